From an optimization exercise on the open Yosys and OpenROAD flow, aimed at small area; shortcuts taken in it are not production practice. The RTL was checked by simulation tests, not by an equivalence proof against the original design. Runs are listed by start time; runs that overlapped did not see each other's results, and the first one shown may already differ from the original design. Some runs may be left out. An edit can pass the tests and still lose a function that they never use. The clock port is modelled as an ideal driver; clocking choices that lean on that would not hold on a real chip.

$ cat design/flow/config.mk
export PLATFORM = sky130hd
export DESIGN_NAME = top
export DESIGN_NICKNAME = top
export VERILOG_FILES = /design/flow/design.v
export SDC_FILE = /design/flow/constraint.sdc
export NUM_CORES = 4
export LEC_CHECK = 0
export CAP_MARGIN = 20
export CORE_MARGIN = 2
export CORE_UTILIZATION = 40
export SLEW_MARGIN = 20
$ cat design/flow/constraint.sdc
create_clock -name core_clock -period 20.0 [get_ports {clk}]
set_input_delay 4.0000 -clock core_clock [delete_from_list [all_inputs] [get_ports {clk}]]
set_output_delay 4.0000 -clock core_clock [all_outputs]
set_load 0.01 [all_outputs]
$ cat design/flow/design.v
module clkgen
    #(  parameter CLOCK_FREQ = 20_000_000,   
        parameter f_clk = 17)               
    ( input wire reset, sysclk,              
                output reg clk_div);         
    parameter limit = CLOCK_FREQ/f_clk;
    reg [31:0]counter;
    always @ (posedge sysclk)
    begin
        if (reset == 1'b0)
            begin
                clk_div = 1'b0;
                counter = 0;
            end
        else
        begin   
            if (counter < limit/2-1)
            begin
                clk_div = 0;
                counter = counter + 1;
            end
            else if (counter < limit-1)
            begin
                clk_div = 1;
                counter = counter + 1;
            end
            else if (counter == limit-1)
            begin
                clk_div = 0;
                counter = 0;
            end   
        end
    end
endmodule
module uart2 #(parameter PARITY = 0, parameter STOP_BITS = 1, parameter DATA_LENGTH = 8, BAUD_RATE = 460800, CLOCK_SPEED = 50000000)
            (   input clk, 
					input reset, 
					input rx_pin, 
					input tx_start, 
					input [7:0] tx_data,
               output tx_pin, 
					output tx_busy , 
					output reg [7:0] rx_data, 
					output reg rx_busy);
	parameter HALF_PERIOD = CLOCK_SPEED/BAUD_RATE/2;						
	parameter FULL_PERIOD = 2*HALF_PERIOD;
	parameter PACKET_SIZE = (PARITY + STOP_BITS + DATA_LENGTH + 1); 	 
	reg [1:0]current_state, next_state;
	parameter   idle = 2'b00,
				 tx_mode = 2'b01;
	reg [(PACKET_SIZE-1):0]tx_data_buffer;
	reg tx_pin_buffer;
	reg tx_busy_buffer;
	reg [3:0]tx_shift_counter;
	integer uart_clk;
	always @ (posedge clk or negedge reset) begin: tx_state_memory
	  if (!reset)
			current_state <= idle;
	  else
			current_state <= next_state;
	end
	always @ (current_state or tx_start or clk or tx_shift_counter) begin:tx_next_state_logic
	  case(current_state)
			idle:   
				 if(tx_start == 1'b1) 
					  next_state = tx_mode;
				 else
					  next_state = idle;
			tx_mode:
				 if(tx_shift_counter == (PACKET_SIZE))
					  next_state = idle;
				 else
					  next_state = tx_mode;
			default:
				 next_state = idle;
	  endcase
	end
	always @ (posedge clk) begin: tx_output_logic
		case(current_state)
			idle: begin
					tx_busy_buffer <= 1'b0;
					tx_pin_buffer <= 1'b1;
					tx_shift_counter <= 0;
					uart_clk <= 0;
					if(tx_start == 1'b1)
						tx_data_buffer <= { 1'b1, tx_data, 1'b0};     
				end
			tx_mode: begin
					tx_busy_buffer <= 1'b1;
					tx_pin_buffer <= tx_data_buffer[0];
					if (uart_clk == FULL_PERIOD - 1) 
						begin
							tx_data_buffer <= {1'b1, tx_data_buffer[9:1]};
							tx_shift_counter <= tx_shift_counter + 1;
							uart_clk <= 0;
						end
					else
						uart_clk <= uart_clk + 1;
				end
		endcase
	end
	assign tx_pin = tx_pin_buffer;
	assign tx_busy = tx_busy_buffer;
	reg [1:0] rx_current_state, rx_next_state;
	parameter   rx_idle = 2'b00,
				 rx_mode = 2'b10,
				 rx_end = 2'b11;
	reg [9:0]rx_data_buffer;
	integer rx_shift_counter;
	integer rx_clk_counter;
	always @ (posedge clk or negedge reset) begin: rx_state_memory
	  if (!reset)
			rx_current_state <= rx_idle;
	  else
			rx_current_state <= rx_next_state;
	end	
	always @ (rx_current_state or rx_pin or rx_shift_counter or clk or rx_clk_counter) begin:rx_next_state_logic
		case(rx_current_state)
			rx_idle: begin
				if(rx_pin == 1'b0) 
					rx_next_state <= rx_mode;
				else
					rx_next_state <= rx_idle;
			end
			rx_mode: begin
				if (rx_shift_counter == PACKET_SIZE)
					rx_next_state <= rx_end;
				else
					rx_next_state <= rx_mode;
			end
			rx_end: begin
				rx_next_state <= rx_idle;
			end
			default: begin
				rx_next_state <= rx_idle;
			end
		endcase
	end
	always @(posedge clk) begin : rx_output_logic
		case(rx_current_state)
			idle: begin
				rx_shift_counter <= 0;
				rx_clk_counter <= 0;
				rx_data_buffer <= 10'b0000000000;
				rx_busy <= 1'b0;
			end
			rx_mode: begin
				rx_busy <= 1'b1;
				rx_clk_counter <= rx_clk_counter + 1;
				if((rx_shift_counter == 0) && (rx_clk_counter == HALF_PERIOD)) begin
					rx_data_buffer <= {9'b000000000, rx_pin};
					rx_clk_counter <= 0;
					rx_shift_counter <= 1;
				end else if((rx_shift_counter <= PACKET_SIZE) && (rx_clk_counter == FULL_PERIOD)) begin
					rx_data_buffer[rx_shift_counter] <= rx_pin;
					rx_shift_counter <= rx_shift_counter + 1;
					rx_clk_counter <= 0;
				end else begin
					rx_data_buffer <= rx_data_buffer;
					rx_shift_counter <= rx_shift_counter;
				end
			end
			rx_end: begin
				rx_busy <= 1'b1;
				rx_shift_counter <= 0;
				rx_clk_counter <= 0;
				if((rx_data_buffer[0] == 1'b0) && (rx_data_buffer[9] == 1'b1))
					rx_data <= rx_data_buffer[8:1];
			end
		endcase
	end
endmodule
module top( input clk,
				input reset,
				input rx_in,
				output blinker,
            output tx_pin);			
    wire tx_clk_rst;
	 wire sys_rst;
    wire uart_busy_signal;
	 wire [7:0] tmp_rx_data;
	 wire tmp_rx_busy;
	 reg one_shot1, one_shot2;
	 wire begin_tx;
	 reg really_start;
	 reg [7:0] return_data;
    clkgen #(.CLOCK_FREQ(50000000), .f_clk(9600)) u1(sys_rst, clk, sys_clk);
    clkgen #(.CLOCK_FREQ(50000000), .f_clk(25)) u2(tx_clk_rst, clk, sys_clk2);
	 clkgen #(.CLOCK_FREQ(50000000), .f_clk(2)) u3(sys_rst, clk, sys_clk3);
    assign tx_clk_rst = (sys_rst & ~uart_busy_signal);
    assign sys_rst = reset;
	 assign blinker = sys_clk3;
    uart2 test_uart(    
        .clk(clk),
        .reset(sys_rst),
        .rx_pin(rx_in),
        .tx_start(really_start),
        .tx_data(return_data),
        .tx_pin(tx_pin), 
        .rx_data(tmp_rx_data), 
        .rx_busy(tmp_rx_busy),
        .tx_busy(uart_busy_signal));
	always @ (posedge clk) begin
		if(!reset) begin
			one_shot1 <= 1'b0;
		end else begin
			one_shot1 <= tmp_rx_busy;
		end
	end
	assign begin_tx = ~tmp_rx_busy & one_shot1;
	always @ (posedge clk) begin
		if (begin_tx == 1) begin
			return_data <= tmp_rx_data + 1;
			really_start <= 1'b1;
		 end else begin
			really_start <= 1'b0;
		end
	end
endmodule
$ cat design/flow/run.sh
#!/bin/bash
# synth_recipe.tcl (not shown) runs the flow's synth.tcl, then flattens the netlist and writes it again
# the make line also repeats each setting of config.mk as NAME=value (left out here)
make -C /OpenROAD-flow-scripts/flow DESIGN_CONFIG=/design/flow/config.mk WORK_HOME=/design/flow/orfs CLKGATE_MAP_FILE= SYNTH_SCRIPT=/design/flow/synth_recipe.tcl finish
==> reports/qor.yml, run 1 <==
finish:
  area_growth_pct: 9.14
  fillers: 2384
  n_antenna_cell: 0
  nets: 1037
  layout-drive-gt1-share_pct: 6.69
cts:
  htree_levels: 4
  root_buffer: "clkbuf_16"
  cts.repair.resized: 0
  insertion_delay_ns: 0.44
  postCtsHoldBufs: 0
  cts_sinks: 175
  clock_path_buffers: 2
  path_clk_slew_ns: 0.07
  numCtsBuffers: 17
  postCtsSetupBuffers: 0
  cts_tree: "done"
setup_path:
  crit_buf_inv: 1
  cp.arrival_ns: 1.30
  crit_type: "reg2out"
  path_max_fanout: 2
  r2r-start: "test_uart.rx_shift_counter[0]"
  end_kind: "output pin"
  worst_path_largest_cell_delay_ns: 0.53
  critPathLaunchType: "flop"
  r2r_slack_ns: 15.38
  r2r_cells: 11
  cp.required_ns: 16.00
  r2r_end: "test_uart.rx_data_buffer[9]"
  cp_slowest_cell: "clkdlybuf4s50_1"
  cp_top_family: "buffers and inverters"
  crit_chain: "clkdlybuf4s50_1"
drt:
  vias: 7332
  antenna_left: 0
  first_pass_iters: 8
  vias_per_cell: 5.41
  routed_wl_microns: 19500
  route.detailed.drc: 0
  drt_iter0_drc: 495
  route.detailed.wl_per_inst_microns: 14.4
yosys:
  ys_warn_count: 8
  synth_edf_count: 104
  yosysSeqAreaShare_pct: 47.0
  avgSynthCellArea_sq_um: 9.33
  synthFlopType: "edfxtp_1"
  synth-seq-cells: 175
  post_synth_num_cell_types: 64
  async_flop_share_pct: 1.71
  synth_area_sq_um: 9710
  syn_nets: 1058
  synth_cells: 1040
sta:
  clock_skew_ns: 0.0126
  min_period_ns: 5.30
  finalHoldViolCount: 0
  max_freq_mhz: 189
  slew_viol_final: 0
  rsz0062_at_grt: "false"
  finalSetupTns_ns: 0
  setup_violations: 0
  relSlewSlack_pct: 29.3
  timing.final.crit_share_pct: 26.5
  worst_pin_slew_ns: 1.05
global_routing:
  antenna_found_initial: 0
  globalRouteTotalUtil_pct: 15.8
  grt_pass1_vias: 6774
  grt-ovfl-total: 0
  grt_pass1_wl_microns: 33900
  grt_max_degree: 37
die:
  core_area_sq_um: 24000
  initial_core_util_pct: 40.4
  die-area_sq_um: 25500
  die_h_microns: 160
  io_pins: 5
  rows: 57
  die_w_microns: 160
placement:
  portBuffers: 4
  routabilityCongestion: 0.902
  place_hpwl_microns: 13100
min_path:
  worstHoldEndpoint: "test_uart.tx_pin_buffer"
  holdCritPathClass: "reg2reg"
  hp-start: "test_uart.tx_data_buffer[0]"
  min_path_cells: 1
run:
  drv_cap: 0
run_status:
  outcome: "complete, no violations"
[metrics by stage]
step / worst slack, ns / instances / hold WS, ns / utilization [%] / cell area, sq um
after detailed placement: 14.63 / 1324 / 0.419 / 41.7 / 10000
after global routing: 14.66 / 1356 / 0.452 / 44.1 / 10600
after floorplan: 15.20 / 1040 / 0.401 / - / 9710
after global placement: 14.66 / 1324 / 0.422 / 41.7 / 10000
after CTS: 14.67 / 1356 / 0.439 / 44.1 / 10600
final: 14.70 / 1356 / 0.429 / 44.1 / 10600
[per-layer routing]
layer	part of all wire [%]	GRT usage, %	vias to the layer above
met4	1.1	4.34	0
met1	51	23.2	3493
li1	-	-	3700
met5	0	0	-
met2	44	23.7	120
met3	3.3	3.17	19
[cells in the mapped netlist (all sizes together), types with 28 or more instances]
library cell  instances  area (sq um)
dfxtp                68          1360
nor2                165           619
nand2                83           312
edfxtp              104          3120
nor4                 33           206
xor2                 55           482
inv                  28           105
nand4                35           219
clkbuf               47           176
nand3                57           285
and3                 32           200
nor3                 31           160
xnor2                59           517
[placed cells by master (no fill, tap or decap), types with 4 or more instances in the layout]
cell and instances:
nor2_1 164, edfxtp_1 104, nand2_1 82, dfxtp_1 68
xnor2_1 59, nand3_1 57, xor2_1 55, nand4_1 35
nor4_1 32, and3_1 32, nor3_1 30, inv_1 28
o21ai_0 20, a21oi_1 18, clkbuf_16 17, or3_1 15
and2_1 15, mux2i_1 15, ha_1 15, and4_1 14
or4_1 11, or2_2 11, nor2b_1 11, mux2_2 10
a31oi_1 9, buf_4 8, nand4b_1 6, o211ai_1 6
nor3b_1 4, nand2b_1 4, a311oi_1 4, clkdlybuf4s50_1 4
[cell type report]
cell class	count	area, sq um	share of cell area, %
inverters	28	105	0.992
multi-input cells	785	4850	45.8
well taps	324	405	3.83
clock buffers	20	447	4.22
repair buffers	12	100	0.945
clock inverters	12	124	1.17
flip-flops and latches	175	4560	43.0
[logic make-up after synthesis]
logic type,Yosys count,share of synthesized area (%)
and+or+nand+nor,535,27.9
DFF,175,47.0
xor gates and xnor gates,114,10.3
AOI/OAI and AO/OA,95,6.86
buffers and inverters,80,3.18
muxes,26,2.86
adders and majority gates,15,1.93
[how the worst max path moves through the flow]
stage          startpoint        endpoint  slack (ns)  cells past startpoint
3_3_place_gp        reset      u3.clk_div       14.66                      4
3_5_place_dp        reset      u3.clk_div       14.63                      4
6_report       u3.clk_div         blinker       14.70                      1
4_1_cts        u3.clk_div         blinker       14.67                      1
2_1_floorplan       reset  u3.counter[10]       15.20                      4
5_1_grt        u3.clk_div         blinker       14.66                      1
[state kept, by name, summed over array words and instances, names as in the netlist, 2 cells and up]
signal                      count
test_uart.rx_current_state      2
test_uart.uart_clk             32
test_uart.rx_clk_counter       32
return_data                     8
test_uart.rx_shift_counter     32
u3.counter                     32
test_uart.tx_shift_counter      4
test_uart.rx_data               8
test_uart.rx_data_buffer       10
test_uart.tx_data_buffer        9
Power of run 1 is not shown: the default activity estimate is doubtful for this run.
==> run 2: changes to the inputs <==
==> design/flow/design.v (replaced) <==
module clkgen
    ( input wire reset, sysclk,
      output reg clk_div);
    reg [23:0] q;
    wire term = (q == 24'h398681);
    wire clr  = ~reset | term;
    always @(posedge sysclk) begin
        q       <= clr ? 24'd0 : {~q[22:0], q[23] ^ q[18]};
        clk_div <= reset & (clk_div ^ term);
    end
endmodule
module uart2
    (   input  clk,
        input  reset,
        input  rx_pin,
        output tx_pin);
    reg [3:0] ri;
    reg [6:0] rt;
    reg [9:0] sr;
    reg [7:0] rx_data;
    wire r_idle = (ri[3] & ri[2]);
    wire r_tail = (ri[3] & ri[1]);
    wire r_end  = (ri[3] & ri[1] & ri[0]);
    wire rtick  = rt[0] & ~rt[1] & ~rt[3] & rt[4] & ~rt[5];
    always @(posedge clk) begin
        if (r_idle)
            rt <= 7'b0101000;             
        else if (rtick)
            rt <= 7'b0001000;             
        else
            rt <= {~rt[5:0], rt[6] ^ rt[3]};
        if (rtick)
            sr <= {rx_pin, sr[9:1]};
        if (!reset)
            ri <= 4'd12;
        else if (r_idle)
            ri <= rx_pin ? 4'd12 : 4'd0;
        else if (rtick | r_tail)
            ri <= ri + 4'd1;
        if (reset & r_end & ~sr[0] & sr[9])
            rx_data <= sr[8:1];
    end
    reg [3:0] ti;
    reg [6:0] tt;
    reg carry;
    wire t_idle = (ti == 4'd1);
    wire t_stop = (ti == 4'd0);
    wire ttick  = tt[0] & ~tt[1] & tt[2] & tt[4] & tt[6];
    wire t_atA  = ~tt[1] & ~tt[3] & ~tt[4] & ~tt[5] & ~tt[6];
    wire dbit   = rx_data[ti[2:0]];
    always @(posedge clk) begin
        if (t_idle)
            tt <= 7'b0000100;             
        else if (ttick)
            tt <= 7'b1010100;             
        else
            tt <= {~tt[5:0], ~(tt[6] ^ tt[5])};
        if (!reset)
            ti <= 4'd1;
        else if (t_idle)
            ti <= r_end ? 4'd6 : 4'd1;
        else if (ttick | (t_stop & t_atA))
            ti <= ti + 4'd1;
        if (ti == 4'd7)
            carry <= 1'b1;
        else if (ti[3] & ttick)
            carry <= carry & dbit;
    end
    assign tx_pin = (ti == 4'd7) ? 1'b0 : (ti[3] ? (dbit ^ carry) : 1'b1);
endmodule
module top( input clk,
            input reset,
            input rx_in,
            output blinker,
            output tx_pin);
    clkgen u3(.reset(reset), .sysclk(clk), .clk_div(blinker));
    uart2 u_uart(.clk(clk), .reset(reset), .rx_pin(rx_in), .tx_pin(tx_pin));
endmodule
==> run 2 against run 1 <==
Still clean on timing, DRC and antenna. Worst hold slack got worse by 0.042 ns. Die area shrank 75%. Via count fell by 81%. Setup slack worse by 1.2 ns. Maximum frequency shrank 18%. Sequential cell count down 109. Synthesized cell count fell by 81%. Critical path depth rose by 6. Synthesized area fell by 76%. Routed wire length down 82%. Cell area decreased by 75%. Largest cell class is now sequential cells. Highest routed layer unchanged.
==> reports/qor.yml, run 2 <==
run_status:
  outcome: "complete, no violations"  # unchanged
setup_path:
  critPathLaunchType: "flop"  # unchanged
  crit_type: "reg2out"  # unchanged
  cp.arrival_ns: 2.45  # was 1.30 ns
  cp.required_ns: 16.00  # about the same
  cp_slowest_cell: "clkdlybuf4s50_1"  # unchanged
  crit_chain: "mux4_2 > nand2_1 > nand2_1 > ha_1 > inv_1 > a21oi_1 > clkdlybuf4s50_1"  # was clkdlybuf4s50_1
  end_kind: "output pin"  # unchanged
  path_max_fanout: 7  # was 2
  worst_path_largest_cell_delay_ns: 0.55  # was 0.53 ns
  crit_top_cell: "nand2_1"
die:
  die_h_microns: 79.8  # was 160 microns
  die-area_sq_um: 6370  # was 25500 sq um
  rows: 27  # was 57
  core_area_sq_um: 5540  # was 24000 sq um
  die_w_microns: 79.8  # was 160 microns
  initial_core_util_pct: 41.5  # was 40.4%
  io_pins: 5  # unchanged
cts:
  root_buffer: "clkbuf_8"  # was clkbuf_16
  postCtsHoldBufs: 0  # unchanged
  insertion_delay_ns: 0.33  # was 0.44 ns
  numCtsBuffers: 9  # was 17
  clock_path_buffers: 2  # unchanged
  cts.repair.resized: 0  # unchanged
  postCtsSetupBuffers: 0  # unchanged
  cts_sinks: 66  # was 175
  cts_tree: "done"  # unchanged
  htree_levels: 3  # was 4
  path_clk_slew_ns: 0.07  # about the same
sta:
  timing.final.crit_share_pct: 32.3  # was 26.5%
  max_freq_mhz: 155  # was 189 MHz
  worst_pin_slew_ns: 1.03  # was 1.05 ns
  hold_slack_ns: 0.387  # was 0.429 ns
  slew_viol_final: 0  # unchanged
  finalSetupTns_ns: 0  # unchanged
  relSlewSlack_pct: 31.1  # was 29.3%
  finalHoldViolCount: 0  # unchanged
  min_period_ns: 6.45  # was 5.30 ns
  clock_skew_ns: 0.00769  # was 0.0126 ns
  rsz0062_at_grt: "false"  # unchanged
  setup_violations: 0  # unchanged
global_routing:
  antenna_found_initial: 0  # unchanged
  grt_max_degree: 22  # was 37
  globalRouteTotalUtil_pct: 13.0  # was 15.8%
  grt_pass1_vias: 1330  # was 6774
  grt-ovfl-total: 0  # unchanged
  grt_pass1_wl_microns: 6040  # was 33900 microns
placement:
  routabilityCongestion: 0.726  # was 0.902
  place_inst: 263  # was 1324
  place_hpwl_microns: 2320  # was 13100 microns
  portBuffers: 4  # unchanged
finish:
  largest_register_ffs: 24
  largestRegisters: "u3.q (24), u_uart.sr (10), u_uart.rx_data (8)"
  final_cells: 279  # was 1356
  final_common_cell: "dfxtp_1"  # was nor2_1
  n_antenna_cell: 0  # unchanged
  mostFrequentLayoutCells: "48 x dfxtp_1, 35 x nor2_1, 18 x edfxtp_1, 13 x nand2_1, 10 x clkbuf_8"  # was 164 x nor2_1, 104 x edfxtp_1, 82 x nand2_1, 68 x dfxtp_1, 59 x xnor2_1
  area_growth_pct: 14.6  # was 9.14%
  utilization_pct: 47.6  # was 44.1%
  largest_register: "u3.q"
  fillers: 490  # was 2384
  nets: 210  # was 1037
  layout-drive-gt1-share_pct: 10.1  # was 6.69%
run:
  drv_cap: 0  # unchanged
drt:
  vias: 1363  # was 7332
  routed_wl_microns: 3440  # was 19500 microns
  route.detailed.drc: 0  # unchanged
  route.detailed.wl_per_inst_microns: 12.3  # was 14.4 microns
  antenna_left: 0  # unchanged
  drt_iter0_drc: 58  # was 495
  vias_per_cell: 4.89  # was 5.41
  first_pass_iters: 4  # was 8
yosys:
  synth_common_cells: "48 x dfxtp_1, 35 x nor2_1, 18 x edfxtp_1, 13 x nand2_1"  # was 165 x nor2_1, 104 x edfxtp_1, 83 x nand2_1, 68 x dfxtp_1, 59 x xnor2_1
  synth-seq-cells: 66  # was 175
  yosysSeqAreaShare_pct: 65.3  # was 47.0%
  avgSynthCellArea_sq_um: 11.9  # was 9.33 sq um
  async_flop_share_pct: 0  # was 1.71%
  yosysTopAreaCell: "dfxtp_1"  # was edfxtp_1
  synth_cells: 193  # was 1040
  post_synth_num_cell_types: 39  # was 64
  synth_top_area_share_pct: 41.8  # was 32.2%
  synth.most_common_cell: "dfxtp_1"  # was nor2_1
  synth_edf_count: 18  # was 104
  synth_area_sq_um: 2300  # was 9710 sq um
  syn_nets: 201  # was 1058
  ys_warn_count: 2  # was 8
  synthFlopType: "dfxtp_1"  # was edfxtp_1
  synth_area_leaders: "dfxtp_1 42%, edfxtp_1 24%, nor2_1 5.7%"  # was edfxtp_1 32%, dfxtp_1 14%, nor2_1 6.4%
min_path:
  holdCritPathClass: "reg2reg"  # unchanged
run 2: routing by layer:
metal | share of wire, % | track usage (%) | up-vias
li1 | - | - | 704
met1 | 51 | 16.9 | 623
met2 | 42 | 17.6 | 30
met3 | 4.7 | 5.09 | 6
met4 | 2.2 | 8.64 | 0
met5 | 0 | 0 | -
run 2: per-stage QoR:
| stage | area [sq um] | setup slack (ns) |
|---|---|---|
| 5_1_grt | 2640 | 13.37 |
| 6_report | 2640 | 13.55 |
| 2_1_floorplan | 2300 | 14.42 |
| 3_5_place_dp | 2390 | 13.87 |
| 3_3_place_gp | 2390 | 13.94 |
| 4_1_cts | 2640 | 13.51 |
run 2: path summary, 6_finish.rpt:
kind	cells after the start	slack (ns)	from	end
max	7	13.55	u_uart.ti[0]	tx_pin
min	1	0.39	u_uart.rt[4]	u_uart.rt[5]
max reg2reg	3	17.98	u3.q[23]	u3.q[9]
min reg2reg	1	0.39	u_uart.rt[4]	u_uart.rt[5]
run 2: kinds of logic (layout without fill, tap and decap cells):
kind of cell | after synthesis | after routing | synth area share [%]
adders and majority gates | 5 | 5 | 2.72
AOI/OAI and AO/OA | 25 | 25 | 8.32
muxes | 4 | 4 | 2.83
DFF | 66 | 66 | 65.3
buffers and inverters | 13 | 27 | 2.83
xor gates and xnor gates | 3 | 3 | 1.14
and+or+nand+nor | 77 | 77 | 16.9
run 2: critical path, delay by kind of cell, from the launching register on:
kind	cells	cell delay, ns
buffers and inverters	2	0.58
AO/OA/AOI/OAI	1	0.14
multiplexers	1	0.53
adder cells (fa/ha/maj)	1	0.26
AND/OR/NAND/NOR	2	0.13
flip-flops	1	0.48
run 2: final cells by class:
class | count | area, sq um | area share, %
flip-flops and latches | 66 | 1500 | 57.0
multi-input cells | 114 | 733 | 27.8
clock buffers | 11 | 163 | 6.17
well taps | 72 | 90.1 | 3.42
clock inverters | 5 | 81.3 | 3.09
repair buffers | 4 | 40.0 | 1.52
inverters | 7 | 26.3 | 0.997
Power of run 2 is not shown: the default activity estimate is doubtful for this run.
==> run 3: changes to the inputs <==
--- a/design/flow/design.v
+++ b/design/flow/design.v
@@ -3,7 +3,21 @@
       output reg clk_div);
-    reg [23:0] q;
-    wire term = (q == 24'h398681);
+    localparam [23:0] UNG  = 24'h955292;
+    localparam [23:0] TERM = 24'h004010;    
+    reg  [23:0] q;
+    wire term = (q == TERM);
     wire clr  = ~reset | term;
+    wire [23:0] d;
+    assign d[0] = ~(clr | (q[23] ^ q[18]));
+    genvar i;
+    generate
+        for (i = 1; i < 24; i = i + 1) begin : stage
+            if (UNG[i]) begin : copy
+                assign d[i] = q[i-1];
+            end else begin : inv
+                assign d[i] = ~(clr | q[i-1]);
+            end
+        end
+    endgenerate
     always @(posedge sysclk) begin
-        q       <= clr ? 24'd0 : {~q[22:0], q[23] ^ q[18]};
+        q       <= d;
         clk_div <= reset & (clk_div ^ term);
@@ -18,3 +32,3 @@
     reg [6:0] rt;
-    reg [9:0] sr;
+    reg [8:0] sr;     
     reg [7:0] rx_data;
@@ -23,2 +37,3 @@
     wire r_end  = (ri[3] & ri[1] & ri[0]);
+    wire r_w9   = (ri[3] & ~ri[1] & ri[0]);
     wire rtick  = rt[0] & ~rt[1] & ~rt[3] & rt[4] & ~rt[5];
@@ -31,4 +46,6 @@
             rt <= {~rt[5:0], rt[6] ^ rt[3]};
-        if (rtick)
-            sr <= {rx_pin, sr[9:1]};
+        if (rtick & ~r_w9)
+            sr <= {rx_pin, sr[8:1]};
+        else if (rtick)
+            sr[0] <= sr[0] | ~rx_pin;
         if (!reset)
@@ -39,3 +56,3 @@
             ri <= ri + 4'd1;
-        if (reset & r_end & ~sr[0] & sr[9])
+        if (reset & r_end & ~sr[0])
             rx_data <= sr[8:1];
==> run 3 against run 2 <==
Die area shrank 2.6%. Still clean on timing, DRC and antenna. First-iteration DRC count increased by 43%. Core utilization decreased by 0.95 points. Maximum frequency is 2.1% lower. Setup slack worse by 0.14 ns. Cell area down 3.8%. Non-clock buffer count did not move. Via count decreased by 4.0%. Synthesized area fell by 2.8%. Sequential cell count down 1.
==> reports/qor.yml, run 3 <==
setup_path:
  r2r_slack_ns: 18.17  # was 17.98 ns
  path_max_fanout: 6  # was 7
  crit_type: "reg2out"  # unchanged
  critPathLaunchType: "flop"  # unchanged
  cp.required_ns: 16.00  # about the same
  end_kind: "output pin"  # unchanged
  cp.arrival_ns: 2.59  # was 2.45 ns
global_routing:
  grt_pass1_wl_microns: 5710  # was 6040 microns
  grt_max_degree: 14  # was 22
  globalRouteTotalUtil_pct: 12.2  # was 13.0%
  antenna_found_initial: 0  # unchanged
  grt-ovfl-total: 0  # unchanged
  grt_pass1_vias: 1304  # was 1330
yosys:
  synth.most_common_cell: "dfxtp_1"  # unchanged
  synth_common_cells: "48 x dfxtp_1, 25 x nor2_1, 17 x edfxtp_1, 10 x a21oi_1, 10 x nand2_1"  # was 48 x dfxtp_1, 35 x nor2_1, 18 x edfxtp_1, 13 x nand2_1
  ys_warn_count: 2  # unchanged
  yosysSeqAreaShare_pct: 65.8  # was 65.3%
  async_flop_share_pct: 0  # unchanged
  synth_cells: 181  # was 193
  syn_nets: 189  # was 201
  synth-seq-cells: 65  # was 66
  yosysTopAreaCell: "dfxtp_1"  # unchanged
  synth_edf_count: 17  # was 18
  synth_area_sq_um: 2240  # was 2300 sq um
  avgSynthCellArea_sq_um: 12.4  # was 11.9 sq um
  synth_area_leaders: "dfxtp_1 43%, edfxtp_1 23%, nor2_1 4.2%"  # was dfxtp_1 42%, edfxtp_1 24%, nor2_1 5.7%
  post_synth_num_cell_types: 42  # was 39
  synth_top_area_share_pct: 43.0  # was 41.8%
  synthFlopType: "dfxtp_1"  # unchanged
die:
  io_pins: 5  # unchanged
  core_area_sq_um: 5440  # was 5540 sq um
  die_h_microns: 78.8  # was 79.8 microns
  initial_core_util_pct: 41.1  # was 41.5%
  die_w_microns: 78.8  # was 79.8 microns
  rows: 27  # unchanged
  die-area_sq_um: 6200  # was 6370 sq um
sta:
  relSlewSlack_pct: 33.6  # was 31.1%
  clock_skew_ns: 0.00759  # was 0.00769 ns
  worst_pin_slew_ns: 0.988  # was 1.03 ns
  timing.final.crit_share_pct: 33.0  # was 32.3%
  slew_viol_final: 0  # unchanged
  finalSetupTns_ns: 0  # unchanged
  min_period_ns: 6.59  # was 6.45 ns
  rsz0062_at_grt: "false"  # unchanged
  finalHoldViolCount: 0  # unchanged
  max_freq_mhz: 152  # was 155 MHz
  setup_violations: 0  # unchanged
drt:
  route.detailed.drc: 0  # unchanged
  vias: 1309  # was 1363
  route.detailed.wl_per_inst_microns: 12.3  # about the same
  antenna_left: 0  # unchanged
  vias_per_cell: 4.87  # was 4.89
  first_pass_iters: 4  # unchanged
  routed_wl_microns: 3310  # was 3440 microns
  drt_iter0_drc: 83  # was 58
cts:
  postCtsSetupBuffers: 0  # unchanged
  cts.repair.resized: 0  # unchanged
  numCtsBuffers: 9  # unchanged
  path_clk_slew_ns: 0.08  # was 0.07 ns
  postCtsHoldBufs: 0  # unchanged
  htree_levels: 3  # unchanged
  cts_tree: "done"  # unchanged
  clock_path_buffers: 2  # unchanged
  cts_sinks: 65  # was 66
  insertion_delay_ns: 0.34  # was 0.33 ns
  root_buffer: "clkbuf_8"  # unchanged
finish:
  n_antenna_cell: 0  # unchanged
  largest_register: "u3.q"  # unchanged
  final_common_cell: "dfxtp_1"  # unchanged
  utilization_pct: 46.6  # was 47.6%
  fillers: 488  # was 490
  nets: 200  # was 210
  largest_register_ffs: 24  # unchanged
  mostFrequentLayoutCells: "48 x dfxtp_1, 25 x nor2_1, 17 x edfxtp_1, 10 x nand2_1, 10 x a21oi_1"  # was 48 x dfxtp_1, 35 x nor2_1, 18 x edfxtp_1, 13 x nand2_1, 10 x clkbuf_8
  largestRegisters: "u3.q (24), u_uart.sr (9), u_uart.rx_data (8)"  # was u3.q (24), u_uart.sr (10), u_uart.rx_data (8)
  area_growth_pct: 13.4  # was 14.6%
  layout-drive-gt1-share_pct: 13.7  # was 10.1%
run_status:
  outcome: "complete, no violations"  # unchanged
placement:
  portBuffers: 4  # unchanged
  place_hpwl_microns: 2270  # was 2320 microns
  routabilityCongestion: 0.787  # was 0.726
run:
  drv_cap: 0  # unchanged
min_path:
  holdCritPathClass: "reg2reg"  # unchanged
-- run 3: changes by cell type after synthesis, sizes merged, moves of 3 or more --
cell    change
o21ai       +3
a211oi      -4
nand4       -3
nor2        -9
o41ai       -3
mux2        +3
nor2b       -4
clkbuf      -3
a21oi       +3
-- run 3: final timing paths --
kind,start,to,cells after the start
min reg2reg,u3.q[22],u3.q[23],0
max,u_uart.ti[0],tx_pin,5
min,u3.q[22],u3.q[23],0
max reg2reg,u_uart.rt[3],u_uart.sr[0],4
-- run 3: logic make-up after synthesis --
family	after synthesis	share of synthesized area, %
adder cells (fa/ha/maj)	5	2.80
XOR/XNOR	4	1.57
AO/OA/AOI/OAI	26	7.11
multiplexers	9	5.32
AND/OR/NAND/NOR	62	15.1
buffers and inverters	10	2.35
flip-flops	65	65.8
-- run 3: layout make-up --
cell class	instances	area (sq um)	area share [%]
flip-flops and latches	65	1470	58.0
repair buffers	4	40.0	1.58
multi-input cells	106	712	28.1
well taps	72	90.1	3.55
inverters	6	22.5	0.888
clock buffers	10	149	5.87
clock inverters	6	50.0	1.97
-- run 3: routing by layer --
layer	up-vias	global-route usage [%]	wire, microns
met1	619	15.1	1650
met2	14	17.8	1490
met4	0	9.47	83
li1	668	-	-
met5	-	0	0
met3	8	3.75	95
-- run 3: worst max-delay path, cell delays in order, from the launching register on --
cell             delay (ns)
dfxtp_1                0.46
mux4_2                 0.53
mux2_2                 0.28
ha_1                   0.26
mux2_2                 0.26
clkdlybuf4s50_1        0.47
-- run 3: stage by stage --
stage / cells / setup slack [ns] / hold slack, ns / area (sq um)
after floorplan: 181 / 14.26 / 0.331 / 2240
after global placement: 253 / 13.78 / 0.338 / 2340
after detailed placement: 253 / 13.76 / 0.339 / 2340
after CTS: 269 / 13.37 / 0.353 / 2530
after global routing: 269 / 13.31 / 0.361 / 2530
final: 269 / 13.41 / 0.353 / 2530
Power of run 3 is not shown: the default activity estimate is doubtful for this run.
==> run 4: changes to the inputs <==
--- a/design/flow/design.v
+++ b/design/flow/design.v
@@ -34,6 +34,6 @@
     reg [7:0] rx_data;
-    wire r_idle = (ri[3] & ri[2]);
-    wire r_tail = (ri[3] & ri[1]);
-    wire r_end  = (ri[3] & ri[1] & ri[0]);
-    wire r_w9   = (ri[3] & ~ri[1] & ri[0]);
+    wire r_idle = ~ri[3] & ~ri[2] &  ri[1];
+    wire r_tail = ~ri[3] & ~ri[2] & ~ri[1];
+    wire r_end  = ~ri[3] & ~ri[2] &  ri[0];
+    wire r_w9   =  ri[3] &  ri[2] &  ri[1] & ri[0];
     wire rtick  = rt[0] & ~rt[1] & ~rt[3] & rt[4] & ~rt[5];
@@ -51,6 +51,7 @@
         if (!reset)
-            ri <= 4'd12;
-        else if (r_idle)
-            ri <= rx_pin ? 4'd12 : 4'd0;
-        else if (rtick | r_tail)
+            ri <= 4'd2;
+        else if (r_idle) begin
+            if (!rx_pin)
+                ri <= 4'd6;
+        end else if (rtick | r_tail)
             ri <= ri + 4'd1;
@@ -62,4 +63,5 @@
     reg carry;
-    wire t_idle = (ti == 4'd1);
-    wire t_stop = (ti == 4'd0);
+    wire t_idle =  ti[3] & ~ti[1] &  ti[0];
+    wire t_stop =  ti[3] & ~ti[1] & ~ti[0];
+    wire t_p0   =  ti[3] &  ti[1] &  ti[0];
     wire ttick  = tt[0] & ~tt[1] & tt[2] & tt[4] & tt[6];
@@ -75,13 +77,14 @@
         if (!reset)
-            ti <= 4'd1;
-        else if (t_idle)
-            ti <= r_end ? 4'd6 : 4'd1;
-        else if (ttick | (t_stop & t_atA))
+            ti <= 4'd9;
+        else if (t_idle) begin
+            if (r_end)
+                ti <= 4'd14;
+        end else if (ttick | (t_stop & t_atA))
             ti <= ti + 4'd1;
-        if (ti == 4'd7)
+        if (t_p0)
             carry <= 1'b1;
-        else if (ti[3] & ttick)
+        else if (~ti[3] & ttick)
             carry <= carry & dbit;
     end
-    assign tx_pin = (ti == 4'd7) ? 1'b0 : (ti[3] ? (dbit ^ carry) : 1'b1);
+    assign tx_pin = ti[3] ? ~(ti[1] & ti[0]) : (dbit ^ carry);
 endmodule
==> design/flow/flow/run.sh (new file) <==
#!/bin/bash
# Layout flow: the standard flow (standard.sh) with three changes that
# only cut cell area:
#  - after the standard synthesis, combinational cells are swapped for the
#    smallest drive strength of the same cell (downsize.tcl); registers keep
#    their cells,
#  - clock tree synthesis builds the tree from clkbuf_4 only and inserts no
#    dummy load cells,
#  - the port buffers are buf_1.
# Each tool's output goes to a log file of its own in the work folder.
set -euo pipefail
here=$(pwd)
export CTS_ARGS="-sink_clustering_enable -repair_clock_nets -dont_use_dummy_load -buf_list sky130_fd_sc_hd__clkbuf_4"
export BUFFER_PORTS_ARGS="-buffer_cell sky130_fd_sc_hd__buf_1"
bash standard.sh synth > "$here/flow_synth.log" 2>&1
DS_ODB="$here/orfs/results/${FLOW_PLATFORM:-sky130hd}/top/base/1_synth.odb" \
  openroad -no_init -exit "$here/flow/downsize.tcl" > "$here/flow_downsize.log" 2>&1
bash standard.sh finish > "$here/flow_layout.log" 2>&1
==> design/flow/flow/downsize.tcl (new file) <==
# Swap every combinational cell for the smallest cell of the same family
# (same function and pins, other drive strength). Registers and latches keep
# their cells; don't-use families (lpflow, probe) are never chosen.
set odb $::env(DS_ODB)
read_db $odb
set db [ord::get_db]
set fam [dict create]
foreach lib [$db getLibs] {
  foreach m [$lib getMasters] {
    set n [$m getName]
    if {[$m getType] ne "CORE"} continue
    if {[string match *lpflow* $n] || [string match *probe* $n]} continue
    if {![regexp {^(.*)_([0-9]+)$} $n -> base drv]} continue
    set a [expr {[$m getWidth] * [$m getHeight]}]
    if {![dict exists $fam $base] || $a < [lindex [dict get $fam $base] 1]} {
      dict set fam $base [list $m $a]
    }
  }
}
set n 0
foreach inst [[[$db getChip] getBlock] getInsts] {
  set m [$inst getMaster]
  set mn [$m getName]
  if {[string match *df* $mn] || [string match *dl* $mn]} continue
  if {![regexp {^(.*)_([0-9]+)$} $mn -> base drv]} continue
  if {![dict exists $fam $base]} continue
  lassign [dict get $fam $base] best a
  if {$a < [$m getWidth] * [$m getHeight]} {
    puts "downsize [$inst getName] $mn -> [$best getName]"
    $inst swapMaster $best
    incr n
  }
}
puts "downsized $n cells"
write_db $odb
==> design/flow/standard.sh (new file) <==
#!/bin/bash
# synth_recipe.tcl (not shown) runs the flow's synth.tcl, then flattens the netlist and writes it again
# the make line also repeats each setting of config.mk as NAME=value (left out here)
make -C /OpenROAD-flow-scripts/flow DESIGN_CONFIG=/design/flow/config.mk WORK_HOME=/design/flow/orfs CLKGATE_MAP_FILE= SYNTH_SCRIPT=/design/flow/synth_recipe.tcl "${@:-finish}"
removed: design/flow/run.sh
==> run 4 against run 3 <==
First-iteration DRC count increased by 33%. Maximum frequency up 4.7%. Via count up 3.9%. Global-route usage up 0.93 points. Core utilization is 1.3 points lower. Sequential cell count unchanged. Critical path depth up 1. Final cell count down 3.0%. Critical endpoint unchanged. Setup slack improved by 0.30 ns. Register-to-register slack lost 0.48 ns. Synthesized area fell by 2.4%.
==> reports/qor.yml, run 4 <==
cts:
  postCtsHoldBufs: 0  # unchanged
  insertion_delay_ns: 0.41  # was 0.34 ns
  htree_levels: 3  # unchanged
  cts.repair.resized: 0  # unchanged
  cts_sinks: 65  # unchanged
  root_buffer: "clkbuf_4"  # was clkbuf_8
  clock_path_buffers: 2  # unchanged
  cts_tree: "done"  # unchanged
  path_clk_slew_ns: 0.10  # was 0.08 ns
  numCtsBuffers: 9  # unchanged
  postCtsSetupBuffers: 0  # unchanged
finish:
  n_antenna_cell: 0  # unchanged
  area_growth_pct: 7.28  # was 13.4%
  utilization_pct: 45.3  # was 46.6%
  mostFrequentLayoutCells: "48 x dfxtp_1, 25 x nor2_1, 17 x edfxtp_1, 12 x nand2_1, 9 x clkbuf_4"  # was 48 x dfxtp_1, 25 x nor2_1, 17 x edfxtp_1, 10 x nand2_1, 10 x a21oi_1
  regArea_sq_um: 1470  # unchanged
  multi_input_area_sq_um: 673  # was 712 sq um
  fillers: 469  # was 488
  final_common_cell: "dfxtp_1"  # unchanged
  largestRegisters: "u3.q (24), u_uart.sr (9), u_uart.rx_data (8)"  # unchanged
  largest_register_ffs: 24  # unchanged
  largest_register: "u3.q"  # unchanged
  nets: 199  # was 200
  layout-drive-gt1-share_pct: 8.38  # was 13.7%
sta:
  slew_viol_final: 0  # unchanged
  rsz0062_at_grt: "false"  # unchanged
  setup_violations: 0  # unchanged
  worst_pin_slew_ns: 1.01  # was 0.988 ns
  relSlewSlack_pct: 32.4  # was 33.6%
  layout_setup_ws_ns: 13.71  # was 13.41 ns
  finalHoldViolCount: 0  # unchanged
  finalSetupTns_ns: 0  # unchanged
  timing.final.crit_share_pct: 31.5  # was 33.0%
  clock_skew_ns: 0.0252  # was 0.00759 ns
  max_freq_mhz: 159  # was 152 MHz
  min_period_ns: 6.29  # was 6.59 ns
drt:
  route.detailed.wl_per_inst_microns: 13.2  # was 12.3 microns
  route.detailed.drc: 0  # unchanged
  vias_per_cell: 5.21  # was 4.87
  first_pass_iters: 4  # unchanged
  drt_iter0_drc: 110  # was 83
  routed_wl_microns: 3440  # was 3310 microns
  vias: 1360  # was 1309
  antenna_left: 0  # unchanged
global_routing:
  antenna_found_initial: 0  # unchanged
  globalRouteTotalUtil_pct: 13.2  # was 12.2%
  grt_max_degree: 12  # was 14
  grt_pass1_wl_microns: 5930  # was 5710 microns
  grt-ovfl-total: 0  # unchanged
  grt_pass1_vias: 1344  # was 1304
yosys:
  syn_nets: 188  # was 189
  avgSynthCellArea_sq_um: 12.0  # was 12.4 sq um
  synth_cells: 182  # was 181
  synth_area_sq_um: 2180  # was 2240 sq um
  ys_warn_count: 2  # unchanged
placement:
  place_hpwl_microns: 2420  # was 2270 microns
  dp_slack_ns: 14.08  # was 13.76 ns
  portBuffers: 4  # unchanged
  routabilityCongestion: 0.860  # was 0.787
setup_path:
  crit_type: "reg2out"  # unchanged
  crit_chain: "mux4_2 > mux2_2 > ha_1 > inv_1 > mux2i_1 > buf_1"  # was mux4_2 > mux2_2 > ha_1 > mux2_2 > clkdlybuf4s50_1
  path_max_fanout: 7  # was 6
  cp_slowest_cell: "mux4_2"  # unchanged
  end_kind: "output pin"  # unchanged
  critPathLaunchType: "flop"  # unchanged
  worst_path_largest_cell_delay_ns: 0.55  # was 0.53 ns
  cp.arrival_ns: 2.29  # was 2.59 ns
  cp.required_ns: 16.00  # about the same
die:
  core_area_sq_um: 5170  # was 5440 sq um
  rows: 26  # was 27
  io_pins: 5  # unchanged
  die_w_microns: 77.9  # was 78.8 microns
  initial_core_util_pct: 42.2  # was 41.1%
  die_h_microns: 77.9  # was 78.8 microns
  die-area_sq_um: 6060  # was 6200 sq um
min_path:
  holdCritPathClass: "reg2reg"  # unchanged
run:
  drv_cap: 0  # unchanged
run_status:
  outcome: "complete, no violations"  # unchanged
## run 4: cell count changes in the layout (fill, tap and decap cells not counted), sizes merged, moves of 2 or more
cell	before	now
clkinvlp	2	0
or2	0	3
clkdlybuf4s50	4	0
a31oi	3	1
nor3	2	8
ha	5	3
clkinv	3	0
inv	7	5
a21oi	10	7
buf	0	5
## run 4: layout make-up
class | count | share of cell area, %
inverters | 5 | 0.802
repair buffers | 5 | 0.962
clock buffers | 9 | 2.89
flip-flops and latches | 65 | 62.9
multi-input cells | 107 | 28.8
well taps | 70 | 3.74
## run 4: worst max-delay path, delay by kind of cell (launching register included)
| family | cells | cell delay, ns |
|---|---|---|
| buf+inv | 2 | 0.20 |
| flops | 1 | 0.49 |
| mux | 3 | 0.94 |
| fa+ha+maj | 1 | 0.27 |
## run 4: worst paths after layout
check,start,end,slack [ns],depth (start not counted)
worst max-delay path,u_uart.ti[0],tx_pin,13.71,6
worst min-delay path,u3.q[15],u3.q[16],0.36,0
worst max register to register,u_uart.rt[3],u_uart.sr[0],17.69,4
worst min register to register,u3.q[15],u3.q[16],0.36,0
## run 4: through the flow
stage	std cells	cell area, sq um	hold WS, ns
floorplan	182	2180	0.331
global placement	252	2270	0.339
detailed placement	252	2270	0.344
CTS	261	2340	0.357
global route	261	2340	0.367
finish	261	2340	0.356
## run 4: metal layers
metal  vias to the layer above  GRT usage [%]  routed length (microns)
li1                        675              -                        -
met1                       644           15.5                     1610
met2                        32           19.7                     1570
met3                         9           5.58                      167
met4                         0           8.21                       97
met5                         -              0                        0
Power of run 4 is not shown: the default activity estimate is doubtful for this run.
==> run 5: changes to the inputs <==
==> design/flow/design.v (replaced) <==
module clkgen
    ( input wire reset, sysclk,
      output reg clk_div);
    localparam [23:0] UNG  = 24'h955292;
    localparam [23:0] TERM = 24'h004010;    
    reg  [23:0] q;
    wire term = (q == TERM);
    wire clr  = ~reset | term;
    wire [23:0] d;
    assign d[0] = ~(clr | (q[23] ^ q[18]));
    genvar i;
    generate
        for (i = 1; i < 24; i = i + 1) begin : stage
            if (UNG[i]) begin : copy
                assign d[i] = q[i-1];
            end else begin : inv
                assign d[i] = ~(clr | q[i-1]);
            end
        end
    endgenerate
    always @(posedge sysclk) begin
        q       <= d;
        clk_div <= reset & (clk_div ^ term);
    end
endmodule
module uart2
    (   input  clk,
        input  reset,
        input  rx_pin,
        output tx_pin);
    reg ra, re;
    reg [6:0] rt;
    reg [10:0] sr;
    reg [7:0] rx_data;
    wire r_idle = ~ra & ~re;
    wire r_done = sr[0];
    wire rtick  = rt[1] & ~rt[2] & ~rt[4] & rt[5] & ~rt[6];
    wire r_trig = sr[1] & ~sr[0] & ~rt[0] & ~rt[1] & rt[2] & rt[3] & ~rt[5] & ~rt[6];
    always @(posedge clk) begin
        if (r_idle)
            rt <= 7'b1010000;             
        else if (rtick)
            rt <= 7'b0010000;             
        else
            rt <= {~rt[5:0], ~(rt[6] ^ rt[3])};
        if (r_idle)
            sr <= 11'b10000000000;
        else if (rtick)
            sr <= {rx_pin, sr[10:1]};
        ra <= reset & (r_idle ? ~rx_pin : (ra & ~r_done));
        re <= reset & ra & r_done;
        if (reset & re & ~sr[1] & sr[10])
            rx_data <= sr[9:2];
    end
    reg [3:0] ti;
    reg [6:0] tt;
    reg carry;
    wire t_idle =  ti[3] & ~ti[1] &  ti[0];
    wire t_last =  ti[3] & ~ti[1] & ~ti[0];
    wire t_p0   =  ti[3] &  ti[1] &  ti[0];
    wire ttick  = tt[0] & ~tt[1] & tt[2] & ~tt[3] & tt[4];
    wire dbit   = rx_data[ti[2:0]];
    always @(posedge clk) begin
        if (t_idle | ttick)
            tt <= 7'b0000000;
        else
            tt <= {~tt[5:0], ~(tt[6] ^ tt[0])};
        if (!reset)
            ti <= 4'd9;
        else if (t_idle) begin
            if (r_trig)
                ti <= 4'd14;
        end else if (ttick | t_last)
            ti <= ti + 4'd1;
        if (t_p0)
            carry <= 1'b1;
        else if (~ti[3] & ttick)
            carry <= carry & dbit;
    end
    assign tx_pin = ti[3] ? ~(ti[1] & ti[0]) : (dbit ^ carry);
endmodule
module top( input clk,
            input reset,
            input rx_in,
            output blinker,
            output tx_pin);
    clkgen u3(.reset(reset), .sysclk(clk), .clk_div(blinker));
    uart2 u_uart(.clk(clk), .reset(reset), .rx_pin(rx_in), .tx_pin(tx_pin));
endmodule
==> run 5 against run 4 <==
Still clean. Clock-buffer cell count did not move. Synthesized cell count down 0.55%. Final cell count decreased by 0.77%. Clock skew is essentially flat. Critical path depth stayed put. Non-clock buffer count stayed put. Maximum frequency grew 0.57%. Largest cell class unchanged.
==> reports/qor.yml, run 5 <==
sta:
  slew_viol_final: 0  # unchanged
  finalHoldViolCount: 0  # unchanged
  timing.final.crit_share_pct: 31.3  # was 31.5%
  relSlewSlack_pct: 43.4  # was 32.4%
  min_period_ns: 6.26  # was 6.29 ns
  worst_pin_slew_ns: 0.843  # was 1.01 ns
  max_freq_mhz: 160  # was 159 MHz
  setup_violations: 0  # unchanged
  rsz0062_at_grt: "false"  # unchanged
  clock_skew_ns: 0.0257  # was 0.0252 ns
  finalSetupTns_ns: 0  # unchanged
cts:
  path_clk_slew_ns: 0.10  # about the same
  numCtsBuffers: 9  # unchanged
  postCtsSetupBuffers: 0  # unchanged
  postCtsHoldBufs: 0  # unchanged
  cts.repair.resized: 0  # unchanged
  htree_levels: 3  # unchanged
  clock_path_buffers: 2  # unchanged
  cts_sinks: 65  # unchanged
  cts_tree: "done"  # unchanged
  insertion_delay_ns: 0.39  # was 0.41 ns
  root_buffer: "clkbuf_4"  # unchanged
setup_path:
  path_max_fanout: 9  # was 7
  critPathLaunchType: "flop"  # unchanged
  cp_top_family: "multiplexers"  # unchanged
  cp.required_ns: 16.00  # about the same
  r2r-start: "u_uart.ti[0]"  # was u_uart.rt[3]
  cp_slowest_cell: "mux4_2"  # unchanged
  crit_type: "reg2out"  # unchanged
  cp.arrival_ns: 2.26  # was 2.29 ns
  crit_buf_inv: 1  # was 2
  end_kind: "output pin"  # unchanged
  worst_path_largest_cell_delay_ns: 0.54  # was 0.55 ns
  crit_chain: "mux4_2 > mux2_2 > ha_1 > nand2_1 > o21ai_0 > buf_1"  # was mux4_2 > mux2_2 > ha_1 > inv_1 > mux2i_1 > buf_1
  r2r_end: "u_uart.carry"  # was u_uart.sr[0]
  cp_num_cells: 6  # unchanged
  r2r_slack_ns: 18.18  # was 17.69 ns
  r2r_cells: 5  # was 4
global_routing:
  use_met3_pct: 5.45  # was 5.58%
  globalRouteTotalUtil_pct: 12.7  # was 13.2%
  use_met1_pct: 17.1  # was 15.5%
  antenna_found_initial: 0  # unchanged
  grt_pass1_wl_microns: 5710  # was 5930 microns
  grt-ovfl-total: 0  # unchanged
  top_usage_layer: "met2"  # unchanged
  grt_use_met2_pct: 17.1  # was 19.7%
  grt_max_degree: 14  # was 12
  grt_pass1_vias: 1217  # was 1344
finish:
  area_growth_pct: 7.69  # was 7.28%
  layout-drive-gt1-share_pct: 8.47  # was 8.38%
  mostFrequentLayoutCells: "57 x dfxtp_1, 39 x nor2_1, 13 x mux2i_1, 9 x clkbuf_4, 8 x edfxtp_1"  # was 48 x dfxtp_1, 25 x nor2_1, 17 x edfxtp_1, 12 x nand2_1, 9 x clkbuf_4
  n_antenna_cell: 0  # unchanged
  nets: 196  # was 199
  largest_register_ffs: 24  # unchanged
  final_common_cell: "dfxtp_1"  # unchanged
  largestRegisters: "u3.q (24), u_uart.sr (11), u_uart.rx_data (8)"  # was u3.q (24), u_uart.sr (9), u_uart.rx_data (8)
  largest_register: "u3.q"  # unchanged
die:
  die-area_sq_um: 5840  # was 6060 sq um
  initial_core_util_pct: 41.3  # was 42.2%
  die_w_microns: 76.4  # was 77.9 microns
  rows: 26  # unchanged
  die_h_microns: 76.4  # was 77.9 microns
  core_area_sq_um: 5070  # was 5170 sq um
  io_pins: 5  # unchanged
min_path:
  min_path_cells: 0  # unchanged
  hp-start: "u3.q[0]"  # was u3.q[15]
  worstHoldEndpoint: "u3.q[1]"  # was u3.q[16]
  holdCritPathClass: "reg2reg"  # unchanged
placement:
  routabilityCongestion: 0.773  # was 0.860
  portBuffers: 4  # unchanged
  place_hpwl_microns: 2180  # was 2420 microns
yosys:
  ys_warn_count: 2  # unchanged
  synth_area_sq_um: 2100  # was 2180 sq um
  syn_nets: 186  # was 188
  synth_cells: 181  # was 182
  avgSynthCellArea_sq_um: 11.6  # was 12.0 sq um
run:
  drv_cap: 0  # unchanged
drt:
  route.detailed.wl_per_inst_microns: 12.3  # was 13.2 microns
  vias: 1230  # was 1360
  vias_per_cell: 4.75  # was 5.21
  first_pass_iters: 4  # unchanged
  antenna_left: 0  # unchanged
  route.detailed.drc: 0  # unchanged
  routed_wl_microns: 3180  # was 3440 microns
  drt_iter0_drc: 38  # was 110
run_status:
  outcome: "complete, no violations"  # unchanged
-- run 5: per-stage QoR --
step	utilization (%)	cells	hold slack [ns]	setup WS, ns	cell area [sq um]
after detailed placement	43.2	250	0.339	14.12	2190
final	44.5	259	0.358	13.74	2260
after global routing	44.5	259	0.354	13.62	2260
after floorplan	-	181	0.331	14.20	2100
after global placement	43.2	250	0.338	14.15	2190
after CTS	44.5	259	0.354	13.70	2260
-- run 5: how the worst max path moves through the flow --
stage | slack (ns) | startpoint | end
2_1_floorplan | 14.20 | u_uart.ti[0] | tx_pin
3_3_place_gp | 14.15 | u_uart.ti[0] | tx_pin
3_5_place_dp | 14.12 | u_uart.ti[0] | tx_pin
4_1_cts | 13.70 | u_uart.ti[0] | tx_pin
5_1_grt | 13.62 | u_uart.ti[0] | tx_pin
6_report | 13.74 | u_uart.ti[0] | tx_pin
-- run 5: layout make-up --
| type | instances | area, sq um |
|---|---|---|
| clock buffer | 9 | 67.6 |
| multi-input combinational | 108 | 693 |
| fill | 500 | 2820 |
| timing repair buffer | 5 | 22.5 |
| tap | 70 | 87.6 |
| inverter | 2 | 7.51 |
| sequential | 65 | 1380 |
-- run 5: per-layer routing --
layer | up-vias | part of all wire, %
li1 | 644 | -
met5 | - | 0
met3 | 5 | 4.7
met2 | 15 | 41
met4 | 0 | 2.1
met1 | 566 | 52
Power of run 5 is not shown: the default activity estimate is doubtful for this run.
==> run 6: changes to the inputs <==
--- a/design/flow/design.v
+++ b/design/flow/design.v
@@ -32,8 +32,7 @@
     reg [6:0] rt;
-    reg [10:0] sr;
+    reg [9:0] sr;
     reg [7:0] rx_data;
     wire r_idle = ~ra & ~re;
-    wire r_done = sr[0];
     wire rtick  = rt[1] & ~rt[2] & ~rt[4] & rt[5] & ~rt[6];
-    wire r_trig = sr[1] & ~sr[0] & ~rt[0] & ~rt[1] & rt[2] & rt[3] & ~rt[5] & ~rt[6];
+    wire r_trig = ra & ~re & sr[0] & ~rt[0] & ~rt[1] & rt[2] & rt[3] & ~rt[5] & ~rt[6];
     always @(posedge clk) begin
@@ -46,8 +45,10 @@
         if (r_idle)
-            sr <= 11'b10000000000;
+            sr <= 10'b1000000000;
+        else if (rtick & ~sr[0])
+            sr <= {rx_pin, sr[9:1]};
         else if (rtick)
-            sr <= {rx_pin, sr[10:1]};
-        ra <= reset & (r_idle ? ~rx_pin : (ra & ~r_done));
-        re <= reset & ra & r_done;
-        if (reset & re & ~sr[1] & sr[10])
+            sr[1] <= sr[1] | ~rx_pin;
+        ra <= reset & ~re & (ra | ~rx_pin);
+        re <= reset & ra & (re | (sr[0] & rtick));
+        if (reset & re & ~ra & ~sr[1])
             rx_data <= sr[9:2];
@@ -57,5 +58,5 @@
     reg carry;
-    wire t_idle =  ti[3] & ~ti[1] &  ti[0];
-    wire t_last =  ti[3] & ~ti[1] & ~ti[0];
-    wire t_p0   =  ti[3] &  ti[1] &  ti[0];
+    wire t_idle = ~ti[3] & ~ti[1] &  ti[0];
+    wire t_last = ~ti[3] & ~ti[1] & ~ti[0];
+    wire t_p0   = ~ti[3] &  ti[1] &  ti[0];
     wire ttick  = tt[0] & ~tt[1] & tt[2] & ~tt[3] & tt[4];
@@ -68,6 +69,6 @@
         if (!reset)
-            ti <= 4'd9;
+            ti <= 4'd1;
         else if (t_idle) begin
             if (r_trig)
-                ti <= 4'd14;
+                ti <= 4'd6;
         end else if (ttick | t_last)
@@ -76,6 +77,6 @@
             carry <= 1'b1;
-        else if (~ti[3] & ttick)
+        else if (ti[3] & ttick)
             carry <= carry & dbit;
     end
-    assign tx_pin = ti[3] ? ~(ti[1] & ti[0]) : (dbit ^ carry);
+    assign tx_pin = ti[3] ? (dbit ^ carry) : ~(ti[1] & ti[0]);
 endmodule
==> run 6 against run 5 <==
Synthesized area fell by 1.6%. Sequential cell count fell by 1. Critical endpoint unchanged. Clock skew increased by 0.0020 ns. First-iteration DRC count decreased by 11%. Routed wire length is 0.19% lower. Non-clock buffer count is 1 lower. Final cell count grew 0.39%. Still clean. Core utilization fell by 0.26 points. Via count up 3.7%. Worst hold slack got worse by 0.022 ns. Critical path type unchanged. Critical path depth unchanged.
==> reports/qor.yml, run 6 <==
yosys:
  synth_area_sq_um: 2070  # was 2100 sq um
  synth_cells: 182  # was 181
  ys_warn_count: 2  # unchanged
  syn_nets: 187  # was 186
  avgSynthCellArea_sq_um: 11.4  # was 11.6 sq um
sta:
  rsz0062_at_grt: "false"  # unchanged
  worst_pin_slew_ns: 0.981  # was 0.843 ns
  timing.final.crit_share_pct: 31.4  # was 31.3%
  max_freq_mhz: 159  # was 160 MHz
  slew_viol_final: 0  # unchanged
  finalHoldViolCount: 0  # unchanged
  setup_violations: 0  # unchanged
  clock_skew_ns: 0.0277  # was 0.0257 ns
  finalSetupTns_ns: 0  # unchanged
  relSlewSlack_pct: 34.1  # was 43.4%
  min_period_ns: 6.27  # was 6.26 ns
placement:
  place_hpwl_microns: 2330  # was 2180 microns
  portBuffers: 4  # unchanged
  routabilityCongestion: 0.787  # was 0.773
drt:
  route.detailed.drc: 0  # unchanged
  route.detailed.wl_per_inst_microns: 12.2  # was 12.3 microns
  antenna_left: 0  # unchanged
  vias_per_cell: 4.91  # was 4.75
  vias: 1276  # was 1230
  routed_wl_microns: 3170  # was 3180 microns
  first_pass_iters: 4  # unchanged
  drt_iter0_drc: 34  # was 38
cts:
  cts.repair.resized: 0  # unchanged
  insertion_delay_ns: 0.38  # was 0.39 ns
  postCtsHoldBufs: 0  # unchanged
  root_buffer: "clkbuf_4"  # unchanged
  cts_tree: "done"  # unchanged
  clock_path_buffers: 2  # unchanged
  numCtsBuffers: 9  # unchanged
  postCtsSetupBuffers: 0  # unchanged
  path_clk_slew_ns: 0.10  # about the same
  cts_sinks: 64  # was 65
  htree_levels: 3  # unchanged
global_routing:
  grt_pass1_wl_microns: 5440  # was 5710 microns
  antenna_found_initial: 0  # unchanged
  grt_pass1_vias: 1239  # was 1217
  globalRouteTotalUtil_pct: 13.2  # was 12.7%
  grt-ovfl-total: 0  # unchanged
  grt_max_degree: 14  # unchanged
die:
  die_w_microns: 75.9  # was 76.4 microns
  initial_core_util_pct: 41.0  # was 41.3%
  die_h_microns: 75.9  # was 76.4 microns
  core_area_sq_um: 5040  # was 5070 sq um
  die-area_sq_um: 5760  # was 5840 sq um
  rows: 26  # unchanged
  io_pins: 5  # unchanged
finish:
  layout-drive-gt1-share_pct: 7.37  # was 8.47%
  largest_register_ffs: 24  # unchanged
  n_antenna_cell: 0  # unchanged
  final_common_cell: "dfxtp_1"  # unchanged
  nets: 197  # was 196
  largest_register: "u3.q"  # unchanged
  mostFrequentLayoutCells: "56 x dfxtp_1, 39 x nor2_1, 10 x mux2i_1, 9 x nand2_1, 9 x clkbuf_4"  # was 57 x dfxtp_1, 39 x nor2_1, 13 x mux2i_1, 9 x clkbuf_4, 8 x edfxtp_1
  utilization_pct: 44.3  # was 44.5%
  area_growth_pct: 8.06  # was 7.69%
  largestRegisters: "u3.q (24), u_uart.sr (10), u_uart.rx_data (8)"  # was u3.q (24), u_uart.sr (11), u_uart.rx_data (8)
min_path:
  holdCritPathClass: "reg2reg"  # unchanged
setup_path:
  crit_type: "reg2out"  # unchanged
  path_max_fanout: 9  # unchanged
  critPathLaunchType: "flop"  # unchanged
  end_kind: "output pin"  # unchanged
  cp.required_ns: 16.00  # about the same
  cp.arrival_ns: 2.27  # was 2.26 ns
run:
  drv_cap: 0  # unchanged
run_status:
  outcome: "complete, no violations"  # unchanged
run 6: per-layer routing:
metal | vias to the layer above | share of wire [%] | global-route usage [%]
met1 | 604 | 49 | 16.8
met4 | 0 | 1.3 | 10.1
li1 | 653 | - | -
met3 | 4 | 2.8 | 4.10
met5 | - | 0 | 0
met2 | 15 | 46 | 18.6
run 6: worst paths after layout:
kind | depth (start not counted) | end | slack (ns) | start
min reg2reg | 0 | u3.q[7] | 0.34 | u3.q[6]
max | 6 | tx_pin | 13.73 | u_uart.ti[0]
max reg2reg | 4 | u_uart.ti[2] | 18.06 | u_uart.ti[0]
min | 0 | u3.q[7] | 0.34 | u3.q[6]
run 6: critical path: stages, from the launching register on:
cell     delay, ns
dfxtp_1       0.53
mux4_2        0.55
mux2_2        0.28
ha_1          0.27
nand2_1       0.04
o21ai_0       0.07
buf_1         0.17
run 6: stage by stage:
stage | setup WS [ns] | hold slack (ns) | std cells | instance area (sq um)
after global placement | 14.15 | 0.339 | 251 | 2160
after CTS | 13.67 | 0.338 | 260 | 2220
after floorplan | 14.17 | 0.331 | 182 | 2070
final | 13.73 | 0.335 | 260 | 2230
after global routing | 13.57 | 0.357 | 260 | 2230
after detailed placement | 14.10 | 0.343 | 251 | 2160
run 6: area by class of cell:
type	count	area, sq um
fillers	490	2810
inverters	2	7.51
clock buffers	9	67.6
multi-input cells	111	693
well taps	70	87.6
flip-flops and latches	64	1360
repair buffers	4	15.0
Power of run 6 is not shown: the default activity estimate is doubtful for this run.
==> run 7: changes to the inputs <==
--- a/design/flow/design.v
+++ b/design/flow/design.v
@@ -35,11 +35,11 @@
     wire r_idle = ~ra & ~re;
-    wire rtick  = rt[1] & ~rt[2] & ~rt[4] & rt[5] & ~rt[6];
-    wire r_trig = ra & ~re & sr[0] & ~rt[0] & ~rt[1] & rt[2] & rt[3] & ~rt[5] & ~rt[6];
+    wire rtick  = rt[0] & ~rt[1] & rt[2] & rt[3] & rt[5] & rt[6];
+    wire r_trig = ra & ~re & sr[0] & ~rt[0] & ~rt[2] & rt[3] & ~rt[5] & rt[6];
     always @(posedge clk) begin
         if (r_idle)
-            rt <= 7'b1010000;             
+            rt <= 7'b0111001;             
         else if (rtick)
-            rt <= 7'b0010000;             
+            rt <= 7'b0101101;             
         else
-            rt <= {~rt[5:0], ~(rt[6] ^ rt[3])};
+            rt <= {~rt[5:0], (rt[6] ^ rt[3])};
         if (r_idle)
@@ -61,3 +61,3 @@
     wire t_p0   = ~ti[3] &  ti[1] &  ti[0];
-    wire ttick  = tt[0] & ~tt[1] & tt[2] & ~tt[3] & tt[4];
+    wire ttick  = tt[1] & ~tt[2] & tt[3] & ~tt[4] & tt[5];
     wire dbit   = rx_data[ti[2:0]];
@@ -67,3 +67,3 @@
         else
-            tt <= {~tt[5:0], ~(tt[6] ^ tt[0])};
+            tt <= {~tt[5:0], (tt[6] ^ tt[0])};
         if (!reset)
--- a/design/flow/config.mk
+++ b/design/flow/config.mk
@@ -7,5 +7,5 @@
 export LEC_CHECK = 0
-export CAP_MARGIN = 20
+export CAP_MARGIN = 0
 export CORE_MARGIN = 2
 export CORE_UTILIZATION = 40
-export SLEW_MARGIN = 20
+export SLEW_MARGIN = 0
==> run 7 against run 6 <==
First-iteration DRC count is 35% higher. Register-to-register slack better by 0.06 ns. Sequential cell count stayed put. Critical path depth stayed put.
==> reports/qor.yml, run 7 <==
setup_path:
  cp.arrival_ns: 2.27  # about the same
  crit_buf_inv: 1  # unchanged
  crit_chain: "mux4_2 > mux2_2 > ha_1 > nand2_1 > o21ai_0 > buf_1"  # unchanged
  cp_slowest_cell: "mux4_2"  # unchanged
  path_max_fanout: 9  # unchanged
  cp.required_ns: 16.00  # about the same
  worst_path_largest_cell_delay_ns: 0.54  # was 0.55 ns
  critPathLaunchType: "flop"  # unchanged
  end_kind: "output pin"  # unchanged
  cp_top_family: "multiplexers"  # unchanged
  crit_type: "reg2out"  # unchanged
yosys:
  avgSynthCellArea_sq_um: 11.6  # was 11.4 sq um
  synth_common_cells: "56 x dfxtp_1, 36 x nor2_1, 12 x nand2_1, 9 x mux2i_1, 8 x edfxtp_1"
  synth-seq-cells: 64
  synth_cells: 177  # was 182
  synth.most_common_cell: "dfxtp_1"
  yosysTopAreaCell: "dfxtp_1"
  synth_top_area_share_pct: 54.4
  async_flop_share_pct: 0
  yosysSeqAreaShare_pct: 66.1
  synthFlopType: "dfxtp_1"
  synth_area_leaders: "dfxtp_1 54%, edfxtp_1 12%, nor2_1 6.6%"
  syn_nets: 182  # was 187
  synth_edf_count: 8
  synth_area_sq_um: 2050  # was 2070 sq um
  yosys_area_sq_um: 2060
  ys_warn_count: 2  # unchanged
  post_synth_num_cell_types: 35
global_routing:
  grt-ovfl-total: 0  # unchanged
  use_met3_pct: 5.56  # was 4.10%
  grt_use_met2_pct: 17.6  # was 18.6%
  use_met1_pct: 16.1  # was 16.8%
  grt_pass1_wl_microns: 5200  # was 5440 microns
  top_usage_layer: "met2"  # unchanged
  antenna_found_initial: 0  # unchanged
  globalRouteTotalUtil_pct: 13.0  # was 13.2%
  grt_max_degree: 14  # unchanged
  grt_pass1_vias: 1161  # was 1239
die:
  core_area_sq_um: 5010  # was 5040 sq um
  die_h_microns: 75.6  # was 75.9 microns
  rows: 26  # unchanged
  initial_core_util_pct: 40.9  # was 41.0%
  die_w_microns: 75.6  # was 75.9 microns
  io_pins: 5  # unchanged
  die-area_sq_um: 5710  # was 5760 sq um
sta:
  worst_pin_slew_ns: 0.998  # was 0.981 ns
  max_freq_mhz: 160  # was 159 MHz
  setup_violations: 0  # unchanged
  min_period_ns: 6.27  # about the same
  slew_viol_final: 0  # unchanged
  timing.final.crit_share_pct: 31.3  # was 31.4%
  layout_setup_ws_ns: 13.73  # about the same
  finalHoldViolCount: 0  # unchanged
  relSlewSlack_pct: 32.9  # was 34.1%
  rsz0062_at_grt: "false"  # unchanged
  clock_skew_ns: 0.0387  # was 0.0277 ns
  finalSetupTns_ns: 0  # unchanged
drt:
  drt_iter0_drc: 46  # was 34
  vias_per_cell: 4.84  # was 4.91
  first_pass_iters: 4  # unchanged
  vias: 1250  # was 1276
  route.detailed.wl_per_inst_microns: 12.0  # was 12.2 microns
  antenna_left: 0  # unchanged
  routed_wl_microns: 3090  # was 3170 microns
  route.detailed.drc: 0  # unchanged
cts:
  root_buffer: "clkbuf_4"  # unchanged
  numCtsBuffers: 9  # unchanged
  clock_path_buffers: 2  # unchanged
  insertion_delay_ns: 0.41  # was 0.38 ns
  postCtsSetupBuffers: 0  # unchanged
  cts_tree: "done"  # unchanged
  cts.repair.resized: 0  # unchanged
  cts_sinks: 64  # unchanged
  path_clk_slew_ns: 0.12  # was 0.10 ns
  postCtsHoldBufs: 0  # unchanged
  htree_levels: 3  # unchanged
finish:
  layout-drive-gt1-share_pct: 7.98  # was 7.37%
  largestRegisters: "u3.q (24), u_uart.sr (10), u_uart.rx_data (8)"  # unchanged
  n_antenna_cell: 0  # unchanged
  final_common_cell: "dfxtp_1"  # unchanged
  nets: 195  # was 197
  mostFrequentLayoutCells: "56 x dfxtp_1, 36 x nor2_1, 12 x nand2_1, 9 x mux2i_1, 9 x clkbuf_4"  # was 56 x dfxtp_1, 39 x nor2_1, 10 x mux2i_1, 9 x nand2_1, 9 x clkbuf_4
  fillers: 489  # was 490
  final_cell_area_sq_um: 2220  # was 2230 sq um
  largest_register_ffs: 24  # unchanged
  area_growth_pct: 8.30  # was 8.06%
  largest_register: "u3.q"  # unchanged
  regArea_sq_um: 1360  # unchanged
  multi_input_area_sq_um: 673  # was 693 sq um
placement:
  place_hpwl_microns: 2180  # was 2330 microns
  portBuffers: 4  # unchanged
  routabilityCongestion: 0.793  # was 0.787
  dp_slack_ns: 14.14  # was 14.10 ns
  placed_cell_area_sq_um: 2150  # was 2160 sq um
min_path:
  holdCritPathClass: "reg2reg"  # unchanged
run_status:
  outcome: "complete, no violations"  # unchanged
run:
  drv_cap: 0  # unchanged
run 7: cell types whose count changed in the layout (fill, tap and decap cells not counted), moves of 2 or more:
cell,previous run,this run
xor2_1,3,1
inv_1,2,0
nand2b_1,3,0
xnor2_1,0,3
nand4_1,3,1
nand2_1,9,12
and2_1,0,2
buf_4,0,2
nor2_1,39,36
or4b_1,0,2
run 7: per-stage QoR:
stage / utilization (%) / hold slack (ns) / cells
6_report: 44.3 / 0.304 / 258
3_5_place_dp: 43.0 / 0.340 / 249
5_1_grt: 44.3 / 0.323 / 258
4_1_cts: 44.3 / 0.312 / 258
3_3_place_gp: 43.0 / 0.337 / 249
2_1_floorplan: - / 0.331 / 177
run 7: final cells by class:
class	count	share of cell area, %
Clock buffer	9	3.04
Sequential cell	64	61.3
Multi-Input combinational cell	109	30.3
Timing Repair Buffer	6	1.35
Tap cell	70	3.95
run 7: kinds of logic (layout without fill, tap and decap cells):
family,after synthesis,in the layout,share of synthesized area [%]
compound gates,16,16,4.86
xor+xnor,4,4,1.70
fa+ha+maj,2,2,1.21
buf+inv,4,15,0.729
flops,64,64,66.1
mux,12,12,7.11
simple gates,75,75,18.3
run 7: path summary, 6_finish.rpt:
path | cells past startpoint | endpoint | start | slack (ns)
worst max-delay path | 6 | tx_pin | u_uart.ti[0] | 13.73
worst min register to register | 0 | u3.q[20] | u3.q[19] | 0.30
worst min-delay path | 0 | u3.q[20] | u3.q[19] | 0.30
worst max register to register | 4 | u_uart.ti[2] | u_uart.ra | 18.12
run 7: worst register-to-register path: stages (launching register included):
cell      delay [ns]
dfxtp_1         0.43
or4b_1          0.44
or4b_1          0.50
a21oi_1         0.26
o2111a_1        0.20
run 7: routing by layer:
layer / vias up / part of all wire [%] / routed length, microns
met1: 584 / 49 / 1530
met5: - / 0 / 0
met2: 15 / 44 / 1350
met4: 0 / 3.2 / 99
met3: 11 / 3.8 / 117
li1: 640 / - / -
Power of run 7 is not shown: the default activity estimate is doubtful for this run.
==> run 8: changes to the inputs <==
==> design/flow/flow/run.sh (replaced) <==
#!/bin/bash
# Layout flow: the standard flow (standard.sh) with changes that only cut
# cell area:
#  - after the standard synthesis, combinational cells are swapped for the
#    smallest drive strength of the same cell (downsize.tcl); registers keep
#    their cells,
#  - the clock tree is built before CTS by clocktree.tcl: the clock port
#    drives one clkbuf_1, which drives six clkbuf_4, each driving the
#    registers of one sixth of the layout; TritonCTS is then limited to the
#    port's net, which has a single sink, so it adds nothing,
#  - the port buffers are buf_1.
# Each tool's output goes to a log file of its own in the work folder.
set -euo pipefail
here=$(pwd)
export CTS_ARGS="-sink_clustering_enable -repair_clock_nets -dont_use_dummy_load -buf_list sky130_fd_sc_hd__clkbuf_4 -clk_nets clk"
export PRE_CTS_TCL="$here/flow/clocktree.tcl"
export CLK_COLS=3 CLK_ROWS=2
export CLK_LEAF=sky130_fd_sc_hd__clkbuf_4 CLK_ROOT=sky130_fd_sc_hd__clkbuf_1
export BUFFER_PORTS_ARGS="-buffer_cell sky130_fd_sc_hd__buf_1"
bash standard.sh synth > "$here/flow_synth.log" 2>&1
DS_ODB="$here/orfs/results/${FLOW_PLATFORM:-sky130hd}/top/base/1_synth.odb" \
  openroad -no_init -exit "$here/flow/downsize.tcl" > "$here/flow_downsize.log" 2>&1
bash standard.sh finish > "$here/flow_layout.log" 2>&1
==> design/flow/flow/clocktree.tcl (new file) <==
# Clock tree: the clock port drives one root buffer, which drives
# CLK_COLS x CLK_ROWS leaf buffers; each leaf drives the registers of one
# region (the registers split into columns by x, then each column into rows
# by y, all of equal size) and sits at their centroid.
set block [ord::get_db_block]
set db [ord::get_db]
set clknet [$block findNet clk]
set rootm [$db findMaster $::env(CLK_ROOT)]
set leafm [$db findMaster $::env(CLK_LEAF)]
set cols $::env(CLK_COLS)
set rows $::env(CLK_ROWS)
set sinks {}
foreach iterm [$clknet getITerms] {
  set loc [[$iterm getInst] getLocation]
  lappend sinks [list $iterm [lindex $loc 0] [lindex $loc 1]]
}
proc split_n {lst idx n} {
  set s [lsort -integer -index $idx $lst]
  set out {}
  set len [llength $s]
  for {set i 0} {$i < $n} {incr i} {
    lappend out [lrange $s [expr {$i * $len / $n}] [expr {($i + 1) * $len / $n - 1}]]
  }
  return $out
}
set groups {}
foreach col [split_n $sinks 1 $cols] {
  foreach g [split_n $col 2 $rows] { lappend groups $g }
}
set root [odb::dbInst_create $block $rootm clkbuf_root]
set rnet [odb::dbNet_create $block clknet_root]
$rnet setSigType CLOCK
[$root findITerm A] connect $clknet
[$root findITerm X] connect $rnet
set lx 0; set ly 0; set g 0
foreach grp $groups {
  set leaf [odb::dbInst_create $block $leafm clkbuf_leaf$g]
  set net [odb::dbNet_create $block clknet_leaf$g]
  $net setSigType CLOCK
  set sx 0; set sy 0
  foreach s $grp {
    lassign $s iterm x y
    set sx [expr {$sx + $x}]; set sy [expr {$sy + $y}]
    $iterm disconnect
    $iterm connect $net
  }
  [$leaf findITerm A] connect $rnet
  [$leaf findITerm X] connect $net
  set cx [expr {$sx / [llength $grp]}]; set cy [expr {$sy / [llength $grp]}]
  $leaf setLocation $cx $cy
  $leaf setPlacementStatus PLACED
  set lx [expr {$lx + $cx}]; set ly [expr {$ly + $cy}]
  puts "clocktree: clkbuf_leaf$g drives [llength $grp] clock pins"
  incr g
}
$root setLocation [expr {$lx / $g}] [expr {$ly / $g}]
$root setPlacementStatus PLACED
==> run 8 against run 7 <==
Critical path depth unchanged. Maximum frequency decreased by 2.9%. Clock skew decreased by 0.025 ns. Die area unchanged. Final cell count decreased by 0.78%. First-iteration DRC count decreased by 4.3%. Critical path type unchanged. Worst hold slack improved by 0.054 ns. Via count decreased by 0.56%. Core utilization decreased by 0.37 points.
==> reports/qor.yml, run 8 <==
run_status:
  outcome: "complete, no violations"  # unchanged
finish:
  n_antenna_cell: 0  # unchanged
  layout-drive-gt1-share_pct: 6.45  # was 7.98%
  mostFrequentLayoutCells: "56 x dfxtp_1, 36 x nor2_1, 12 x nand2_1, 9 x mux2i_1, 8 x edfxtp_1"  # was 56 x dfxtp_1, 36 x nor2_1, 12 x nand2_1, 9 x mux2i_1, 9 x clkbuf_4
  fillers: 487  # was 489
  largest_register_ffs: 24  # unchanged
  regArea_sq_um: 1360  # unchanged
  final_common_cell: "dfxtp_1"  # unchanged
  multi_input_area_sq_um: 673  # unchanged
  nets: 193  # was 195
  largest_register: "u3.q"  # unchanged
  final_cells: 256  # was 258
  area_growth_pct: 7.39  # was 8.30%
  largestRegisters: "u3.q (24), u_uart.sr (10), u_uart.rx_data (8)"  # unchanged
sta:
  relSlewSlack_pct: 33.0  # was 32.9%
  min_period_ns: 6.46  # was 6.27 ns
  slew_viol_final: 0  # unchanged
  max_freq_mhz: 155  # was 160 MHz
  clock_skew_ns: 0.0133  # was 0.0387 ns
  finalHoldViolCount: 0  # unchanged
  rsz0062_at_grt: "false"  # unchanged
  setup_violations: 0  # unchanged
  timing.final.crit_share_pct: 32.3  # was 31.3%
  finalSetupTns_ns: 0  # unchanged
  worst_pin_slew_ns: 0.997  # was 0.998 ns
die:
  initial_core_util_pct: 40.9  # unchanged
  core_area_sq_um: 5010  # unchanged
  io_pins: 5  # unchanged
  die-area_sq_um: 5710  # unchanged
  die_w_microns: 75.6  # unchanged
  rows: 26  # unchanged
  die_h_microns: 75.6  # unchanged
cts:
  cts.repair.resized: 0  # unchanged
  postCtsSetupBuffers: 0  # unchanged
  insertion_delay_ns: 0.56  # was 0.41 ns
  path_clk_slew_ns: 0.12  # about the same
  postCtsHoldBufs: 0  # unchanged
global_routing:
  globalRouteTotalUtil_pct: 11.1  # was 13.0%
  grt_pass1_wl_microns: 5130  # was 5200 microns
  grt_pass1_vias: 1157  # was 1161
  antenna_found_initial: 0  # unchanged
  grt-ovfl-total: 0  # unchanged
  grt_max_degree: 14  # unchanged
yosys:
  synth_area_leaders: "dfxtp_1 54%, edfxtp_1 12%, nor2_1 6.6%"  # unchanged
  yosysSeqAreaShare_pct: 66.1  # unchanged
  synth_common_cells: "56 x dfxtp_1, 36 x nor2_1, 12 x nand2_1, 9 x mux2i_1, 8 x edfxtp_1"  # unchanged
  yosys_area_sq_um: 2060  # unchanged
  ys_warn_count: 2  # unchanged
  post_synth_num_cell_types: 35  # unchanged
  synth_edf_count: 8  # unchanged
  syn_nets: 182  # unchanged
  synth_top_area_share_pct: 54.4  # unchanged
  avgSynthCellArea_sq_um: 11.6  # unchanged
  synth_cells: 177  # unchanged
  yosysTopAreaCell: "dfxtp_1"  # unchanged
  async_flop_share_pct: 0  # unchanged
  synth.most_common_cell: "dfxtp_1"  # unchanged
  synth_area_sq_um: 2050  # unchanged
  synthFlopType: "dfxtp_1"  # unchanged
  synth-seq-cells: 64  # unchanged
drt:
  route.detailed.wl_per_inst_microns: 11.8  # was 12.0 microns
  routed_wl_microns: 3020  # was 3090 microns
  drt_iter0_drc: 44  # was 46
  first_pass_iters: 4  # unchanged
  vias_per_cell: 4.86  # was 4.84
  route.detailed.drc: 0  # unchanged
  antenna_left: 0  # unchanged
  vias: 1243  # was 1250
setup_path:
  end_kind: "output pin"  # unchanged
  crit_path_end: "tx_pin"  # unchanged
  cp.arrival_ns: 2.46  # was 2.27 ns
  cp.required_ns: 16.00  # about the same
  r2r_end: "u_uart.ti[2]"  # unchanged
  r2r_cells: 4  # unchanged
  startpoint: "u_uart.ti[0]"  # unchanged
  critPathLaunchType: "flop"  # unchanged
  r2r_slack_ns: 18.12  # about the same
  crit_type: "reg2out"  # unchanged
  r2r-start: "u_uart.ra"  # unchanged
  path_max_fanout: 9  # unchanged
min_path:
  holdCritPathClass: "reg2reg"  # unchanged
  hp-start: "u3.q[22]"  # was u3.q[19]
placement:
  portBuffers: 4  # unchanged
  routabilityCongestion: 0.793  # unchanged
  place_inst: 249  # unchanged
  place_hpwl_microns: 2180  # unchanged
run:
  drv_cap: 0  # unchanged
==> run 8: cell counts after synthesis <==
No cell type changed its count.
==> run 8: cells by family after synthesis <==
| logic type | share of synthesized area (%) |
|---|---|
| compound gates | 4.86 |
| xor+xnor | 1.70 |
| fa+ha+maj | 1.21 |
| buf+inv | 0.729 |
| flops | 66.1 |
| mux | 7.11 |
| simple gates | 18.3 |
==> run 8: critical path, stage by stage, from the launching register on <==
cell	delay, ns
dfxtp_1	0.52
mux4_2	0.53
mux2_2	0.28
ha_1	0.27
nand2_1	0.04
o21ai_0	0.08
buf_1	0.17
==> run 8: worst min-delay path by stage <==
stage / end / depth (start not counted)
floorplan: u3.q[14] / 0
detailed placement: u3.q[4] / 0
global route: u3.q[18] / 0
global placement: u3.q[23] / 0
finish: u3.q[23] / 0
CTS: u3.q[20] / 0
==> run 8: cell type report <==
cell class	instances	area share (%)
plain buffers	7	2.22
repair buffers	6	1.36
flip-flops and latches	64	61.9
multi-input cells	109	30.6
well taps	70	3.98
==> run 8: stage by stage <==
stage	hold WS, ns	setup slack [ns]	util [%]	instance area [sq um]
final	0.358	13.54	43.9	2200
after global routing	0.360	13.36	43.9	2200
after CTS	0.340	14.14	43.9	2200
after detailed placement	0.340	14.14	43.0	2150
after global placement	0.337	14.16	43.0	2150
after floorplan	0.331	14.19	-	2050
==> run 8: per-layer routing <==
| metal | vias up | track usage (%) | part of all wire (%) |
|---|---|---|---|
| met5 | - | 0 | 0 |
| met1 | 576 | 14.8 | 48 |
| li1 | 645 | - | - |
| met2 | 18 | 18.6 | 46 |
| met4 | 0 | 2.34 | 1.3 |
| met3 | 4 | 2.51 | 4.3 |
Power of run 8 is not shown: the default activity estimate is doubtful for this run.
==> run 9: changes to the inputs <==
--- a/design/flow/flow/run.sh
+++ b/design/flow/flow/run.sh
@@ -3,5 +3,6 @@
 # cell area:
-#  - after the standard synthesis, combinational cells are swapped for the
-#    smallest drive strength of the same cell (downsize.tcl); registers keep
-#    their cells,
+#  - synthesis is standard.sh's, except that ABC maps the logic with an
+#    area-oriented script (synth.tcl, area.abc); registers are unchanged,
+#  - after synthesis, combinational cells are swapped for the smallest drive
+#    strength of the same cell (downsize.tcl); registers keep their cells,
 #  - the clock tree is built before CTS by clocktree.tcl: the clock port
@@ -14,2 +15,5 @@
 here=$(pwd)
+sed "s|/synth_recipe.tcl|/flow/synth.tcl|" standard.sh > "$here/flow_standard.sh"
+grep -q "/flow/synth.tcl" "$here/flow_standard.sh"
+export AREA_ABC_SCRIPT="$here/flow/area.abc"
 export CTS_ARGS="-sink_clustering_enable -repair_clock_nets -dont_use_dummy_load -buf_list sky130_fd_sc_hd__clkbuf_4 -clk_nets clk"
@@ -19,5 +23,5 @@
 export BUFFER_PORTS_ARGS="-buffer_cell sky130_fd_sc_hd__buf_1"
-bash standard.sh synth > "$here/flow_synth.log" 2>&1
+bash "$here/flow_standard.sh" synth > "$here/flow_synth.log" 2>&1
 DS_ODB="$here/orfs/results/${FLOW_PLATFORM:-sky130hd}/top/base/1_synth.odb" \
   openroad -no_init -exit "$here/flow/downsize.tcl" > "$here/flow_downsize.log" 2>&1
-bash standard.sh finish > "$here/flow_layout.log" 2>&1
+bash "$here/flow_standard.sh" finish > "$here/flow_layout.log" 2>&1
==> design/flow/flow/area.abc (new file) <==
strash
&get -n
&fraig -x
&put
dch -f
amap -m
topo
dnsize -c
==> design/flow/flow/synth.tcl (new file) <==
# The standard synthesis (synth_recipe.tcl) with one change: ABC maps the
# logic with an area-oriented script (flow/area.abc) instead of ORFS's speed
# script. Registers are mapped before ABC runs, so they are the same.
proc synth {args} { yosys synth -nofsm -noshare {*}$args }
proc abc {args} {
  set i [lsearch -exact $args -script]
  if {$i >= 0} { lset args [expr {$i + 1}] $::env(AREA_ABC_SCRIPT) }
  puts "abc with area script: $args"
  yosys abc {*}$args
}
source $::env(SCRIPTS_DIR)/synth.tcl
# left out here: clear keep_hierarchy, flatten, clean up, hide names made inside functions, write 1_2_yosys.v
==> run 9 against run 8 <==
Core utilization up 1.3 points. Largest cell class unchanged. Routed wire length grew 6.1%. Final cell count increased by 1.2%. Die area shrank 1.9%. Register-to-register slack worse by 0.57 ns. First-iteration DRC count is 20% higher. Critical path depth increased by 2. Synthesized cell count grew 1.7%. Via count grew 3.1%. Clock skew up 0.0017 ns. Cell area fell by 1.7%. Critical path type unchanged. Synthesized area is 2.0% lower.
==> reports/qor.yml, run 9 <==
die:
  die_h_microns: 74.9  # was 75.6 microns
  core_area_sq_um: 4790  # was 5010 sq um
  io_pins: 5  # unchanged
  die_w_microns: 74.9  # was 75.6 microns
  initial_core_util_pct: 42.0  # was 40.9%
  die-area_sq_um: 5600  # was 5710 sq um
  rows: 25  # was 26
yosys:
  synth_top_family_by_area: "simple AND/OR/NAND/NOR gates"  # unchanged
  muxShareOfSynthArea_pct: 0  # was 7.11%
  synth_common_cells: "56 x dfxtp_1, 36 x nor2_1, 17 x clkinv_1, 8 x a21oi_1, 8 x edfxtp_1"  # was 56 x dfxtp_1, 36 x nor2_1, 12 x nand2_1, 9 x mux2i_1, 8 x edfxtp_1
  synth-seq-cells: 64  # unchanged
  synth_edf_count: 8  # unchanged
  synth_top_area_share_pct: 55.8  # was 54.4%
  yosysSeqAreaShare_pct: 67.8  # was 66.1%
  avgSynthCellArea_sq_um: 11.2  # was 11.6 sq um
  yosysTopAreaCell: "dfxtp_1"  # unchanged
  synth_compound_area_share_pct: 12.9  # was 4.86%
  synth_area_sq_um: 2010  # was 2050 sq um
  synthFlopType: "dfxtp_1"  # unchanged
  synthSimpleGateAreaFrac_pct: 14.9  # was 18.3%
  post_synth_num_cell_types: 25  # was 35
  synth_cells: 180  # was 177
  syn_nets: 185  # was 182
  ys_warn_count: 2  # unchanged
  synth_area_leaders: "dfxtp_1 56%, edfxtp_1 12%, nor2_1 6.7%"  # was dfxtp_1 54%, edfxtp_1 12%, nor2_1 6.6%
  synthAdderAreaFrac_pct: 1.25  # was 1.22%
  async_flop_share_pct: 0  # unchanged
  synth.most_common_cell: "dfxtp_1"  # unchanged
  synth_xor_area_share_pct: 0  # was 1.70%
min_path:
  min_path_cells: 0  # unchanged
  holdCritPathClass: "reg2reg"  # unchanged
sta:
  timing.final.crit_share_pct: 31.9  # was 32.3%
  relSlewSlack_pct: 50.4  # was 33.0%
  min_period_ns: 6.39  # was 6.46 ns
  finalHoldViolCount: 0  # unchanged
  max_freq_mhz: 156  # was 155 MHz
  finalSetupTns_ns: 0  # unchanged
  worst_pin_slew_ns: 0.744  # was 0.997 ns
  clock_skew_ns: 0.0150  # was 0.0133 ns
  rsz0062_at_grt: "false"  # unchanged
  slew_viol_final: 0  # unchanged
  setup_violations: 0  # unchanged
drt:
  first_pass_iters: 4  # unchanged
  drt_iter0_drc: 53  # was 44
  route.detailed.drc: 0  # unchanged
  vias_per_cell: 4.95  # was 4.86
  vias: 1281  # was 1243
  route.detailed.wl_per_inst_microns: 12.4  # was 11.8 microns
  routed_wl_microns: 3200  # was 3020 microns
  antenna_left: 0  # unchanged
setup_path:
  critPathLaunchType: "flop"  # unchanged
  r2r_cells: 7  # was 4
  cp.required_ns: 16.00  # about the same
  crit_type: "reg2out"  # unchanged
  path_max_fanout: 9  # unchanged
  cp.arrival_ns: 2.39  # was 2.46 ns
  end_kind: "output pin"  # unchanged
finish:
  n_antenna_cell: 0  # unchanged
  nets: 199  # was 193
  regArea_sq_um: 1360  # unchanged
  final_common_cell: "dfxtp_1"  # unchanged
  largest_register: "u3.q"  # unchanged
  mostFrequentLayoutCells: "56 x dfxtp_1, 36 x nor2_1, 17 x clkinv_1, 8 x a21oi_1, 8 x edfxtp_1"  # was 56 x dfxtp_1, 36 x nor2_1, 12 x nand2_1, 9 x mux2i_1, 8 x edfxtp_1
  fillers: 468  # was 487
  area_growth_pct: 7.73  # was 7.39%
  layout-drive-gt1-share_pct: 3.65  # was 6.45%
  largest_register_ffs: 24  # unchanged
  multi_input_area_sq_um: 583  # was 673 sq um
  largestRegisters: "u3.q (24), u_uart.sr (10), u_uart.rx_data (8)"  # unchanged
run_status:
  outcome: "complete, no violations"  # unchanged
global_routing:
  grt-ovfl-total: 0  # unchanged
  grt_max_degree: 15  # was 14
  grt_pass1_wl_microns: 5640  # was 5130 microns
  globalRouteTotalUtil_pct: 12.4  # was 11.1%
  grt_pass1_vias: 1312  # was 1157
  antenna_found_initial: 0  # unchanged
cts:
  cts.repair.resized: 0  # unchanged
  postCtsHoldBufs: 0  # unchanged
  postCtsSetupBuffers: 0  # unchanged
  path_clk_slew_ns: 0.11  # was 0.12 ns
  insertion_delay_ns: 0.58  # was 0.56 ns
run:
  drv_cap: 0  # unchanged
placement:
  portBuffers: 4  # unchanged
  routabilityCongestion: 0.776  # was 0.793
  place_hpwl_microns: 2340  # was 2180 microns
[run 9: cell type report]
class / count / area share (%)
buffer: 7 / 2.26
inverter: 17 / 2.95
sequential: 64 / 62.9
tap: 67 / 3.88
timing repair buffer: 5 / 1.04
multi-input combinational: 99 / 27.0
[run 9: final timing paths]
path	startpoint	slack (ns)	to
worst max register to register	u_uart.rt[6]	17.55	u_uart.sr[1]
worst min-delay path	u3.q[17]	0.36	u3.q[18]
worst max-delay path	u_uart.ti[0]	13.61	tx_pin
worst min register to register	u3.q[17]	0.36	u3.q[18]
[run 9: layer usage]
| layer | part of all wire (%) | vias to the layer above | track usage, % |
|---|---|---|---|
| met4 | 1.9 | 0 | 2.98 |
| li1 | - | 667 | - |
| met1 | 47 | 590 | 15.6 |
| met2 | 47 | 18 | 22.2 |
| met3 | 4.2 | 6 | 1.87 |
| met5 | 0 | - | 0 |
[run 9: per-stage QoR]
| step | utilization, % | cell area (sq um) | std cells | worst slack [ns] | hold WS (ns) |
|---|---|---|---|---|---|
| floorplan | - | 2010 | 180 | 14.50 | 0.322 |
| global placement | 44.2 | 2110 | 252 | 14.37 | 0.328 |
| detailed placement | 44.2 | 2110 | 252 | 14.23 | 0.335 |
| CTS | 45.2 | 2160 | 259 | 14.23 | 0.336 |
| global route | 45.2 | 2160 | 259 | 13.38 | 0.366 |
| finish | 45.2 | 2160 | 259 | 13.61 | 0.356 |
[run 9: cells by family (layout without fill, tap and decap cells)]
kind of cell	after synthesis	after routing
flops	64	64
simple gates	64	64
compound gates	33	33
buf+inv	17	29
fa+ha+maj	2	2
[run 9: critical path, cell delays in order (launching register included)]
cell and delay, ns:
dfxtp_1 0.51, clkinv_1 0.24, o221ai_1 0.23, and3_1 0.18, a31oi_1 0.05, ha_1 0.29
nor2_1 0.03, a21oi_1 0.10, buf_1 0.17
Power of run 9 is not shown: the default activity estimate is doubtful for this run.
==> run 10: changes to the inputs <==
--- a/design/flow/design.v
+++ b/design/flow/design.v
@@ -6,3 +6,3 @@
     reg  [23:0] q;
-    wire term = (q == TERM);
+    wire term = ((q & 24'hFFEFDF) == TERM);
     wire clr  = ~reset | term;
==> design/flow/flow/area.abc (replaced) <==
strash
&get -n
&fraig -x
&syn3
&put
dch -f
amap -m
topo
dnsize -c
==> run 10 against run 9 <==
Synthesized area fell by 1.4%. Critical path type unchanged. Clock skew fell by 0.0037 ns. Setup slack gained 0.11 ns. Still clean. Routed wire length is 4.4% lower. Via count down 0.86%. Register-to-register slack gained 0.29 ns.
==> reports/qor.yml, run 10 <==
drt:
  drt_iter0_drc: 55  # was 53
  route.detailed.drc: 0  # unchanged
  antenna_left: 0  # unchanged
  route.detailed.wl_per_inst_microns: 12.0  # was 12.4 microns
  vias_per_cell: 5.00  # was 4.95
  routed_wl_microns: 3060  # was 3200 microns
  first_pass_iters: 4  # unchanged
  vias: 1270  # was 1281
yosys:
  synth_edf_count: 8  # unchanged
  synthAdderAreaFrac_pct: 1.26  # was 1.25%
  muxShareOfSynthArea_pct: 0  # unchanged
  ys_warn_count: 2  # unchanged
  yosysSeqAreaShare_pct: 68.8  # was 67.8%
  avgSynthCellArea_sq_um: 11.2  # about the same
  synthSimpleGateAreaFrac_pct: 14.5  # was 14.9%
  post_synth_num_cell_types: 28  # was 25
  async_flop_share_pct: 0  # unchanged
  synth_top_family_by_area: "simple AND/OR/NAND/NOR gates"  # unchanged
  synth.most_common_cell: "dfxtp_1"  # unchanged
  synth_compound_area_share_pct: 12.7  # was 12.9%
  syn_nets: 181  # was 185
  synth_xor_area_share_pct: 0.442  # was 0%
  synth_area_sq_um: 1980  # was 2010 sq um
  synth-seq-cells: 64  # unchanged
  synth_cells: 176  # was 180
  synth_common_cells: "56 x dfxtp_1, 35 x nor2_1, 14 x nand2_1, 12 x clkinv_1, 8 x edfxtp_1"  # was 56 x dfxtp_1, 36 x nor2_1, 17 x clkinv_1, 8 x a21oi_1, 8 x edfxtp_1
  synth_area_leaders: "dfxtp_1 57%, edfxtp_1 12%, nor2_1 6.6%"  # was dfxtp_1 56%, edfxtp_1 12%, nor2_1 6.7%
  yosysTopAreaCell: "dfxtp_1"  # unchanged
  synthFlopType: "dfxtp_1"  # unchanged
  synth_top_area_share_pct: 56.6  # was 55.8%
sta:
  relSlewSlack_pct: 36.3  # was 50.4%
  finalHoldViolCount: 0  # unchanged
  rsz0062_at_grt: "false"  # unchanged
  min_period_ns: 6.28  # was 6.39 ns
  setup_violations: 0  # unchanged
  timing.final.crit_share_pct: 31.4  # was 31.9%
  max_freq_mhz: 159  # was 156 MHz
  worst_pin_slew_ns: 0.948  # was 0.744 ns
  clock_skew_ns: 0.0113  # was 0.0150 ns
  slew_viol_final: 0  # unchanged
  finalSetupTns_ns: 0  # unchanged
setup_path:
  critPathLaunchType: "flop"  # unchanged
  path_max_fanout: 8  # was 9
  cp_slowest_cell: "dfxtp_1"  # unchanged
  cp.arrival_ns: 2.28  # was 2.39 ns
  crit_type: "reg2out"  # unchanged
  r2r_slack_ns: 17.84  # was 17.55 ns
  crit_buf_inv: 2  # unchanged
  cp_top_family: "compound AO/OA/AOI/OAI gates"  # was flip-flops
  r2r-start: "u3.q[8]"  # was u_uart.rt[6]
  cp.required_ns: 16.00  # about the same
  crit_chain: "clkinv_1 > a221oi_1 > o31ai_1 > ha_1 > nand2_1 > o21ai_0 > buf_1"  # was clkinv_1 > o221ai_1 > and3_1 > a31oi_1 > ha_1 > nor2_1 > a21oi_1 > buf_1
  end_kind: "output pin"  # unchanged
  r2r_end: "u3.q[11]"  # was u_uart.sr[1]
  r2r_cells: 4  # was 7
  worst_path_largest_cell_delay_ns: 0.48  # was 0.51 ns
min_path:
  min_path_cells: 0  # unchanged
  worstHoldEndpoint: "u3.q[12]"  # was u3.q[18]
  holdCritPathClass: "reg2reg"  # unchanged
  hp-start: "u3.q[11]"  # was u3.q[17]
finish:
  n_antenna_cell: 0  # unchanged
  final_cells: 254  # was 259
  area_growth_pct: 7.46  # was 7.73%
  multi_input_area_sq_um: 573  # was 583 sq um
  layout-drive-gt1-share_pct: 3.21  # was 3.65%
  largestRegisters: "u3.q (24), u_uart.sr (10), u_uart.rx_data (8)"  # unchanged
  nets: 194  # was 199
  largest_register: "u3.q"  # unchanged
  largest_register_ffs: 24  # unchanged
  fillers: 453  # was 468
  regArea_sq_um: 1360  # unchanged
  final_common_cell: "dfxtp_1"  # unchanged
  mostFrequentLayoutCells: "56 x dfxtp_1, 35 x nor2_1, 14 x nand2_1, 12 x clkinv_1, 8 x edfxtp_1"  # was 56 x dfxtp_1, 36 x nor2_1, 17 x clkinv_1, 8 x a21oi_1, 8 x edfxtp_1
placement:
  place_inst: 247  # was 252
  routabilityCongestion: 0.838  # was 0.776
  portBuffers: 4  # unchanged
  place_hpwl_microns: 2240  # was 2340 microns
die:
  die_h_microns: 74.3  # was 74.9 microns
  die_w_microns: 74.3  # was 74.9 microns
  die-area_sq_um: 5530  # was 5600 sq um
  io_pins: 5  # unchanged
  core_area_sq_um: 4750  # was 4790 sq um
  initial_core_util_pct: 41.6  # was 42.0%
  rows: 25  # unchanged
cts:
  insertion_delay_ns: 0.57  # was 0.58 ns
  postCtsSetupBuffers: 0  # unchanged
  path_clk_slew_ns: 0.11  # about the same
  cts.repair.resized: 0  # unchanged
  postCtsHoldBufs: 0  # unchanged
run_status:
  outcome: "complete, no violations"  # unchanged
global_routing:
  top_usage_layer: "met2"  # unchanged
  grt-ovfl-total: 0  # unchanged
  grt_max_degree: 15  # unchanged
  use_met1_pct: 17.2  # was 15.6%
  grt_pass1_vias: 1168  # was 1312
  grt_pass1_wl_microns: 5360  # was 5640 microns
  globalRouteTotalUtil_pct: 11.9  # was 12.4%
  grt_use_met2_pct: 19.3  # was 22.2%
  antenna_found_initial: 0  # unchanged
  use_met3_pct: 2.03  # was 1.87%
run:
  drv_cap: 0  # unchanged
-- run 10: cell types whose count changed after synthesis, moves of 3 or more --
cell and change:
nand3_1 -3, o22ai_1 +3, nor3_1 +4, clkinv_1 -5
nand2_1 +8, a21oi_1 -4, nor4_1 -3, o221ai_1 -4
-- run 10: layout make-up --
type	count	area share, %
flip-flops and latches	64	64.0
multi-input cells	100	26.9
well taps	67	3.94
plain buffers	7	2.29
inverters	12	2.12
repair buffers	4	0.706
-- run 10: logic make-up after synthesis --
logic type,Yosys count
buf+inv,12
xor+xnor,1
fa+ha+maj,2
compound gates,32
simple gates,65
flops,64
-- run 10: through the flow --
stage / utilization, % / instance area, sq um / worst slack [ns] / hold WS (ns)
final: 44.7 / 2130 / 13.72 / 0.353
after global routing: 44.7 / 2130 / 13.40 / 0.362
after CTS: 44.7 / 2130 / 14.34 / 0.334
after detailed placement: 43.7 / 2080 / 14.34 / 0.332
after global placement: 43.7 / 2080 / 14.42 / 0.329
after floorplan: - / 1980 / 14.56 / 0.322
-- run 10: layer usage --
metal  routed length (microns)  vias to the layer above
li1                          -                      657
met1                      1510                      591
met2                      1400                       16
met3                       107                        6
met4                        38                        0
met5                         0                        -
-- run 10: worst max path at each step --
stage / to / slack, ns / startpoint / cells past startpoint
floorplan: tx_pin / 14.56 / u_uart.ti[1] / 6
global placement: tx_pin / 14.42 / u_uart.ti[1] / 7
detailed placement: tx_pin / 14.34 / u_uart.ti[1] / 7
CTS: tx_pin / 14.34 / u_uart.ti[1] / 7
global route: tx_pin / 13.40 / u_uart.ti[1] / 7
finish: tx_pin / 13.72 / u_uart.ti[1] / 7
Power of run 10 is not shown: the default activity estimate is doubtful for this run.
==> run 11: changes to the inputs <==
==> design/flow/flow/area.abc (replaced) <==
strash
&get -n
&fraig -x
&syn3
&syn3
&put
dch -f
amap -m
topo
dnsize -c
==> run 11 against run 10 <==
Setup slack worse by 0.048 ns. Critical endpoint unchanged. Clock skew up 0.0018 ns. Register-to-register slack worse by 0.07 ns. Global-route usage up 0.078 points. Via count up 1.1%. Die area down 0.17%. Sequential cell count unchanged. Core utilization down 0.079 points. Sequential share of layout area up 0.11 points. Still clean on timing, DRC and antenna. Synthesized area down 0.19%. Maximum frequency down 0.75%. Routed wire length up 3.9%.
==> reports/qor.yml, run 11 <==
drt:
  first_pass_iters: 4  # unchanged
  vias_per_cell: 5.10  # was 5.00
  vias: 1284  # was 1270
  route.detailed.drc: 0  # unchanged
  drt_iter0_drc: 46  # was 55
  routed_wl_microns: 3180  # was 3060 microns
  route.detailed.wl_per_inst_microns: 12.6  # was 12.0 microns
  antenna_left: 0  # unchanged
sta:
  worst_pin_slew_ns: 0.967  # was 0.948 ns
  slew_viol_final: 0  # unchanged
  finalHoldViolCount: 0  # unchanged
  finalSetupTns_ns: 0  # unchanged
  setup_violations: 0  # unchanged
  max_freq_mhz: 158  # was 159 MHz
  hold_slack_ns: 0.348  # was 0.353 ns
  timing.final.crit_share_pct: 31.6  # was 31.4%
  min_period_ns: 6.33  # was 6.28 ns
  rsz0062_at_grt: "false"  # unchanged
  relSlewSlack_pct: 35.0  # was 36.3%
  clock_skew_ns: 0.0131  # was 0.0113 ns
global_routing:
  antenna_found_initial: 0  # unchanged
  grt-ovfl-total: 0  # unchanged
  globalRouteTotalUtil_pct: 12.0  # was 11.9%
  grt_pass1_wl_microns: 5430  # was 5360 microns
  grt_pass1_vias: 1208  # was 1168
  use_met3_pct: 2.17  # was 2.03%
  use_met1_pct: 16.4  # was 17.2%
  top_usage_layer: "met2"  # unchanged
  grt_use_met2_pct: 20.2  # was 19.3%
  grt_max_degree: 15  # unchanged
setup_path:
  end_kind: "output pin"  # unchanged
  critPathLaunchType: "flop"  # unchanged
  cp.arrival_ns: 2.33  # was 2.28 ns
  cp.required_ns: 16.00  # about the same
  path_max_fanout: 8  # unchanged
  crit_type: "reg2out"  # unchanged
min_path:
  holdCritPathClass: "reg2reg"  # unchanged
yosys:
  synth_cells: 174  # was 176
  yosysSeqAreaShare_pct: 68.9  # was 68.8%
  post_synth_num_cell_types: 27  # was 28
  synth_edf_count: 8  # unchanged
  synthFlopType: "dfxtp_1"  # unchanged
  synth-seq-cells: 64  # unchanged
  synth_area_sq_um: 1980  # about the same
  avgSynthCellArea_sq_um: 11.4  # was 11.2 sq um
  synth_area_leaders: "dfxtp_1 57%, edfxtp_1 12%, nor2_1 6.6%"  # unchanged
  synth_top_area_share_pct: 56.7  # was 56.6%
  syn_nets: 179  # was 181
  yosysTopAreaCell: "dfxtp_1"  # unchanged
  ys_warn_count: 2  # unchanged
  synth_common_cells: "56 x dfxtp_1, 35 x nor2_1, 12 x clkinv_1, 11 x nand2_1, 8 x edfxtp_1"  # was 56 x dfxtp_1, 35 x nor2_1, 14 x nand2_1, 12 x clkinv_1, 8 x edfxtp_1
  async_flop_share_pct: 0  # unchanged
  synth.most_common_cell: "dfxtp_1"  # unchanged
die:
  die_h_microns: 74.3  # about the same
  core_area_sq_um: 4750  # unchanged
  initial_core_util_pct: 41.6  # about the same
  die_w_microns: 74.3  # about the same
  rows: 25  # unchanged
  die-area_sq_um: 5520  # was 5530 sq um
  io_pins: 5  # unchanged
finish:
  final_cells: 252  # was 254
  largest_register: "u3.q"  # unchanged
  largest_register_ffs: 24  # unchanged
  final_common_cell: "dfxtp_1"  # unchanged
  mostFrequentLayoutCells: "56 x dfxtp_1, 35 x nor2_1, 12 x clkinv_1, 11 x nand2_1, 8 x edfxtp_1"  # was 56 x dfxtp_1, 35 x nor2_1, 14 x nand2_1, 12 x clkinv_1, 8 x edfxtp_1
  layout-drive-gt1-share_pct: 3.24  # was 3.21%
  nets: 192  # was 194
  area_growth_pct: 7.47  # was 7.46%
  n_antenna_cell: 0  # unchanged
  largestRegisters: "u3.q (24), u_uart.sr (10), u_uart.rx_data (8)"  # unchanged
cts:
  insertion_delay_ns: 0.58  # was 0.57 ns
  path_clk_slew_ns: 0.11  # about the same
  postCtsHoldBufs: 0  # unchanged
  cts.repair.resized: 0  # unchanged
  postCtsSetupBuffers: 0  # unchanged
placement:
  routabilityCongestion: 0.936  # was 0.838
  place_hpwl_microns: 2350  # was 2240 microns
  place_inst: 245  # was 247
  portBuffers: 4  # unchanged
run:
  drv_cap: 0  # unchanged
run_status:
  outcome: "complete, no violations"  # unchanged
-- run 11: area by class of cell --
type	count	area, sq um
fillers	485	2630
flip-flops and latches	64	1360
multi-input cells	98	569
well taps	67	83.8
plain buffers	7	48.8
inverters	12	45.0
repair buffers	4	15.0
-- run 11: cell families (layout without fill, tap and decap cells) --
family / after synthesis / after routing / share of synthesized area, %
flops: 64 / 64 / 68.9
simple gates: 62 / 62 / 14.0
fa+ha+maj: 2 / 2 / 1.27
buf+inv: 12 / 23 / 2.28
xor+xnor: 1 / 1 / 0.443
compound gates: 33 / 33 / 13.1
-- run 11: worst paths after layout --
kind                 from            to  slack, ns  cells after the start
max          u_uart.ti[1]        tx_pin      13.67                      8
min              u3.q[11]      u3.q[12]       0.35                      0
max reg2reg     u_uart.ra  u_uart.ti[3]      17.77                      7
min reg2reg      u3.q[11]      u3.q[12]       0.35                      0
-- run 11: stage by stage --
stage | instance area (sq um) | util (%) | worst slack (ns)
finish | 2120 | 44.7 | 13.67
global route | 2120 | 44.7 | 13.40
CTS | 2120 | 44.7 | 14.31
detailed placement | 2070 | 43.6 | 14.31
global placement | 2070 | 43.6 | 14.43
floorplan | 1980 | - | 14.56
-- run 11: layer usage --
layer  vias to the layer above  wire (microns)
li1                        646               -
met3                         8             165
met4                         0              70
met2                        23            1480
met5                         -               0
met1                       607            1470
-- run 11: critical path, cell delays in order, from the launching register on --
cell,delay [ns]
dfxtp_1,0.48
clkinv_1,0.22
o22ai_1,0.23
a221o_1,0.18
o31ai_1,0.07
ha_1,0.28
nand2_1,0.04
o21ai_0,0.07
buf_1,0.17
Power of run 11 is not shown: the default activity estimate is doubtful for this run.

==> static timing again, ports no longer ideal <==
Ports are ideal in the flow. The routed layouts listed here were re-timed in OpenROAD.
Step 1: set_driving_cell puts a clkbuf_16 on clk and a buf_2 on each other input, an assumption about the parent block.
Step 2 times the ports against the registers' clock, not the clock port: input delays grow and output delays shrink by t, the midpoint of the rising clock arrivals with the driver on.
Three values: ideal ports, drivers, drivers and shift; two values: the first two.
run	t, ns	setup slack, ns	worst hold slack (ns)	slew at the worst register clock pin (ns)	worst slew at a driven data input, ns
run 1	0.471	14.700 / 14.659 / 14.636	0.429 / 0.429 / 0.429	0.08 / 0.08	0.03
run 2	0.357	13.550 / 13.523 / 13.875	0.387 / 0.387 / 0.387	0.07 / 0.07	0.03
run 3	0.361	13.409 / 13.382 / 13.743	0.353 / 0.353 / 0.353	0.08 / 0.08	0.03
run 4	0.417	13.707 / 13.682 / 14.100	0.356 / 0.356 / 0.356	0.10 / 0.10	0.03
run 5	0.400	13.743 / 13.717 / 14.117	0.358 / 0.358 / 0.358	0.10 / 0.10	0.03
run 6	0.390	13.726 / 13.700 / 14.091	0.335 / 0.335 / 0.335	0.11 / 0.11	0.03
run 7	0.412	13.733 / 13.709 / 14.121	0.304 / 0.304 / 0.304	0.12 / 0.12	0.03
run 8	0.579	13.544 / 13.519 / 14.098	0.358 / 0.358 / 0.358	0.12 / 0.12	0.03
run 9	0.595	13.610 / 13.585 / 14.180	0.356 / 0.356 / 0.356	0.11 / 0.11	0.03
run 10	0.589	13.721 / 13.697 / 14.286	0.353 / 0.353 / 0.353	0.11 / 0.11	0.03
run 11	0.594	13.674 / 13.650 / 14.244	0.348 / 0.348 / 0.348	0.11 / 0.11	0.03
After both steps every run listed still meets setup and hold. For run 1, which loses most, drivers alone change the setup slack by -0.041 ns; drivers and shift together by -0.064 ns.
